This design comes from an exercise in tuning for small area on the open sky130 flow, not from production work. In this exercise RTL edits were held to simulation tests only and were not proved equivalent to the original. Runs are listed by start time; runs that overlapped did not see each other's results, and the first one shown may already differ from the original design. Not every run is shown, and edits may drop behaviour that the tests do not exercise.

## design.v

```verilog
`timescale 1ns / 1ps
module ascon_sbox (
  input logic [127:0] state_in,
  output logic [127:0] state_out
);
  logic [127:0] sbox_out;
  always_comb begin
    sbox_out[  31: 0] = ~state_in[ 127:96] & state_in[ 63:32] ^ state_in[  31: 0];
    sbox_out[ 63: 32] = ~state_in[  31: 0] & state_in[ 95: 64] ^ state_in[ 63: 32];
    sbox_out[ 95: 64] = ~state_in[ 63: 32] & state_in[ 127:96] ^ state_in[ 95: 64];
    sbox_out[ 127:96] = ~state_in[ 95: 64] & state_in[  31: 0] ^ state_in[ 127:96];
  end
  assign state_out = sbox_out;
endmodule
`timescale 1ns / 1ps
module ascon_add_constant(
  input logic [127:0] state_in,
  output logic [127:0] state_out,
  input logic [3:0] round_num
);
  logic [127:0] c;
  always_comb begin
    case (round_num)
      4'd0:  c = 128'h0000000000000000;
      4'd1:  c = 128'h13198a2e03707344;
      4'd2:  c = 128'ha4093822299f31d0;
      4'd3:  c = 128'h082efa98ec4e6c89;
      4'd4:  c = 128'h9b05688c2b3e6c1f;
      4'd5:  c = 128'h7b978c9dd695f5c5;
      4'd6:  c = 128'h97d4f3c3c5b0e3c6;
      4'd7:  c = 128'hbefa4f7e679f25fe;
      4'd8:  c = 128'h6dfe1e62b4f1c395;
      4'd9:  c = 128'hc11e1edb4b76f39b;
      4'd10: c = 128'hf1d32c4d6b70858;
      4'd11: c = 128'h3d93dda3e2787c13;
      default: c = 128'h0;
    endcase
  end
  logic [127:0] state_out_reg;
  always_comb begin
    state_out_reg = state_in + c;
  end
  assign state_out = state_out_reg;
endmodule
`timescale 1ns / 1ps
module ascon_linear_diffusion (
  input logic [127:0] state_in,
  output logic [127:0] state_out
);
  function automatic rotate (input x, input l);
    rotate = (x >> l) ^ (x << (64 - l));
  endfunction
  logic [63:0] t0, t1, t2, t3, t4;
  always_comb begin
    t0 = state_in[63:0];
    t1 = state_in[127:64];
    t2 = state_in[63:0];
    t3 = state_in[127:64];
    t4 = state_in[63:0];
    t0 = rotate(t0, 19);
    t1 = rotate(t1, 28);
    t2 = rotate(t2, 1);
    t3 = rotate(t3, 10);
    t4 = rotate(t4, 7);
    state_out[63:0] = state_in[63:0] ^ t0 ^ t1;
    state_out[127:64] = state_in[127:64] ^ t2 ^ t3 ^ t4;
  end
endmodule
`timescale 1ns / 1ps
module ascon_round (
  input logic clk,
  input logic rst,
  input logic enable,
  input logic [127:0] state_in,
  output logic [127:0] state_out,
  input logic [3:0] round_number
);
  logic [127:0] add_const_state;
  logic [127:0] sbox_state;
  logic [127:0] linear_state;
  ascon_add_constant constant_inst (
    .round_num(round_number),
    .state_in(state_in),
    .state_out(add_const_state)
  );
  ascon_sbox sbox_inst (
    .state_in(add_const_state),
    .state_out(sbox_state)
  );
  ascon_linear_diffusion diffusion_inst (
    .state_in(sbox_state),
    .state_out(linear_state)
  );
  always @(posedge clk or posedge rst) begin
    if (rst) begin
      state_out <= 128'h00000000000000000000000000000000;
    end else if (enable) begin
      state_out <= linear_state;
    end
  end
endmodule
`timescale 1ns / 1ps
module ascon_initialization (
  input logic clk,
  input logic rst,
  input logic enable,
  input logic [127:0] key,
  input logic [127:0] nonce,
  output logic [127:0] state_out
);
  logic [127:0] round_state;
  ascon_round round_inst (
    .clk(clk),
    .rst(rst),
    .enable(enable),
    .state_in(key ^ nonce),
    .state_out(round_state),
    .round_number(4'b0000)
  );
  always @(posedge clk or posedge rst) begin
    if (rst) begin
      state_out <= 128'h00000000000000000000000000000000;
    end else if (enable) begin
      state_out <= round_state;
    end
  end
endmodule
`timescale 1ns / 1ps
module ascon_key_schedule (
  input logic clk,
  input logic rst,
  input logic enable,
  input logic [127:0] state,
  input logic [127:0] key,
  output logic [127:0] state_out
);
  logic [127:0] round_key [5];
  logic [127:0] temp;
  always @(posedge clk or posedge rst) begin
    if (rst) begin
      round_key[0] <= 0;
      round_key[1] <= 0;
      round_key[2] <= 0;
      round_key[3] <= 0;
      round_key[4] <= 0;
      temp <= 0;
    end else if (enable) begin
      round_key[0] <= key ^ state;
      round_key[1] <= round_key[0] ^ state[63:0] ^ state[127:64];
      round_key[2] <= round_key[1] ^ state[95:32] ^ state[127:96];
      round_key[3] <= round_key[2] ^ state[127:64] ^ state[31:0];
      round_key[4] <= round_key[3] ^ state[95:32] ^ state[63:32] ^ state[127:96];
      temp <= round_key[4] ^ (temp >> 8);
    end
  end
  assign state_out = temp;
endmodule
`timescale 1ns / 1ps
module ascon_finalization (
  input logic clk,
  input logic rst,
  input logic enable,
  input logic [127:0] state,
  output logic [127:0] state_out
);
  logic [127:0] temp_state;
  always_ff @(posedge clk, posedge rst) begin
    if (rst) begin
      temp_state <= 0;
    end else if (enable) begin
      temp_state <= state ^ 64'h8080808080808080;
    end
  end
  assign state_out = temp_state;
endmodule
`timescale 1ns / 1ps
module ascon_128 (
  input logic clk,
  input logic rst,
  input enable,
  input logic [127:0] key,
  input logic [127:0] nonce,
  input logic [127:0] plaintext,
  output logic [127:0] ciphertext
);
  localparam int LENGTH = 128;
  localparam int ROUNDS = 12;
  logic [LENGTH-1:0] initialization_state;
  logic [LENGTH-1:0] key_schedule_state;
  logic [LENGTH-1:0] round_state [12];
  logic [LENGTH-1:0] finalization_state;
  ascon_initialization init_inst(
    .clk(clk),
    .rst(rst),
    .enable(enable),
    .key(key),
    .nonce(nonce),
    .state_out(initialization_state)
  );
  ascon_key_schedule ks_inst(
    .clk(clk),
    .rst(rst),
    .enable(enable),
    .state(initialization_state),
    .key(key),
    .state_out(key_schedule_state)
  );
  assign round_state[0] = key_schedule_state ^ plaintext;
  genvar i;
  generate
    for (i = 1; i < ROUNDS; i = i + 1) begin
      ascon_round round_inst (
        .clk(clk),
        .rst(rst),
        .enable(enable),
        .state_in(round_state[i-1]),
        .state_out(round_state[i]),
        .round_number(i)
      );
    end
  endgenerate
  ascon_finalization final_inst(
    .clk(clk),
    .rst(rst),
    .enable(enable),
    .state(round_state[11]),
    .state_out(finalization_state)
  );
    assign ciphertext = finalization_state;
endmodule
```

## run.sh

```bash
#!/bin/bash
# synth_recipe.tcl (not shown) runs the flow's synth.tcl, then flattens the netlist and writes it again
# the make line also repeats each setting of config.mk as NAME=value (left out here)
make -C /OpenROAD-flow-scripts/flow DESIGN_CONFIG=/design/flow/config.mk WORK_HOME=/design/flow/orfs CLKGATE_MAP_FILE= SYNTH_SCRIPT=/design/flow/synth_recipe.tcl finish
```

## config.mk

```make
export PLATFORM = sky130hd
export DESIGN_NAME = ascon_128
export DESIGN_NICKNAME = ascon_128
export VERILOG_FILES = /design/flow/design.v
export SDC_FILE = /design/flow/constraint.sdc
export NUM_CORES = 4
export LEC_CHECK = 0
export CAP_MARGIN = 20
export CORE_MARGIN = 2
export CORE_UTILIZATION = 40
export SLEW_MARGIN = 20
```

## constraint.sdc

```tcl
create_clock -name core_clock -period 5.0 [get_ports {clk}]
set_input_delay 1.0000 -clock core_clock [delete_from_list [all_inputs] [get_ports {clk}]]
set_output_delay 1.0000 -clock core_clock [all_outputs]
set_load 0.01 [all_outputs]
```

==> results of run 1 <==
## logic make-up (layout without fill, tap and decap cells)
| logic type | after synthesis | after routing | synth area share |
|---|---|---|---|
| and+or+nand+nor | 4450 | 4450 | 0.143 |
| buffers and inverters | 766 | 1596 | 0.0209 |
| AOI/OAI and AO/OA | 2562 | 2562 | 0.107 |
| xor gates and xnor gates | 2839 | 2839 | 0.180 |
| muxes | 1116 | 1116 | 0.0901 |
| DFF | 2546 | 2546 | 0.459 |
| adders and majority gates | 11 | 11 | 0.000991 |
| other | 1 | 20 | 0.0000270 |
## metal layers
metal  vias to the layer above  track usage  part of all wire
li1                      50025            -                 -
met2                      2650        0.399              0.47
met4                        46       0.0914             0.042
met5                         -            0           0.00063
met1                     51016        0.329              0.44
met3                       691       0.0341             0.052
## synthesized netlist by cell type (46+ instances only)
| cell | number |
|---|---|
| a211oi_1 | 48 |
| nor2_1 | 2213 |
| dfrtp_1 | 2546 |
| a31oi_1 | 158 |
| inv_1 | 133 |
| clkbuf_1 | 609 |
| nor2b_1 | 197 |
| o31ai_1 | 74 |
| o211ai_1 | 51 |
| o21ai_0 | 346 |
| xnor2_1 | 1968 |
| nand2b_1 | 50 |
| nand3_1 | 235 |
| xor2_1 | 863 |
| or3_1 | 125 |
| nand2_1 | 929 |
| nand4_1 | 57 |
| or4_1 | 46 |
| a21oi_1 | 1489 |
| nor4_1 | 73 |
| nor3_1 | 210 |
| and2_1 | 50 |
| and3_1 | 76 |
| mux2_2 | 1080 |
## stage by stage
stage               utilization  cells  instance area (µm²)  hold WS [ns]
floorplan                     -  14291               139000         0.420
global placement          0.437  19186               151000         0.438
detailed placement        0.437  19186               151000         0.440
CTS                       0.466  19699               161000         0.449
global route              0.466  19705               161000         0.469
finish                    0.466  19718               161000         0.449
## path summary, 6_finish.rpt
path                            cells after the start                                  from  slack, ns                              endpoint
worst max-delay path                               13    genblk1[6].round_inst.state_out[1]       0.52   genblk1[7].round_inst.state_out[30]
worst min-delay path                                1  genblk1[11].round_inst.state_out[39]       0.45             final_inst.temp_state[39]
worst max register to register                     13    genblk1[6].round_inst.state_out[1]       0.52   genblk1[7].round_inst.state_out[30]
worst min register to register                      1  genblk1[11].round_inst.state_out[39]       0.45             final_inst.temp_state[39]
max in group asynchronous                           5                                   rst       3.01   genblk1[9].round_inst.state_out[15]
min in group asynchronous                           3                                   rst       1.01  genblk1[3].round_inst.state_out[100]
## final cells by class
cell class,count,area [µm²],area share
clock buffer,418,8500,0.0528
multi-input combinational,10979,72300,0.449
antenna,19,47.5,0.000295
tap,4578,5730,0.0355
timing repair buffer,948,8960,0.0556
clock inverter,95,1330,0.00822
sequential,2546,63700,0.395
inverter,135,518,0.00321
==> results by group, run 1 <==
Outcome
  – Status: timing/DRC/antenna clean

STA
  – # setup viols final: 0
  – Least-Margin Pin Slew: 1.12 ns
  – Final Hold Vio Count: 0
  – Minimum clock period: between 4 and 5 ns
  – Slew Limit Fails: 0
  – Final setup margin: around 0.52 ns
  – Final Skew: roughly 0.058 ns
  – Max transition margin: 0.251
  – Max Freq: around 220 MHz
  – Unrepaired setup endpoints after global routing: no
  – Setup TNS: 0 ns
  – Period utilization: 0.897

Worst setup path
  – CP arrival: 5.26 ns
  – Most frequent CP cell: buf_4
  – WP buf/inv: 3
  – Critical Path Fanout Max: 5
  – Critical Path Start Type: flip-flop
  – Top delay family on crit path: compound AO/OA/AOI/OAI gates
  – Critical Path Max Stage Delay: 0.61 ns
  – Worst Path Required: approximately 5.8 ns
  – Crit-path cells: buf_4 > or4_1 > o31ai_1 > buf_4 > o221ai_1 > a211oi_1 > o41ai_1 > a311oi_1 > buf_4 > xnor2_1 > nor2b_1 > xnor2_1 > mux2_2
  – CP Class: reg2reg
  – Crit end category: flip-flop
  – CP max-delay cell: or4_1

Yosys
  – FFs w/ async S/R, synth: 1.00
  – Share of the synthesized area in the top cell type: 0.459
  – Synthesized area: 139,000 µm²
  – Post-synth EDFFs: 0
  – Top_reg_cell synth: dfrtp_1
  – Mean Syn Cell Area: around 10 µm²
  – Gate Count Post-Synth: ~14k
  – Mapped Nets: 14.7k
  – Dominant cell type by area after synthesis: dfrtp_1
  – Sequential fraction of the synthesis area: 0.459
  – Synth unique cells: just over 100
  – Synth Register Bits: between 2k and 3k
  – Area contributors post-synth: dfrtp_1 46%, xnor2_1 12%, mux2_2 8.8%
  – Ys Warns: 22

Drt
  – First-pass detailed-route iteration total: 7
  – ANT nets after route: 0
  – DRT iter0 DRCs: 8,698
  – Via count: approximately 100k
  – Drt wl/cell: around 22 µm
  – Final wirelength: 436,000 µm
  – DR DRC count: 0
  – Vias per std cell: ~5.3

Clock tree
  – CTS Buf Count: approximately 290
  – Clock latency on the worst-skew pair: ~0.91 ns
  – Clock root cell: clkbuf_16
  – Clock Sinks: between 2k and 3k
  – Post-cts hold buffer count: 0
  – CTS clock-pin slew for the worst setup and hold paths: roughly 0.060 ns
  – TritonCTS clock tree: built
  – Longest Clk Path Bufs: 4
  – Max H-tree Level: 5
  – Setup bufs post-CTS: 0
  – Resized cells post-CTS: 0

GRT
  – Initial antenna violation count: between 40 and 50
  – First-pass GRT wire length: between 600,000 and 700,000 µm
  – GR Overflow Total: 0
  – Largest net degree at the start of global routing: 226
  – Gr usage total: 0.244
  – Vias in the first global route: around 100k

Final layout
  – Max FFs per register: roughly 1.4k
  – Commonest cells after routing, fill and taps aside: 2,546 x dfrtp_1, 2,213 x nor2_1, 1,967 x xnor2_1
  – Fillers: 32.9k
  – Share of layout cells above drive strength 1: 0.137
  – Syn-to-layout area delta: 16.0%
  – Final nets: approximately 15k
  – Commonest non-fill, non-tap cell in the layout: dfrtp_1

Floorplanning
  – Rows: roughly 220
  – Die height: slightly below 600 µm
  – IO Pins: about 520
  – Initial Util: 0.402
  – Core Region: between 300,000 and 400,000 µm²
  – Die area: ~350,000 µm²
  – Chip width: between 500 and 600 µm

Placement
  – Input/output buffers: approximately 500
  – Post-DP HPWL: 340,000 µm
  – GPL Wtd Cong: between 0.9 and 1
  – Post-place setup slack: 0.0427 ns

Worst hold path
  – Hold Crit Class: reg2reg

Job
  – MaxCap Viol Count: 0
Power of run 1 is not shown: the default activity estimate is doubtful for this run.
==> run 2, diff against run 1 <==
==> design.v (replaced) <==
module ascon_sbox (
  input  logic [127:0] state_in,
  output logic [126:0] state_out
);
  logic [31:0] a0, a1, a2, a3, b0, b1, b2, b3;
  assign {a3, a2, a1, a0} = state_in;
  assign b0 = (~a3 & a1) ^ a0;
  assign b1 = (~a0 & a2) ^ a1;
  assign b2 = (~a1 & a3) ^ a2;
  assign b3 = (~a2 & a0) ^ a3;
  assign state_out = {b3, b2[31:1], b1, b0[31:1], b0[0] ^ b2[0]};
endmodule
module ascon_add_constant #(
  parameter int N = 1,
  parameter bit ZERO64 = 1,
  parameter int B = 4
) (
  input  logic [127:0] state_in,
  output logic [127:0] state_out
);
  function automatic logic [63:0] rc(input int n);
    case (n)
      1:  rc = 64'h13198a2e03707344;
      2:  rc = 64'ha4093822299f31d0;
      3:  rc = 64'h082efa98ec4e6c89;
      4:  rc = 64'h9b05688c2b3e6c1f;
      5:  rc = 64'h7b978c9dd695f5c5;
      6:  rc = 64'h97d4f3c3c5b0e3c6;
      7:  rc = 64'hbefa4f7e679f25fe;
      8:  rc = 64'h6dfe1e62b4f1c395;
      9:  rc = 64'hc11e1edb4b76f39b;
      10: rc = 64'h0f1d32c4d6b70858;
      11: rc = 64'h3d93dda3e2787c13;
      default: rc = 64'h0;
    endcase
  endfunction
  localparam logic [63:0] K = rc(N);
  localparam int W = ZERO64 ? 64 : 128;
  localparam int NB = W / B;
  function automatic int log2up(input int n);
    log2up = 0;
    while ((1 << log2up) < n) log2up++;
  endfunction
  localparam int LV = log2up(NB);
  localparam logic [127:0] KK = {64'h0, K};
  logic [W-1:0] g, t, p, c, sum;
  logic [NB-1:0] bg, bt;
  logic [NB-1:0] pg [0:LV];
  logic [NB-1:0] pt [0:LV];
  logic [NB:0] bc;
  genvar i, j, l;
  generate
    for (i = 0; i < W; i++) begin : g_gt
      if (KK[i]) begin : g_one
        assign g[i] = state_in[i];
        assign t[i] = 1'b1;
        assign p[i] = ~state_in[i];
      end else begin : g_zero
        assign g[i] = 1'b0;
        assign t[i] = state_in[i];
        assign p[i] = state_in[i];
      end
    end
    for (j = 0; j < NB; j++) begin : g_blk
      logic [B:0] gc, tc;
      assign gc[0] = 1'b0;
      assign tc[0] = 1'b1;
      for (i = 0; i < B; i++) begin : g_in
        assign gc[i+1] = g[j*B+i] | (t[j*B+i] & gc[i]);
        assign tc[i+1] = t[j*B+i] & tc[i];
        assign c[j*B+i] = gc[i] | (tc[i] & bc[j]);
      end
      assign bg[j] = gc[B];
      assign bt[j] = tc[B];
    end
    assign pg[0] = bg;
    assign pt[0] = bt;
    for (l = 0; l < LV; l++) begin : g_lv
      for (j = 0; j < NB; j++) begin : g_node
        if ((j >> l) & 1) begin : g_comb
          localparam int S = ((j >> l) << l) - 1;
          assign pg[l+1][j] = pg[l][j] | (pt[l][j] & pg[l][S]);
          assign pt[l+1][j] = pt[l][j] & pt[l][S];
        end else begin : g_pass
          assign pg[l+1][j] = pg[l][j];
          assign pt[l+1][j] = pt[l][j];
        end
      end
    end
    assign bc[0] = 1'b0;
    assign bc[NB:1] = pg[LV];
  endgenerate
  assign sum = p ^ c;
  generate
    if (ZERO64) begin : g_low
      assign state_out = {state_in[127:65], bc[NB], sum};
    end else begin : g_full
      assign state_out = sum;
    end
  endgenerate
endmodule
module ascon_round #(
  parameter int N = 1,
  parameter bit ZERO64 = 1
) (
  input  logic [127:0] state_in,
  output logic [126:0] state_out
);
  logic [127:0] a;
  generate
    if (N == 0) begin : g_nc
      assign a = state_in;
    end else begin : g_c
      ascon_add_constant #(.N(N), .ZERO64(ZERO64)) add_i (.state_in(state_in), .state_out(a));
    end
  endgenerate
  ascon_sbox sbox_i (.state_in(a), .state_out(state_out));
endmodule
module ascon_initialization (
  input  logic clk,
  input  logic rst,
  input  logic enable,
  input  logic [127:0] key,
  input  logic [127:0] nonce,
  output logic [127:0] state_out
);
  logic [126:0] r0, p0, iv;
  ascon_round #(.N(0), .ZERO64(0)) round_i (.state_in(key ^ nonce), .state_out(r0));
  always_ff @(posedge clk or posedge rst) begin
    if (rst) begin
      p0 <= '0;
      iv <= '0;
    end else if (enable) begin
      p0 <= r0;
      iv <= p0;
    end
  end
  assign state_out = {iv[126:64], 1'b0, iv[63:0]};
endmodule
module ascon_key_schedule (
  input  logic clk,
  input  logic rst,
  input  logic enable,
  input  logic [127:0] state,
  input  logic [127:0] key,
  output logic [127:0] state_out
);
  logic [127:0] k0, k1, k2, k3, k4, t;
  logic [31:0] x, y;
  assign x = state[31:0] ^ state[95:64];
  assign y = state[63:32] ^ state[127:96];
  always_ff @(posedge clk or posedge rst) begin
    if (rst) begin
      k0 <= '0;
      k1 <= '0;
      k2 <= '0;
      k3 <= '0;
      k4 <= '0;
      t  <= '0;
    end else if (enable) begin
      k0 <= key ^ state;
      k1 <= k0 ^ {64'h0, y, x};
      k2 <= k1 ^ {64'h0, state[95:64], y};
      k3 <= k2 ^ {64'h0, state[127:96], x};
      k4 <= k3 ^ {64'h0, state[95:64], state[127:96]};
      t  <= k4 ^ (t >> 8);
    end
  end
  assign state_out = t;
endmodule
module ascon_finalization (
  input  logic clk,
  input  logic rst,
  input  logic enable,
  input  logic [126:0] state,
  output logic [127:0] state_out
);
  logic [3:0] age;
  logic [126:0] f, nxt;
  logic [127:0] zv;
  always_comb begin
    case (age)
      4'd0:    zv = 128'h00000000000000008080808080808080;
      4'd1:    zv = 128'he2787c1300000000bd135d235f6b2130;
      4'd2:    zv = 128'h6a95bef792060810cc3190e834a2260f;
      4'd3:    zv = 128'hfae257c72964a218850f2dd75689d808;
      4'd4:    zv = 128'h9c37343302f5e0947c880e2ae24ada8d;
      4'd5:    zv = 128'hd9303262468f67b439c4189ba67b4d4d;
      4'd6:    zv = 128'h41ae404c98543c066c2221ddb5d85d97;
      4'd7:    zv = 128'h256028dbfbfd77b445ac0e039b31516c;
      4'd8:    zv = 128'h120c2004bdfd4f7cf2880af35d79658b;
      4'd9:    zv = 128'h02a0488bfd6fe27caf74974250bb3db5;
      4'd10:   zv = 128'h9a322888cfefd3f6e64e0e40b393f53e;
      default: zv = {state[126:64], 1'b0, state[63:0] ^ 64'h8080808080808080};
    endcase
  end
  assign nxt = {zv[127:65], zv[63:0]};
  always_ff @(posedge clk or posedge rst) begin
    if (rst) begin
      age <= 4'd0;
      f   <= '0;
    end else if (enable) begin
      if (age != 4'd11) age <= age + 4'd1;
      f <= nxt;
    end
  end
  assign state_out = {f[126:64], 1'b0, f[63:0]};
endmodule
module ascon_128 (
  input  logic clk,
  input  logic rst,
  input  enable,
  input  logic [127:0] key,
  input  logic [127:0] nonce,
  input  logic [127:0] plaintext,
  output logic [127:0] ciphertext
);
  logic [127:0] initialization_state;
  logic [127:0] key_schedule_state;
  logic [126:0] round_next [1:11];
  logic [126:0] round_state [1:11];
  ascon_initialization init_inst (
    .clk(clk), .rst(rst), .enable(enable),
    .key(key), .nonce(nonce), .state_out(initialization_state)
  );
  ascon_key_schedule ks_inst (
    .clk(clk), .rst(rst), .enable(enable),
    .state(initialization_state), .key(key), .state_out(key_schedule_state)
  );
  ascon_round #(.N(1), .ZERO64(0)) round1 (
    .state_in(key_schedule_state ^ plaintext), .state_out(round_next[1])
  );
  genvar i;
  generate
    for (i = 2; i <= 11; i = i + 1) begin : g_round
      ascon_round #(.N(i), .ZERO64(1)) round_inst (
        .state_in({round_state[i-1][126:64], 1'b0, round_state[i-1][63:0]}),
        .state_out(round_next[i])
      );
    end
  endgenerate
  always_ff @(posedge clk) begin
    if (enable) begin
      for (int n = 1; n <= 11; n++) round_state[n] <= round_next[n];
    end
  end
  ascon_finalization final_inst (
    .clk(clk), .rst(rst), .enable(enable),
    .state(round_state[11]), .state_out(ciphertext)
  );
endmodule
--- a/config.mk
+++ b/config.mk
@@ -9,3 +9,3 @@
 export CORE_MARGIN = 2
-export CORE_UTILIZATION = 40
+export CORE_UTILIZATION = 60
 export SLEW_MARGIN = 20
==> run 2 against run 1 <==
Against the previous run: still clean on timing, DRC and antenna; global-route usage rose by 6.5 points; clock skew up 0.022 ns; synthesized cell count down 24%; routed wire length fell by 23%; worst setup slack got worse by 0.18 ns; critical path depth rose by 7; largest cell class is now sequential cells.
==> results by group, run 2 <==
Drt
  – DRT iter0 DRCs: 6,286 (-28%)
  – DR DRC count: 0 (unchanged)
  – Vias per std cell: 5.54 (+4.5%)
  – Drt wl/cell: 22.9 µm (+3.8%)
  – Final wirelength: 334,000 µm (-23%)
  – First-pass detailed-route iteration total: 8 (+1)
  – Via count: 80.6k (-23%)
  – ANT nets after route: 0 (unchanged)

Final layout
  – Commonest non-fill, non-tap cell in the layout: xnor2_1
  – Commonest cells after routing, fill and taps aside: 1,941 x xnor2_1, 1,397 x edfxtp_1, 1,251 x nor2_1
  – Syn-to-layout area delta: 14.6%
  – Final nets: 12.2k (-20%)
  – Post-layout util: 0.691 (+0.225)
  – Register with the most flip-flops: round_state
  – Share of layout cells above drive strength 1: 0.114 (-0.0228)
  – Max FFs per register: 1,397 (unchanged)

Yosys
  – Synth Register Bits: 2,550 (+0.16%)
  – Mean Syn Cell Area: 11.8 µm² (+21%)
  – Top_reg_cell synth: edfxtp_1
  – Area contributors post-synth: edfxtp_1 33%, dfrtp_1 23%, xnor2_1 13%
  – Post-synth EDFFs: 1,397 (+1,397)
  – Gate Count Post-Synth: 10.8k (-24%)
  – Synth unique cells: 93 (-8.8%)
  – Share of the synthesized area in the top cell type: 0.329 (-0.130)
  – Ys Warns: 40 (+82%)
  – Post-synth top cells: 1,941 x xnor2_1, 1,397 x edfxtp_1, 1,251 x nor2_1
  – Mapped Nets: 11.5k (-22%)
  – Sequential fraction of the synthesis area: 0.555 (+0.0966)
  – Synthesized area: 128,000 µm² (-8.2%)
  – Dominant cell type by area after synthesis: edfxtp_1
  – Most common cell in the netlist: xnor2_1
  – FFs w/ async S/R, synth: 0.452 (-0.548)

Worst hold path
  – Min-Delay Path Depth: 1 (unchanged)
  – Hold Crit Class: reg2reg
  – Hold_sp: ks_inst.k3[83]
  – WHS Endpoint: ks_inst.k4[83]

STA
  – Minimum clock period: 4.67 ns (+0.181 ns)
  – # setup viols final: 0 (unchanged)
  – Unrepaired setup endpoints after global routing: no
  – Period utilization: 0.933 (+0.0362)
  – Max transition margin: 0.255 (+0.00316)
  – Slew Limit Fails: 0 (unchanged)
  – Final Hold Vio Count: 0 (unchanged)
  – Max Freq: 214 MHz (-3.9%)
  – Final Skew: 0.0794 ns (+0.0216 ns)
  – Least-Margin Pin Slew: 1.11 ns (-0.0114 ns)

Floorplanning
  – Core Region: 212,000 µm² (-39%)
  – Die area: 216,000 µm² (-39%)
  – Initial Util: 0.603 (+0.201)
  – Chip width: 465 µm (-22%)
  – Rows: 169 (-22%)
  – IO Pins: 515 (unchanged)
  – Die height: 465 µm (-22%)

GRT
  – Initial antenna violation count: 8 (-83%)
  – First-pass GRT wire length: 500,000 µm (-23%)
  – GR Overflow Total: 0 (unchanged)
  – Vias in the first global route: 82.1k (-18%)
  – Gr usage total: 0.309 (+0.0646)
  – Largest net degree at the start of global routing: 184 (-19%)

Worst setup path
  – CP arrival: 5.30 ns (+0.04 ns)
  – CP max-delay cell: o21ai_0
  – FF-to-FF End: round_state[9][29]
  – Worst Path Required: 5.64 ns (-0.14 ns)
  – Crit-path cells: inv_1 > ha_1 > inv_1 > ha_1 > inv_1 > ha_1 > nand2b_1 > a311oi_1 > buf_4 > o21ai_1 > buf_4 > o21ai_0 > nand3_1 > o21ai_0 > nand2_1 > and3_1 > ha_1 > xnor2_1 > nor2_1 > xnor2_1
  – CP Class: reg2reg
  – Critical Path Max Stage Delay: 0.50 ns (-0.11 ns)
  – Crit end category: flip-flop
  – Critical R2R Launch: round_state[8][0]
  – Critical Path Fanout Max: 7 (+2)
  – Critical Path Start Type: flip-flop
  – Worst R2R Setup Slack: 0.33 ns (-0.18 ns)
  – FF-to-FF path depth: 20 (+7)
  – Most frequent CP cell: ha_1

Clock tree
  – Setup bufs post-CTS: 0 (unchanged)
  – Max H-tree Level: 5 (unchanged)
  – Post-cts hold buffer count: 0 (unchanged)
  – CTS Buf Count: 285 (-2.1%)
  – CTS clock-pin slew for the worst setup and hold paths: 0.06 ns (about the same)
  – Longest Clk Path Bufs: 4 (unchanged)
  – Clock Sinks: 2,550 (+0.16%)
  – TritonCTS clock tree: built
  – Clock latency on the worst-skew pair: 0.93 ns (+0.02 ns)
  – Clock root cell: clkbuf_16

Placement
  – GPL Wtd Cong: 0.993 (+1.8%)
  – Post-DP HPWL: 263,000 µm (-23%)
  – Input/output buffers: 513 (unchanged)

Outcome
  – Status: timing/DRC/antenna clean

Job
  – MaxCap Viol Count: 0 (unchanged)
## run 2: cell types whose count changed after synthesis, sizes merged, moves of 171 or more
cell	change
inv	+171
dfrtp	-1393
a21oi	-924
mux2	-422
nor2	-962
ha	+260
clkbuf	-324
o21ai	-213
edfxtp	+1397
## run 2: critical path: cells and delay by family (launching register included)
kind	cells	cell delay [ns]
buffers and inverters	5	0.72
adder cells (fa/ha/maj)	4	0.76
XOR/XNOR	2	0.41
AND/OR/NAND/NOR	5	0.87
flip-flops	1	0.39
AO/OA/AOI/OAI	4	1.23
## run 2: worst max path at each step
stage / slack, ns / start / endpoint
floorplan: -11.92 / rst / final_inst.age[0]
global placement: -0.23 / plaintext[68] / round_state[1][68]
detailed placement: -0.22 / plaintext[68] / round_state[1][68]
CTS: 0.24 / round_state[2][0] / round_state[3][73]
global route: 0.01 / round_state[8][0] / round_state[9][92]
finish: 0.33 / round_state[8][0] / round_state[9][29]
## run 2: what timing repair did
action / in CTS / in global routing
endpoints found under the setup margin: 0 / 5
gates resized for setup: 0 / 2
endpoints found under the hold margin: 0 / 0
## run 2: per-stage QoR
step                instance area (µm²)  TNS [ns]  setup slack, ns  cells  hold slack, ns
floorplan                        128000         -           -11.92  10814           0.455
global placement                 137000     -3.17           -0.231  14090           0.472
detailed placement               137000     -2.26           -0.224  14090           0.487
CTS                              146000         0            0.235  14563           0.478
global route                     146000         0           0.0143  14567           0.504
finish                           146000         0            0.335  14568           0.480
## run 2: logic make-up after synthesis
family          synth area share
compound gates            0.0488
xor+xnor                   0.190
fa+ha+maj                 0.0266
buf+inv                   0.0178
flops                      0.555
mux                       0.0593
other cells            0.0000294
simple gates               0.102
## run 2: area by class of cell
type	count	area, µm²
antenna	5	12.5
multi-input combinational	7662	54500
fill	15297	65500
clock buffer	392	8000
inverter	304	1140
tap	2821	3530
clock inverter	81	822
sequential	2550	70800
timing repair buffer	753	7390
## run 2: routing by layer
metal | global-route usage | routed length (µm)
met4 | 0.147 | 17700
met5 | 0 | 27
met2 | 0.544 | 171000
met3 | 0.0458 | 16700
met1 | 0.372 | 129000
Power of run 2 is not shown: the default activity estimate is doubtful for this run.
==> run 3, diff against run 2 <==
==> flow/run.sh (new file) <==
#!/bin/bash
# The standard layout (standard.sh: standard synthesis, floorplan, power
# grid, tap cells, placement, CTS, routing), with two choices changed:
#  - every port is buffered with a sky130_fd_sc_hd__buf_1 cell;
#  - CTS clusters at most 30 flip-flops within 60 um per leaf buffer and
#    inserts no dummy loads.
# make's full output (every tool's output) goes to flow.log here; ORFS keeps
# each step's log under orfs/logs/.
set -euo pipefail
bash standard.sh \
  "BUFFER_PORTS_ARGS=-buffer_cell sky130_fd_sc_hd__buf_1" \
  "CTS_ARGS=-sink_clustering_enable -repair_clock_nets -dont_use_dummy_load -sink_clustering_size 30 -sink_clustering_max_diameter 60" \
  finish > flow.log 2>&1
==> standard.sh (new file) <==
#!/bin/bash
# synth_recipe.tcl (not shown) runs the flow's synth.tcl, then flattens the netlist and writes it again
# the make line also repeats each setting of config.mk as NAME=value (left out here)
make -C /OpenROAD-flow-scripts/flow DESIGN_CONFIG=/design/flow/config.mk WORK_HOME=/design/flow/orfs CLKGATE_MAP_FILE= SYNTH_SCRIPT=/design/flow/synth_recipe.tcl "${@:-finish}"
removed: run.sh
==> run 3 against run 2 <==
Against the previous run: worst setup slack gained 0.063 ns; final area shrank 5.6%; maximum frequency grew 1.4%; critical path type unchanged; critical endpoint is now round_state[8][31]; largest cell class unchanged.
==> results by group, run 3 <==
Worst setup path
  – CP arrival: 5.17 ns (-0.13 ns)
  – Crit end category: flip-flop
  – Most frequent CP cell: ha_1
  – CP max-delay cell: edfxtp_1
  – WP buf/inv: 4 (-1)
  – Critical Path Start Type: flip-flop
  – Crit path depth: 19 (-5.0%)
  – Worst R2R Setup Slack: 0.40 ns (+0.06 ns)
  – Worst setup path startpoint: round_state[7][0]
  – Critical Path End: round_state[8][31]
  – Worst Path Required: 5.57 ns (-0.07 ns)
  – Top delay family on crit path: compound AO/OA/AOI/OAI gates
  – Critical Path Max Stage Delay: 0.45 ns (-0.05 ns)
  – Crit-path cells: ha_1 > inv_1 > ha_1 > inv_1 > ha_1 > o211a_1 > nor4_1 > buf_4 > o21ai_0 > buf_4 > nor4b_1 > o31a_1 > o21ai_0 > nand2_1 > ha_1 > nor3_1 > xor2_1 > nor2_1 > xnor2_1
  – FF-to-FF End: round_state[8][31]
  – Critical Path Fanout Max: 5 (-2)
  – CP Class: reg2reg
  – Critical R2R Launch: round_state[7][0]
  – FF-to-FF path depth: 19 (-5.0%)

Final layout
  – Final nets: 12.0k (-1.4%)
  – Post-route cell area: 138,000 µm² (-5.6%)
  – Syn-to-layout area delta: 8.18%
  – Register with the most flip-flops: round_state
  – Commonest cells after routing, fill and taps aside: 1,940 x xnor2_1, 1,397 x edfxtp_1, 1,251 x nor2_1
  – Max FFs per register: 1,397 (unchanged)
  – Commonest non-fill, non-tap cell in the layout: xnor2_1
  – Share of layout cells above drive strength 1: 0.0953 (-0.0192)
  – Fillers: 16.1k (+5.4%)
  – Post-layout util: 0.652 (-0.0388)

Yosys
  – Mapped Nets: 11.5k (unchanged)
  – Post-synth top cells: 1,941 x xnor2_1, 1,397 x edfxtp_1, 1,251 x nor2_1
  – Area contributors post-synth: edfxtp_1 33%, dfrtp_1 23%, xnor2_1 13%
  – Most common cell in the netlist: xnor2_1
  – Synthesized area: 128,000 µm² (unchanged)
  – FFs w/ async S/R, synth: 0.452 (unchanged)
  – Synth Register Bits: 2,550 (unchanged)
  – Synth unique cells: 93 (unchanged)
  – Sequential fraction of the synthesis area: 0.555 (unchanged)
  – Post-synth EDFFs: 1,397 (unchanged)
  – Top_reg_cell synth: edfxtp_1
  – Mean Syn Cell Area: 11.8 µm² (unchanged)
  – Gate Count Post-Synth: 10.8k (unchanged)
  – Share of the synthesized area in the top cell type: 0.329 (unchanged)
  – Dominant cell type by area after synthesis: edfxtp_1
  – Ys Warns: 40 (unchanged)

GRT
  – Gr usage total: 0.304 (-0.00428)
  – First-pass GRT wire length: 493,000 µm (-1.5%)
  – Initial antenna violation count: 6 (-2)
  – Largest net degree at the start of global routing: 181 (-1.6%)
  – GR Overflow Total: 0 (unchanged)
  – Vias in the first global route: 80.4k (-2.1%)

Clock tree
  – Clock latency on the worst-skew pair: 0.85 ns (-0.08 ns)
  – TritonCTS clock tree: built
  – Clock root cell: clkbuf_16
  – Clock Sinks: 2,550 (unchanged)
  – Setup bufs post-CTS: 0 (unchanged)
  – CTS clock-pin slew for the worst setup and hold paths: 0.08 ns (+0.02 ns)
  – Longest Clk Path Bufs: 3 (-1)
  – Max H-tree Level: 4 (-1)
  – CTS Buf Count: 171 (-40%)

STA
  – Period utilization: 0.920 (-0.0126)
  – Final Hold Vio Count: 0 (unchanged)
  – Slew Limit Fails: 0 (unchanged)
  – Setup TNS: 0 ns (unchanged)
  – Least-Margin Pin Slew: 1.15 ns (+0.0356 ns)
  – Max transition margin: 0.235 (-0.0193)
  – Final Skew: 0.117 ns (+0.0377 ns)
  – Unrepaired setup endpoints after global routing: no
  – Max Freq: 217 MHz (+1.4%)
  – Final setup margin: 0.398 ns (+0.0630 ns)
  – # setup viols final: 0 (unchanged)
  – Minimum clock period: 4.60 ns (-0.0630 ns)

Placement
  – Post-place setup slack: 0.000163 ns (+0.224 ns)
  – Post-DP HPWL: 262,000 µm (-0.55%)
  – Input/output buffers: 513 (unchanged)
  – GPL Wtd Cong: 0.965 (-2.8%)
  – DP Area: 134,000 µm² (-2.7%)

Outcome
  – Status: timing/DRC/antenna clean

Job
  – MaxCap Viol Count: 0 (unchanged)

Floorplanning
  – Chip width: 465 µm (unchanged)
  – Die area: 216,000 µm² (unchanged)
  – Initial Util: 0.603 (unchanged)
  – Die height: 465 µm (unchanged)
  – Core Region: 212,000 µm² (unchanged)
  – Rows: 169 (unchanged)
  – IO Pins: 515 (unchanged)

Drt
  – DRT iter0 DRCs: 6,743 (+7.3%)
  – First-pass detailed-route iteration total: 6 (-2)
  – ANT nets after route: 0 (unchanged)
  – Via count: 79.4k (-1.5%)
  – Drt wl/cell: 23.2 µm (+1.2%)
  – DR DRC count: 0 (unchanged)
  – Final wirelength: 330,000 µm (-1.3%)
  – Vias per std cell: 5.59 (+0.99%)

Worst hold path
  – Hold Crit Class: in2async
run 3: cell counts after synthesis:
No cell type changed its count.
run 3: worst reg2reg max path, stage by stage (launching register included):
cell and delay [ns]:
edfxtp_1 0.45, ha_1 0.25, inv_1 0.06, ha_1 0.14, inv_1 0.05, ha_1 0.22, o211a_1 0.27, nor4_1 0.25
buf_4 0.20, o21ai_0 0.18, buf_4 0.21, nor4b_1 0.16, o31a_1 0.38, o21ai_0 0.38, nand2_1 0.21, ha_1 0.26
nor3_1 0.18, xor2_1 0.29, nor2_1 0.09, xnor2_1 0.14
run 3: timing repair:
item | in CTS | in global routing
setup endpoints to repair | 0 | 6
resized for setup | 0 | 2
hold buffers | 0 | 0
run 3: per-layer routing:
layer / up-vias / global-route usage / part of all wire
met4: 2 / 0.139 / 0.052
li1: 37657 / - / -
met2: 1920 / 0.537 / 0.51
met5: - / 0 / 0.000036
met1: 39333 / 0.376 / 0.40
met3: 534 / 0.0355 / 0.043
run 3: logic make-up (layout without fill, tap and decap cells):
family	count (synthesis)	after routing	share of synthesized area
muxes	672	672	0.0593
AOI/OAI and AO/OA	1041	1041	0.0488
and+or+nand+nor	2905	2905	0.102
DFF	2550	2550	0.555
xor gates and xnor gates	2772	2772	0.190
other	1	6	0.0000294
buffers and inverters	602	1173	0.0178
adders and majority gates	271	271	0.0266
run 3: per-stage QoR:
step / cells / hold slack (ns)
6_report: 14211 / 0.341
5_1_grt: 14208 / 0.336
2_1_floorplan: 10814 / 0.455
3_3_place_gp: 14035 / 0.483
3_5_place_dp: 14035 / 0.480
4_1_cts: 14206 / 0.296
run 3: worst min-delay path by stage:
| stage | startpoint | endpoint | depth (start not counted) |
|---|---|---|---|
| final | rst | init_inst.p0[86] | 2 |
| after global routing | rst | init_inst.p0[23] | 2 |
| after CTS | rst | init_inst.p0[23] | 2 |
| after detailed placement | round_state[11][105] | final_inst.f[105] | 2 |
| after global placement | init_inst.p0[116] | init_inst.iv[116] | 1 |
| after floorplan | round_state[11][18] | final_inst.f[18] | 2 |
run 3: final cells by class:
cell class | count | area, µm² | area share
diodes | 5 | 12.5 | 0.0000907
repair buffers | 698 | 3720 | 0.0269
multi-input cells | 7662 | 54500 | 0.395
inverters | 304 | 1140 | 0.00830
flip-flops and latches | 2550 | 70800 | 0.513
clock buffers | 171 | 4280 | 0.0310
well taps | 2821 | 3530 | 0.0256
Power of run 3 is not shown: the default activity estimate is doubtful for this run.
==> run 4, diff against run 3 <==
--- a/design.v
+++ b/design.v
@@ -145,5 +145,8 @@
   input  logic [127:0] key,
-  output logic [127:0] state_out
-);
-  logic [127:0] k0, k1, k2, k3, k4, t;
+  input  logic kv,
+  output logic [127:0] state_out
+);
+  logic [63:0] k0, k1, k2, k3, k4;       
+  logic [63:0] k0h, k1h, k2h, k3h, k4h;   
+  logic [127:0] t;
   logic [31:0] x, y;
@@ -160,8 +163,17 @@
     end else if (enable) begin
-      k0 <= key ^ state;
-      k1 <= k0 ^ {64'h0, y, x};
-      k2 <= k1 ^ {64'h0, state[95:64], y};
-      k3 <= k2 ^ {64'h0, state[127:96], x};
-      k4 <= k3 ^ {64'h0, state[95:64], state[127:96]};
-      t  <= k4 ^ (t >> 8);
+      k0 <= key[63:0] ^ state[63:0];
+      k1 <= k0 ^ {y, x};
+      k2 <= k1 ^ {state[95:64], y};
+      k3 <= k2 ^ {state[127:96], x};
+      k4 <= k3 ^ {state[95:64], state[127:96]};
+      t  <= {k4h & {64{kv}}, k4} ^ (t >> 8);
+    end
+  end
+  always_ff @(posedge clk) begin
+    if (enable) begin
+      k0h <= key[127:64] ^ state[127:64];
+      k1h <= k0h;
+      k2h <= k1h;
+      k3h <= k2h;
+      k4h <= k3h;
     end
@@ -174,2 +186,3 @@
   input  logic enable,
+  input  logic [3:0] age,
   input  logic [126:0] state,
@@ -177,3 +190,2 @@
 );
-  logic [3:0] age;
   logic [126:0] f, nxt;
@@ -199,6 +211,4 @@
     if (rst) begin
-      age <= 4'd0;
       f   <= '0;
     end else if (enable) begin
-      if (age != 4'd11) age <= age + 4'd1;
       f <= nxt;
@@ -221,2 +231,10 @@
   logic [126:0] round_state [1:11];
+  logic [3:0] age;
+  always_ff @(posedge clk or posedge rst) begin
+    if (rst) begin
+      age <= 4'd0;
+    end else if (enable && age != 4'd11) begin
+      age <= age + 4'd1;
+    end
+  end
   ascon_initialization init_inst (
@@ -227,3 +245,3 @@
     .clk(clk), .rst(rst), .enable(enable),
-    .state(initialization_state), .key(key), .state_out(key_schedule_state)
+    .state(initialization_state), .key(key), .kv(age >= 4'd5), .state_out(key_schedule_state)
   );
@@ -248,4 +266,4 @@
     .clk(clk), .rst(rst), .enable(enable),
-    .state(round_state[11]), .state_out(ciphertext)
-  );
-endmodule
+    .age(age), .state(round_state[11]), .state_out(ciphertext)
+  );
+endmodule
==> run 4 against run 3 <==
Against the previous run: routed wire length down 2.0%; maximum frequency down 3.2%; register-to-register slack worse by 0.15 ns; final cell count decreased by 3.1%; critical path depth is 1 lower; die area down 1.6%; critical endpoint is now round_state[9][68]; sequential share of layout area rose by 2.0 points; non-clock buffer count decreased by 35; worst hold slack gained 0.050 ns; worst setup slack worse by 0.15 ns; largest cell class unchanged; synthesized area is 1.6% lower.
==> results by group, run 4 <==
STA
  – Unrepaired setup endpoints after global routing: no
  – Final Hold Vio Count: 0 (unchanged)
  – Period utilization: 0.951 (+0.0306)
  – Max transition margin: 0.265 (+0.0301)
  – Minimum clock period: 4.76 ns (+0.153 ns)
  – Slew Limit Fails: 0 (unchanged)
  – Least-Margin Pin Slew: 1.09 ns (-0.0524 ns)
  – Max Freq: 210 MHz (-3.2%)
  – Setup TNS: 0 ns (unchanged)
  – # setup viols final: 0 (unchanged)
  – Final Skew: 0.0634 ns (-0.0537 ns)

Floorplanning
  – Die area: 213,000 µm² (-1.6%)
  – Initial Util: 0.605 (+0.00240)
  – Chip width: 461 µm (-0.79%)
  – IO Pins: 515 (unchanged)
  – Core Region: 207,000 µm² (-2.0%)
  – Rows: 167 (-1.2%)
  – Die height: 461 µm (-0.79%)

Drt
  – Drt wl/cell: 23.5 µm (+1.2%)
  – DR DRC count: 0 (unchanged)
  – Routed met2 length: 162,000 µm (-3.5%)
  – DRT iter0 DRCs: 6,117 (-9.3%)
  – Final wirelength: 323,000 µm (-2.0%)
  – First-pass detailed-route iteration total: 6 (unchanged)
  – Vias per std cell: 5.56 (-0.60%)
  – Highest metal used: met5
  – Via count: 76.5k (-3.7%)
  – Met1 WL: 127,000 µm (-2.6%)
  – ANT nets after route: 0 (unchanged)
  – Routed wl met3: 16,400 µm (+16%)

Worst hold path
  – Hold_sp: ks_inst.k0h[15]
  – Hold Crit Class: reg2reg

Worst setup path
  – Crit-path cells: inv_1 > ha_1 > inv_1 > ha_1 > inv_1 > ha_1 > nand2b_1 > a311oi_1 > buf_4 > o2111ai_1 > nand2_1 > a31oi_1 > o31ai_1 > nor2b_1 > ha_1 > xor2_1 > nand2_1 > xnor2_1
  – WP buf/inv: 4 (unchanged)
  – Critical R2R Launch: round_state[8][0]
  – Critical Path Max Stage Delay: 0.56 ns (+0.11 ns)
  – Critical Path Start Type: flip-flop
  – CP Class: reg2reg
  – Worst R2R Setup Slack: 0.24 ns (-0.15 ns)
  – CP arrival: 5.30 ns (+0.13 ns)
  – Crit end category: flip-flop
  – Most frequent CP cell: ha_1
  – Worst setup path startpoint: round_state[8][0]
  – Critical Path Fanout Max: 5 (unchanged)
  – Worst Path Required: 5.54 ns (-0.03 ns)
  – Top delay family on crit path: compound AO/OA/AOI/OAI gates
  – CP max-delay cell: o31ai_1

Yosys
  – Post-synth EDFFs: 1,717 (+23%)
  – Mean Syn Cell Area: 12.1 µm² (+2.4%)
  – Dominant cell type by area after synthesis: edfxtp_1
  – FFs w/ async S/R, synth: 0.327 (-0.125)
  – Sequential fraction of the synthesis area: 0.577 (+0.0217)
  – Synthesized area: 126,000 µm² (-1.6%)
  – Ys Warns: 40 (unchanged)
  – Most common cell in the netlist: xnor2_1
  – Synth Register Bits: 2,550 (unchanged)
  – Gate Count Post-Synth: 10.4k (-3.9%)
  – Area contributors post-synth: edfxtp_1 41%, dfrtp_1 17%, xnor2_1 13%
  – Share of the synthesized area in the top cell type: 0.411 (+0.0818)
  – Top_reg_cell synth: edfxtp_1
  – Synth unique cells: 99 (+6.5%)
  – Post-synth top cells: 1,827 x xnor2_1, 1,717 x edfxtp_1, 1,182 x nor2_1
  – Mapped Nets: 11.0k (-3.7%)

Final layout
  – Commonest cells after routing, fill and taps aside: 1,827 x xnor2_1, 1,717 x edfxtp_1, 1,182 x nor2_1
  – Post-layout util: 0.654 (+0.00214)
  – Final nets: 11.6k (-3.5%)
  – Top flop regs: round_state x1397, ks_inst.t x128
  – Share of layout cells above drive strength 1: 0.0708 (-0.0245)
  – Syn-to-layout area delta: 8.10% (about the same)
  – Register with the most flip-flops: round_state
  – Commonest non-fill, non-tap cell in the layout: xnor2_1
  – Max FFs per register: 1,397 (unchanged)
  – Layout Cells excl Fill: 13.8k (-3.1%)

Clock tree
  – CTS clock-pin slew for the worst setup and hold paths: 0.10 ns (+0.02 ns)
  – TritonCTS clock tree: built
  – Clock Sinks: 2,550 (unchanged)
  – Clock latency on the worst-skew pair: 0.84 ns (about the same)
  – Post-cts hold buffer count: 0 (unchanged)
  – CTS Buf Count: 169 (-1.2%)
  – Longest Clk Path Bufs: 3 (unchanged)
  – Max H-tree Level: 4 (unchanged)
  – Clock root cell: clkbuf_16

Placement
  – GPL Wtd Cong: 0.967 (+0.23%)
  – Input/output buffers: 513 (unchanged)
  – Placed Cells: 13.6k (-3.2%)
  – Post-DP HPWL: 258,000 µm (-1.5%)

Outcome
  – Status: timing/DRC/antenna clean

GRT
  – Vias in the first global route: 76.4k (-4.9%)
  – Gr usage total: 0.304 (-0.000433)
  – GR Overflow Total: 0 (unchanged)
  – Largest net degree at the start of global routing: 237 (+31%)
  – Initial antenna violation count: 34 (+28)
  – First-pass GRT wire length: 476,000 µm (-3.3%)

Job
  – MaxCap Viol Count: 0 (unchanged)
[run 4: cell types whose count changed after synthesis, moves of 14 or more]
cell	previous run	this run
o31a_1	25	11
xor2_1	831	974
mux2_2	658	386
dfrtp_1	1153	833
nor2_1	1251	1182
clkbuf_1	284	233
a31oi_1	34	50
xnor2_1	1941	1827
o21ai_0	140	99
a21oi_1	565	486
or4_1	23	9
edfxtp_1	1397	1717
nand2_1	793	871
[run 4: final cells by class]
cell class | count | area, µm²
inverter | 307 | 1160
antenna | 9 | 22.5
multi-input combinational | 7280 | 51000
tap | 2788 | 3490
timing repair buffer | 663 | 3380
sequential | 2550 | 72400
fill | 15864 | 71800
clock buffer | 169 | 4230
[run 4: path summary, 6_finish.rpt]
kind	to	cells after the start
max	round_state[9][68]	18
min	ks_inst.k1h[15]	0
max reg2reg	round_state[9][68]	18
min reg2reg	ks_inst.k1h[15]	0
max in group asynchronous	ks_inst.k1[20]	4
min in group asynchronous	init_inst.iv[105]	2
[run 4: worst register-to-register path: stages (launching register included)]
cell and delay [ns]:
edfxtp_1 0.40, inv_1 0.16, ha_1 0.32, inv_1 0.09, ha_1 0.20, inv_1 0.07, ha_1 0.21, nand2b_1 0.10
a311oi_1 0.33, buf_4 0.25, o2111ai_1 0.23, nand2_1 0.24, a31oi_1 0.37, o31ai_1 0.57, nor2b_1 0.25, ha_1 0.19
xor2_1 0.28, nand2_1 0.11, xnor2_1 0.13
[run 4: kinds of logic after synthesis]
| family | Yosys count | share of synthesized area |
|---|---|---|
| other cells | 1 | 0.0000299 |
| fa+ha+maj | 271 | 0.0270 |
| xor+xnor | 2803 | 0.196 |
| compound gates | 914 | 0.0448 |
| mux | 397 | 0.0355 |
| buf+inv | 560 | 0.0169 |
| simple gates | 2894 | 0.103 |
| flops | 2550 | 0.577 |
[run 4: repair_timing]
item                       in CTS  in global routing
setup endpoints to repair       0                  4
gates resized for setup         0                  1
buffers inserted                0                  1
[run 4: per-stage QoR]
| step | worst slack (ns) | hold slack [ns] | instance area, µm² |
|---|---|---|---|
| after floorplan | -7.44 | 0.396 | 126000 |
| after global placement | 0.192 | 0.401 | 131000 |
| after detailed placement | 0.148 | 0.405 | 131000 |
| after CTS | 0.133 | 0.382 | 136000 |
| after global routing | 0.0000773 | 0.392 | 136000 |
| final | 0.245 | 0.391 | 136000 |
[run 4: routing by layer]
layer,global-route usage,up-vias
met5,0,-
met4,0.143,34
met3,0.0434,589
met2,0.525,1936
met1,0.377,37688
li1,-,36249
Power of run 4 is not shown: the default activity estimate is doubtful for this run.
==> run 5, diff against run 4 <==
--- a/design.v
+++ b/design.v
@@ -124,2 +124,3 @@
   input  logic [127:0] nonce,
+  input  logic iv_ok,
   output logic [127:0] state_out
@@ -128,7 +129,4 @@
   ascon_round #(.N(0), .ZERO64(0)) round_i (.state_in(key ^ nonce), .state_out(r0));
-  always_ff @(posedge clk or posedge rst) begin
-    if (rst) begin
-      p0 <= '0;
-      iv <= '0;
-    end else if (enable) begin
+  always_ff @(posedge clk) begin
+    if (enable) begin
       p0 <= r0;
@@ -137,3 +135,3 @@
   end
-  assign state_out = {iv[126:64], 1'b0, iv[63:0]};
+  assign state_out = {iv[126:64], 1'b0, iv[63:0]} & {128{iv_ok}};
 endmodule
@@ -241,3 +239,3 @@
     .clk(clk), .rst(rst), .enable(enable),
-    .key(key), .nonce(nonce), .state_out(initialization_state)
+    .key(key), .nonce(nonce), .iv_ok(age >= 4'd2), .state_out(initialization_state)
   );
==> run 5 against run 4 <==
Against the previous run: still clean on timing, DRC and antenna; worst hold slack worse by 0.030 ns; via count is 1.3% higher; routed wire length is 2.3% higher; maximum frequency is 2.5% higher; register-to-register slack better by 0.12 ns; non-clock buffer count is 21 higher.
==> results by group, run 5 <==
Yosys
  – Synth unique cells: 93 (-6.1%)
  – Sequential fraction of the synthesis area: 0.590 (+0.0135)
  – Most common cell in the netlist: edfxtp_1
  – Share of the synthesized area in the top cell type: 0.474 (+0.0635)
  – Mapped Nets: 11.2k (+1.0%)
  – Top_reg_cell synth: edfxtp_1
  – Area contributors post-synth: edfxtp_1 47%, xnor2_1 12%, dfrtp_1 12%
  – Gate Count Post-Synth: 10.5k (+1.1%)
  – FFs w/ async S/R, synth: 0.227 (-0.0996)
  – Synthesized area: 125,000 µm² (-0.57%)
  – Ys Warns: 40 (unchanged)
  – Dominant cell type by area after synthesis: edfxtp_1
  – Synth Register Bits: 2,550 (unchanged)
  – Post-synth EDFFs: 1,971 (+15%)
  – Post-synth top cells: 1,971 x edfxtp_1, 1,746 x xnor2_1, 1,366 x nor2_1
  – Mean Syn Cell Area: 11.9 µm² (-1.6%)

STA
  – Minimum clock period: 4.64 ns (-0.116 ns)
  – Slew Limit Fails: 0 (unchanged)
  – Final Skew: 0.147 ns (+0.0839 ns)
  – Unrepaired setup endpoints after global routing: no
  – Period utilization: 0.928 (-0.0232)
  – Max transition margin: 0.210 (-0.0552)
  – Max Freq: 216 MHz (+2.5%)
  – Worst hold slack: 0.361 ns (-0.0300 ns)
  – Least-Margin Pin Slew: 1.18 ns (+0.0901 ns)
  – # setup viols final: 0 (unchanged)
  – Final Hold Vio Count: 0 (unchanged)

Placement
  – GPL Wtd Cong: 0.960 (-0.72%)
  – Input/output buffers: 513 (unchanged)
  – Post-DP HPWL: 263,000 µm (+1.9%)

Drt
  – Via count: 77.5k (+1.3%)
  – ANT nets after route: 0 (unchanged)
  – Vias per std cell: 5.60 (+0.69%)
  – Drt wl/cell: 23.9 µm (+1.6%)
  – Final wirelength: 331,000 µm (+2.3%)
  – First-pass detailed-route iteration total: 6 (unchanged)
  – DRT iter0 DRCs: 6,650 (+8.7%)
  – DR DRC count: 0 (unchanged)

Clock tree
  – Resized cells post-CTS: 0 (unchanged)
  – Max H-tree Level: 4 (unchanged)
  – Clock latency on the worst-skew pair: 0.86 ns (+0.02 ns)
  – CTS Buf Count: 169 (unchanged)
  – CTS clock-pin slew for the worst setup and hold paths: 0.09 ns (about the same)
  – Longest Clk Path Bufs: 3 (unchanged)
  – Post-cts hold buffer count: 0 (unchanged)
  – Clock Sinks: 2,550 (unchanged)
  – Setup bufs post-CTS: 0 (unchanged)
  – Clock root cell: clkbuf_16
  – TritonCTS clock tree: built

Floorplanning
  – Die height: 460 µm (-0.28%)
  – Core Region: 207,000 µm² (-0.30%)
  – IO Pins: 515 (unchanged)
  – Chip width: 460 µm (-0.28%)
  – Die area: 212,000 µm² (-0.57%)
  – Initial Util: 0.603 (-0.00164)
  – Rows: 167 (unchanged)

Final layout
  – Register with the most flip-flops: round_state
  – Commonest non-fill, non-tap cell in the layout: edfxtp_1
  – Top flop regs: round_state x1397, ks_inst.t x128
  – Syn-to-layout area delta: 8.43%
  – Commonest cells after routing, fill and taps aside: 1,971 x edfxtp_1, 1,746 x xnor2_1, 1,365 x nor2_1
  – Max FFs per register: 1,397 (unchanged)
  – Fillers: 15.7k (-1.0%)
  – Share of layout cells above drive strength 1: 0.0390 (-0.0319)
  – Final nets: 11.8k (+1.5%)

GRT
  – GR Overflow Total: 0 (unchanged)
  – Initial antenna violation count: 20 (-41%)
  – Gr usage total: 0.312 (+0.00750)
  – Vias in the first global route: 76.8k (+0.50%)
  – Largest net degree at the start of global routing: 155 (-35%)
  – First-pass GRT wire length: 483,000 µm (+1.5%)

Worst setup path
  – Worst Path Required: 5.54 ns (about the same)
  – Crit end category: flip-flop
  – Crit-path cells: o21a_1 > o21ai_0 > buf_4 > a2111oi_1 > buf_4 > nor4_1 > buf_4 > a21oi_1 > inv_1 > a21oi_1 > ha_1 > inv_1 > ha_1 > xor2_1 > xor2_1
  – CP max-delay cell: a21oi_1
  – Critical Path Fanout Max: 5 (unchanged)
  – Most frequent CP cell: buf_4
  – Critical Path Start Type: flip-flop
  – Worst setup path startpoint: round_state[9][3]
  – CP Class: reg2reg
  – CP arrival: 5.18 ns (-0.12 ns)
  – Critical Path Max Stage Delay: 0.62 ns (+0.06 ns)
  – Critical R2R Launch: round_state[9][3]

Outcome
  – Status: timing/DRC/antenna clean

Worst hold path
  – Hold Crit Class: in2async

Job
  – MaxCap Viol Count: 0 (unchanged)
[run 5: changes by cell type after synthesis, sizes merged, moves of 89 or more]
cell    change
mux2      -380
dfrtp     -254
edfxtp    +254
nor2      +183
a21oi     +148
nand2     +134
xor2       +89
[run 5: path summary, 6_finish.rpt]
kind	slack (ns)	end	cells after the start
max	0.36	round_state[10][42]	15
max in group asynchronous	3.39	final_inst.f[11]	3
min reg2reg	0.37	ks_inst.k3h[18]	0
min in group core_clock	0.37	ks_inst.k3h[18]	0
min	0.36	ks_inst.t[13]	2
max reg2reg	0.36	round_state[10][42]	15
[run 5: final cells by class]
type                            count  area [µm²]  area share
Tap cell                         2704        3380      0.0250
Timing Repair Buffer              684        3650      0.0270
Antenna cell                       10        25.0    0.000185
Clock buffer                      169        4230      0.0312
Sequential cell                  2550       73700       0.544
Inverter                          318        1200     0.00885
Multi-Input combinational cell   7419       49200       0.363
[run 5: critical path, delay by kind of cell (launching register included)]
kind,cells,cell delay [ns]
AOI/OAI and AO/OA,5,1.81
xor gates and xnor gates,2,0.66
adders and majority gates,2,0.45
buffers and inverters,5,0.85
DFF,1,0.48
and+or+nand+nor,1,0.10
[run 5: routing by layer]
layer | vias to the layer above | part of all wire | GRT usage
met5 | - | 0.00034 | 0
met4 | 18 | 0.060 | 0.163
met3 | 635 | 0.052 | 0.0461
met2 | 2083 | 0.50 | 0.537
met1 | 37900 | 0.39 | 0.380
li1 | 36879 | - | -
[run 5: metrics by stage]
step / cells / setup slack (ns) / setup TNS [ns] / area [µm²] / util
final: 13854 / 0.361 / 0 / 135000 / 0.654
after global routing: 13849 / 0.116 / 0 / 135000 / 0.654
after CTS: 13844 / 0.196 / 0 / 135000 / 0.654
after detailed placement: 13675 / 0.261 / 0 / 131000 / 0.634
after global placement: 13675 / 0.301 / 0 / 131000 / 0.634
after floorplan: 10501 / -3.89 / -2252.01 / 125000 / -
[run 5: logic make-up after synthesis]
group,count (synthesis),synth area share
AO/OA/AOI/OAI,1113,0.0546
adder cells (fa/ha/maj),271,0.0272
multiplexers,15,0.00146
AND/OR/NAND/NOR,3207,0.113
buffers and inverters,532,0.0162
XOR/XNOR,2812,0.198
other,1,0.0000300
flip-flops,2550,0.590
Power of run 5 is not shown: the default activity estimate is doubtful for this run.
==> run 6, diff against run 5 <==
--- a/design.v
+++ b/design.v
@@ -2,5 +2,5 @@
   input  logic [127:0] state_in,
-  output logic [126:0] state_out
-);
-  logic [31:0] a0, a1, a2, a3, b0, b1, b2, b3;
+  output logic [94:0]  state_out
+);
+  logic [31:0] a0, a1, a2, a3, b0, b1, b2;
   assign {a3, a2, a1, a0} = state_in;
@@ -9,4 +9,13 @@
   assign b2 = (~a1 & a3) ^ a2;
-  assign b3 = (~a2 & a0) ^ a3;
-  assign state_out = {b3, b2[31:1], b1, b0[31:1], b0[0] ^ b2[0]};
+  assign state_out = {b2[31:1], b1, b0[31:1], b0[0] ^ b2[0]};
+endmodule
+module ascon_expand (
+  input  logic [94:0]  packed_in,
+  output logic [127:0] state_out
+);
+  logic [31:0] l0, l1, l2;
+  assign l0 = packed_in[31:0];
+  assign l1 = packed_in[63:32];
+  assign l2 = {packed_in[94:64], 1'b0};
+  assign state_out = {l0 ^ l1 ^ l2, l2, l1, l0};
 endmodule
@@ -106,3 +115,3 @@
   input  logic [127:0] state_in,
-  output logic [126:0] state_out
+  output logic [94:0]  state_out
 );
@@ -127,3 +136,3 @@
 );
-  logic [126:0] r0, p0, iv;
+  logic [94:0] r0, p0, iv;
   ascon_round #(.N(0), .ZERO64(0)) round_i (.state_in(key ^ nonce), .state_out(r0));
@@ -135,3 +144,3 @@
   end
-  assign state_out = {iv[126:64], 1'b0, iv[63:0]} & {128{iv_ok}};
+  ascon_expand exp_i (.packed_in(iv & {95{iv_ok}}), .state_out(state_out));
 endmodule
@@ -149,5 +158,6 @@
   logic [127:0] t;
-  logic [31:0] x, y;
-  assign x = state[31:0] ^ state[95:64];
-  assign y = state[63:32] ^ state[127:96];
+  logic [31:0] i2, i3, x;
+  assign i2 = state[95:64];
+  assign i3 = state[127:96];
+  assign x = state[31:0] ^ i2;
   always_ff @(posedge clk or posedge rst) begin
@@ -162,6 +172,6 @@
       k0 <= key[63:0] ^ state[63:0];
-      k1 <= k0 ^ {y, x};
-      k2 <= k1 ^ {state[95:64], y};
-      k3 <= k2 ^ {state[127:96], x};
-      k4 <= k3 ^ {state[95:64], state[127:96]};
+      k1 <= k0 ^ {x, x};
+      k2 <= k1 ^ {i2, x};
+      k3 <= k2 ^ {i3, x};
+      k4 <= k3 ^ {i2, i3};
       t  <= {k4h & {64{kv}}, k4} ^ (t >> 8);
@@ -185,32 +195,30 @@
   input  logic [3:0] age,
-  input  logic [126:0] state,
-  output logic [127:0] state_out
-);
-  logic [126:0] f, nxt;
-  logic [127:0] zv;
+  input  logic [94:0] state,
+  output logic [127:0] state_out
+);
+  logic [94:0] f, zv;
   always_comb begin
     case (age)
-      4'd0:    zv = 128'h00000000000000008080808080808080;
-      4'd1:    zv = 128'he2787c1300000000bd135d235f6b2130;
-      4'd2:    zv = 128'h6a95bef792060810cc3190e834a2260f;
-      4'd3:    zv = 128'hfae257c72964a218850f2dd75689d808;
-      4'd4:    zv = 128'h9c37343302f5e0947c880e2ae24ada8d;
-      4'd5:    zv = 128'hd9303262468f67b439c4189ba67b4d4d;
-      4'd6:    zv = 128'h41ae404c98543c066c2221ddb5d85d97;
-      4'd7:    zv = 128'h256028dbfbfd77b445ac0e039b31516c;
-      4'd8:    zv = 128'h120c2004bdfd4f7cf2880af35d79658b;
-      4'd9:    zv = 128'h02a0488bfd6fe27caf74974250bb3db5;
-      4'd10:   zv = 128'h9a322888cfefd3f6e64e0e40b393f53e;
-      default: zv = {state[126:64], 1'b0, state[63:0] ^ 64'h8080808080808080};
+      4'd0:   zv = 95'h000000008080808080808080;
+      4'd1:   zv = 95'h00000000bd135d235f6b2130;
+      4'd2:   zv = 95'h49030408cc3190e834a2260f;
+      4'd3:   zv = 95'h14b2510c850f2dd75689d808;
+      4'd4:   zv = 95'h017af04a7c880e2ae24ada8d;
+      4'd5:   zv = 95'h2347b3da39c4189ba67b4d4d;
+      4'd6:   zv = 95'h4c2a1e036c2221ddb5d85d97;
+      4'd7:   zv = 95'h7dfebbda45ac0e039b31516c;
+      4'd8:   zv = 95'h5efea7bef2880af35d79658b;
+      4'd9:   zv = 95'h7eb7f13eaf74974250bb3db5;
+      4'd10:  zv = 95'h67f7e9fbe64e0e40b393f53e;
+      default: zv = state ^ 95'h8080808080808080;
     endcase
   end
-  assign nxt = {zv[127:65], zv[63:0]};
   always_ff @(posedge clk or posedge rst) begin
     if (rst) begin
-      f   <= '0;
+      f <= '0;
     end else if (enable) begin
-      f <= nxt;
-    end
-  end
-  assign state_out = {f[126:64], 1'b0, f[63:0]};
+      f <= zv;
+    end
+  end
+  ascon_expand exp_i (.packed_in(f), .state_out(state_out));
 endmodule
@@ -227,4 +235,4 @@
   logic [127:0] key_schedule_state;
-  logic [126:0] round_next [1:11];
-  logic [126:0] round_state [1:11];
+  logic [94:0] round_next [1:11];
+  logic [94:0] round_state [1:11];
   logic [3:0] age;
@@ -251,6 +259,5 @@
     for (i = 2; i <= 11; i = i + 1) begin : g_round
-      ascon_round #(.N(i), .ZERO64(1)) round_inst (
-        .state_in({round_state[i-1][126:64], 1'b0, round_state[i-1][63:0]}),
-        .state_out(round_next[i])
-      );
+      logic [127:0] s;
+      ascon_expand exp_i (.packed_in(round_state[i-1]), .state_out(s));
+      ascon_round #(.N(i), .ZERO64(1)) round_inst (.state_in(s), .state_out(round_next[i]));
     end
==> run 6 against run 5 <==
Against the previous run: final cell count shrank 2.1%; largest cell class unchanged; highest routed layer is now met4; synthesized area shrank 8.4%; critical path depth rose by 3; flip-flop and latch count fell by 448; still clean; global-route usage fell by 0.16 points.
==> results by group, run 6 <==
STA
  – Unrepaired setup endpoints after global routing: no
  – Least-Margin Pin Slew: 1.13 ns (-0.0511 ns)
  – Setup TNS: 0 ns (unchanged)
  – Max transition margin: 0.239 (+0.0286)
  – Slew Limit Fails: 0 (unchanged)
  – Period utilization: 0.949 (+0.0211)
  – # setup viols final: 0 (unchanged)
  – Minimum clock period: 4.74 ns (+0.105 ns)
  – Final Skew: 0.0909 ns (-0.0563 ns)
  – Final setup margin: 0.255 ns (-0.105 ns)
  – Max Freq: 211 MHz (-2.2%)
  – Final Hold Vio Count: 0 (unchanged)

Floorplanning
  – Die height: 440 µm (-4.3%)
  – Chip width: 440 µm (-4.3%)
  – Core Region: 190,000 µm² (-8.3%)
  – Die area: 194,000 µm² (-8.3%)
  – IO Pins: 515 (unchanged)
  – Initial Util: 0.602 (-0.00103)
  – Rows: 160 (-4.2%)

Yosys
  – Compound-gate portion of the synthesized area: 0.0939 (+0.0393)
  – Synth unique cells: 91 (-2.2%)
  – Sequential fraction of the synthesis area: 0.528 (-0.0621)
  – XOR/XNOR Fraction of Synth Area: 0.184 (-0.0136)
  – FFs w/ async S/R, synth: 0.260 (+0.0332)
  – Gate Count Post-Synth: 10.6k (+0.79%)
  – Mapped Nets: 11.2k (+0.70%)
  – Top_reg_cell synth: edfxtp_1
  – Dominant cell type by area after synthesis: edfxtp_1
  – Mean Syn Cell Area: 10.8 µm² (-9.1%)
  – Share of the synthesized area in the top cell type: 0.408 (-0.0657)
  – Largest family of logic cells by synthesized area: XOR/XNOR gates
  – Post-synth EDFFs: 1,555 (-21%)
  – Synth Register Bits: 2,102 (-18%)
  – Mux cell area share after synthesis: 0.0225 (+0.0210)
  – Most common cell in the netlist: edfxtp_1
  – Area contributors post-synth: edfxtp_1 41%, dfrtp_1 12%, xnor2_1 11%
  – Post-synth top cells: 1,555 x edfxtp_1, 1,447 x xnor2_1, 1,188 x nor2_1
  – Synthesized area: 114,000 µm² (-8.4%)
  – Ys Warns: 40 (unchanged)
  – Post-Synth Simple-Gate Area: 0.113 (about the same)
  – Post-Synth Adder-Cell Area: 0.0317 (+0.00458)

Clock tree
  – Clock latency on the worst-skew pair: 0.84 ns (-0.02 ns)
  – Setup bufs post-CTS: 0 (unchanged)
  – Longest Clk Path Bufs: 3 (unchanged)
  – Clock root cell: clkbuf_16
  – Resized cells post-CTS: 0 (unchanged)
  – TritonCTS clock tree: built
  – Post-cts hold buffer count: 0 (unchanged)
  – Max H-tree Level: 4 (unchanged)
  – CTS Buf Count: 157 (-7.1%)
  – CTS clock-pin slew for the worst setup and hold paths: 0.09 ns (about the same)
  – Clock Sinks: 2,102 (-18%)

Placement
  – Post-place setup slack: 0.218 ns (-0.0434 ns)
  – Post-DP HPWL: 240,000 µm (-8.9%)
  – DP Area: 120,000 µm² (-8.6%)
  – Input/output buffers: 513 (unchanged)
  – GPL Wtd Cong: 0.959 (-0.11%)

Final layout
  – Commonest non-fill, non-tap cell in the layout: edfxtp_1
  – Commonest cells after routing, fill and taps aside: 1,555 x edfxtp_1, 1,447 x xnor2_1, 1,187 x nor2_1
  – Final nets: 11.7k (-0.79%)
  – Max FFs per register: 1,045 (-25%)
  – Register with the most flip-flops: round_state
  – Share of layout cells above drive strength 1: 0.0491 (+0.0102)
  – Top flop regs: round_state x1045, ks_inst.t x128
  – Post-route cell area: 124,000 µm² (-8.6%)
  – Post-layout util: 0.652 (-0.00219)
  – Syn-to-layout area delta: 8.25%

Drt
  – Final wirelength: 303,000 µm (-8.3%)
  – Via count: 77.9k (+0.47%)
  – Drt wl/cell: 22.3 µm (-6.4%)
  – ANT nets after route: 0 (unchanged)
  – DR DRC count: 0 (unchanged)
  – First-pass detailed-route iteration total: 6 (unchanged)
  – DRT iter0 DRCs: 6,252 (-6.0%)
  – Vias per std cell: 5.74 (+2.6%)

Worst setup path
  – Worst R2R Setup Slack: 0.26 ns (-0.11 ns)
  – CP arrival: 5.26 ns (+0.08 ns)
  – Critical Path Fanout Max: 7 (+2)
  – Critical Path Start Type: flip-flop
  – CP Class: reg2reg
  – Worst Path Required: 5.52 ns (-0.02 ns)
  – Crit end category: flip-flop

GRT
  – Initial antenna violation count: 11 (-45%)
  – Gr usage total: 0.310 (-0.00164)
  – Vias in the first global route: 75.3k (-2.1%)
  – GR Overflow Total: 0 (unchanged)
  – Largest net degree at the start of global routing: 162 (+4.5%)
  – First-pass GRT wire length: 451,000 µm (-6.7%)

Outcome
  – Status: timing/DRC/antenna clean

Job
  – MaxCap Viol Count: 0 (unchanged)

Worst hold path
  – Hold Crit Class: in2async
run 6: worst max-delay path: stages, from the launching register on:
cell	delay (ns)
edfxtp_1	0.39
inv_1	0.07
ha_1	0.19
ha_1	0.20
ha_1	0.24
nor2b_1	0.17
o41ai_1	0.52
buf_4	0.22
a311oi_1	0.13
or3_1	0.53
o31ai_1	0.51
inv_1	0.12
a21oi_1	0.20
and2_1	0.15
ha_1	0.26
nor2_1	0.09
a211oi_1	0.25
a21oi_1	0.10
xnor2_1	0.14
run 6: logic make-up after synthesis:
logic type | count (synthesis)
AO/OA/AOI/OAI | 1798
adder cells (fa/ha/maj) | 296
XOR/XNOR | 2402
AND/OR/NAND/NOR | 2932
buffers and inverters | 812
other | 1
multiplexers | 241
flip-flops | 2102
run 6: worst paths after layout:
| check | start | end | depth (start not counted) |
|---|---|---|---|
| max in group asynchronous | rst | ks_inst.t[10] | 3 |
| setup reg to reg | round_state[3][1] | round_state[4][21] | 18 |
| setup / recovery | round_state[3][1] | round_state[4][21] | 18 |
| hold reg to reg | init_inst.p0[31] | init_inst.iv[31] | 0 |
| min in group core_clock | init_inst.p0[31] | init_inst.iv[31] | 0 |
| hold / removal | rst | ks_inst.k1[24] | 2 |
run 6: layout make-up:
type	count	area [µm²]
multi-input cells	7670	50900
flip-flops and latches	2102	60400
inverters	417	1570
diodes	6	15.0
fillers	14793	66000
repair buffers	706	3820
well taps	2511	3140
clock buffers	157	3930
run 6: per-layer routing:
layer / global-route usage / vias up / wire (µm)
li1: - / 37303 / -
met1: 0.392 / 38010 / 123000
met2: 0.533 / 2036 / 150000
met3: 0.0356 / 530 / 14200
met4: 0.146 / 0 / 16000
met5: 0 / - / 0
run 6: per-stage QoR:
step | hold WS, ns | instances
4_1_cts | 0.281 | 13563
3_3_place_gp | 0.400 | 13406
3_5_place_dp | 0.405 | 13406
2_1_floorplan | 0.400 | 10584
5_1_grt | 0.313 | 13568
6_report | 0.309 | 13569
Power of run 6 is not shown: the default activity estimate is doubtful for this run.
==> run 7, diff against run 6 <==
--- a/config.mk
+++ b/config.mk
@@ -9,3 +9,3 @@
 export CORE_MARGIN = 2
-export CORE_UTILIZATION = 60
+export CORE_UTILIZATION = 72
 export SLEW_MARGIN = 20
==> run 7 against run 6 <==
Against the previous run: still clean; flip-flop and latch count is the same; non-clock buffer count shrank 29; via count grew 3.1%; synthesized cell count is the same; global-route usage grew 6.3 points; final cell count shrank 3.5%; first-iteration DRC count grew 31%; clock skew is essentially flat; count of clock-buffer cells in the layout shrank 13; register-to-register slack gained 0.03 ns; routed wire length grew 0.55%; final area shrank 0.99%; critical path type unchanged.
==> results by group, run 7 <==
Yosys
  – Ys Warns: 40 (unchanged)
  – Top_reg_cell synth: edfxtp_1
  – Largest family of logic cells by synthesized area: XOR/XNOR gates
  – Post-Synth Adder-Cell Area: 0.0317 (unchanged)
  – Dominant cell type by area after synthesis: edfxtp_1
  – Mux cell area share after synthesis: 0.0225 (unchanged)
  – Post-synth top cells: 1,555 x edfxtp_1, 1,447 x xnor2_1, 1,188 x nor2_1
  – Compound-gate portion of the synthesized area: 0.0939 (unchanged)
  – Post-Synth Simple-Gate Area: 0.113 (unchanged)
  – Synth Register Bits: 2,102 (unchanged)
  – Share of the synthesized area in the top cell type: 0.408 (unchanged)
  – Synth unique cells: 91 (unchanged)
  – XOR/XNOR Fraction of Synth Area: 0.184 (unchanged)
  – Synthesized area: 114,000 µm² (unchanged)
  – FFs w/ async S/R, synth: 0.260 (unchanged)
  – Post-synth EDFFs: 1,555 (unchanged)
  – Mapped Nets: 11.2k (unchanged)
  – Gate Count Post-Synth: 10.6k (unchanged)
  – Area contributors post-synth: edfxtp_1 41%, dfrtp_1 12%, xnor2_1 11%
  – Sequential fraction of the synthesis area: 0.528 (unchanged)
  – Most common cell in the netlist: edfxtp_1
  – Mean Syn Cell Area: 10.8 µm² (unchanged)

Final layout
  – Final nets: 11.7k (-0.36%)
  – Commonest non-fill, non-tap cell in the layout: edfxtp_1
  – Commonest cells after routing, fill and taps aside: 1,555 x edfxtp_1, 1,447 x xnor2_1, 1,187 x nor2_1
  – Top flop regs: round_state x1045, ks_inst.t x128
  – Fillers: 9,819 (-34%)
  – Max FFs per register: 1,045 (unchanged)
  – Share of layout cells above drive strength 1: 0.0456 (-0.00354)
  – Register with the most flip-flops: round_state
  – Post-layout util: 0.775 (+0.123)
  – Syn-to-layout area delta: 7.18%

Outcome
  – Status: timing/DRC/antenna clean

GRT
  – Largest net degree at the start of global routing: 180 (+11%)
  – Initial antenna violation count: 18 (+7)
  – Vias in the first global route: 79.1k (+5.1%)
  – Gr usage total: 0.373 (+0.0627)
  – GR Overflow Total: 0 (unchanged)
  – First-pass GRT wire length: 457,000 µm (+1.4%)

Drt
  – DR DRC count: 0 (unchanged)
  – First-pass detailed-route iteration total: 8 (+2)
  – Vias per std cell: 6.13 (+6.8%)
  – Final wirelength: 305,000 µm (+0.55%)
  – ANT nets after route: 0 (unchanged)
  – Via count: 80.3k (+3.1%)
  – Drt wl/cell: 23.3 µm (+4.2%)
  – DRT iter0 DRCs: 8,211 (+31%)

Floorplanning
  – IO Pins: 515 (unchanged)
  – Rows: 146 (-8.8%)
  – Die area: 162,000 µm² (-17%)
  – Initial Util: 0.723 (+0.121)
  – Core Region: 158,000 µm² (-17%)
  – Chip width: 402 µm (-8.6%)
  – Die height: 402 µm (-8.6%)

Placement
  – Post-DP HPWL: 236,000 µm (-1.6%)
  – Input/output buffers: 513 (unchanged)
  – GPL Wtd Cong: 1.01 (+5.0%)

Worst setup path
  – Critical Path Fanout Max: 7 (unchanged)
  – Critical Path Start Type: flip-flop
  – Crit-path cells: ha_1 > ha_1 > inv_1 > ha_1 > inv_1 > nand4_1 > ha_1 > nand3b_1 > a311oi_1 > o2111ai_1 > a211o_1 > and3_1 > nand2_1 > ha_1 > inv_1 > ha_1 > nor2_1 > a21oi_1 > a21oi_1 > xnor2_1
  – Crit end category: flip-flop
  – CP max-delay cell: a311oi_1
  – CP Class: reg2reg
  – WP buf/inv: 3 (unchanged)
  – Worst Path Required: 5.54 ns (+0.02 ns)
  – Top delay family on crit path: compound AO/OA/AOI/OAI gates
  – Critical Path Max Stage Delay: 0.54 ns (about the same)
  – CP arrival: 5.25 ns (about the same)
  – Most frequent CP cell: ha_1

STA
  – Slew Limit Fails: 0 (unchanged)
  – # setup viols final: 0 (unchanged)
  – Period utilization: 0.942 (-0.00682)
  – Final Hold Vio Count: 0 (unchanged)
  – Max Freq: 212 MHz (+0.72%)
  – Unrepaired setup endpoints after global routing: no
  – Worst hold slack: 0.377 ns (+0.0677 ns)
  – Least-Margin Pin Slew: 1.07 ns (-0.0672 ns)
  – Minimum clock period: 4.71 ns (-0.0341 ns)
  – Max transition margin: 0.287 (+0.0485)
  – Setup TNS: 0 ns (unchanged)
  – Final Skew: 0.0911 ns (+0.000114 ns)

Clock tree
  – Longest Clk Path Bufs: 3 (unchanged)
  – Clock Sinks: 2,102 (unchanged)
  – CTS clock-pin slew for the worst setup and hold paths: 0.11 ns (+0.02 ns)
  – Post-cts hold buffer count: 0 (unchanged)
  – Clock root cell: clkbuf_16
  – Max H-tree Level: 4 (unchanged)
  – TritonCTS clock tree: built
  – CTS Buf Count: 144 (-8.3%)
  – Clock latency on the worst-skew pair: 0.80 ns (-0.04 ns)

Job
  – MaxCap Viol Count: 0 (unchanged)

Worst hold path
  – Hold Crit Class: in2async
run 7: layout make-up:
type                       count  area, µm²  share of cell area
sequential                  2102      60400               0.493
multi-input combinational   7670      50900               0.415
clock buffer                 144       3600              0.0294
timing repair buffer         677       3450              0.0281
tap                         2072       2590              0.0212
inverter                     417       1570              0.0128
antenna                       10       25.0            0.000204
run 7: path summary, 6_finish.rpt:
kind                                   startpoint  slack (ns)  depth (start not counted)                 end
worst min register to register   init_inst.p0[88]        0.40                          0    init_inst.iv[88]
worst max-delay path            round_state[2][1]        0.29                         20  round_state[3][18]
worst min-delay path                          rst        0.38                          3      ks_inst.t[121]
max in group asynchronous                     rst        3.69                          3       ks_inst.k0[8]
min in group core_clock          init_inst.p0[88]        0.40                          0    init_inst.iv[88]
worst max register to register  round_state[2][1]        0.29                         20  round_state[3][18]
run 7: cell families after synthesis:
group	after synthesis
AOI/OAI and AO/OA	1798
xor gates and xnor gates	2402
adders and majority gates	296
buffers and inverters	812
DFF	2102
muxes	241
other	1
and+or+nand+nor	2932
run 7: through the flow:
step,setup WS (ns),cells,area [µm²]
after CTS,0.331,13082,122000
final,0.289,13092,123000
after global routing,0.00903,13091,123000
after detailed placement,0.328,12938,119000
after floorplan,-3.44,10584,114000
after global placement,0.449,12938,119000
run 7: metal layers:
layer | vias to the layer above | routed length [µm] | GRT usage
met2 | 3299 | 151000 | 0.636
li1 | 37199 | - | -
met5 | - | 44 | 0
met3 | 771 | 22500 | 0.0614
met4 | 8 | 18900 | 0.203
met1 | 38997 | 113000 | 0.455
run 7: worst min-delay path, stage by stage:
cell and delay [ns]:
buf_1 0.09, clkinvlp_4 0.19, buf_12 0.27
run 7: repair_timing:
action                     in CTS  in global routing
gates resized for setup         0                  1
setup endpoints to repair       0                  3
setup buffers                   0                  0
Power of run 7 is not shown: the default activity estimate is doubtful for this run.
==> run 8, diff against run 7 <==
--- a/design.v
+++ b/design.v
@@ -73,12 +73,12 @@
     for (j = 0; j < NB; j++) begin : g_blk
-      logic [B:0] gc, tc;
+      logic [B:0] gc, cc;
       assign gc[0] = 1'b0;
-      assign tc[0] = 1'b1;
+      assign cc[0] = bc[j];
       for (i = 0; i < B; i++) begin : g_in
         assign gc[i+1] = g[j*B+i] | (t[j*B+i] & gc[i]);
-        assign tc[i+1] = t[j*B+i] & tc[i];
-        assign c[j*B+i] = gc[i] | (tc[i] & bc[j]);
+        assign cc[i+1] = g[j*B+i] | (t[j*B+i] & cc[i]);
+        assign c[j*B+i] = cc[i];
       end
       assign bg[j] = gc[B];
-      assign bt[j] = tc[B];
+      assign bt[j] = &t[j*B +: B];
     end
==> run 8 against run 7 <==
Against the previous run: critical path depth fell by 6; routed wire length down 5.8%; final area shrank 1.8%; count of clock-buffer cells in the layout fell by 2; largest cell class unchanged; critical endpoint is now round_state[5][94]; core utilization up 0.64 points; register-to-register slack got worse by 0.11 ns; sequential share of layout area increased by 0.91 points; global-route usage down 1.0 points; non-clock buffer count stayed put; worst setup slack worse by 0.11 ns; still clean on timing, DRC and antenna.
==> results by group, run 8 <==
Outcome
  – Status: timing/DRC/antenna clean

Yosys
  – Share of the synthesized area in the top cell type: 0.419 (+0.0104)
  – Gate Count Post-Synth: 9,703 (-8.3%)
  – Synth Register Bits: 2,102 (unchanged)
  – Synthesized area: 111,000 µm² (-2.5%)
  – Ys Warns: 40 (unchanged)
  – Most common cell in the netlist: edfxtp_1
  – FFs w/ async S/R, synth: 0.260 (unchanged)
  – Post-synth EDFFs: 1,555 (unchanged)
  – Post-synth top cells: 1,555 x edfxtp_1, 1,450 x xnor2_1, 985 x nor2_1
  – Top_reg_cell synth: edfxtp_1
  – Mean Syn Cell Area: 11.5 µm² (+6.4%)
  – Synth unique cells: 76 (-16%)
  – Area contributors post-synth: edfxtp_1 42%, dfrtp_1 12%, xnor2_1 11%
  – Mapped Nets: 10.7k (-5.1%)
  – Sequential fraction of the synthesis area: 0.542 (+0.0135)
  – Dominant cell type by area after synthesis: edfxtp_1

Drt
  – Vias per std cell: 5.97 (-2.7%)
  – DRT iter0 DRCs: 6,867 (-16%)
  – Final wirelength: 287,000 µm (-5.8%)
  – DR DRC count: 0 (unchanged)
  – First-pass detailed-route iteration total: 6 (-2)
  – Via count: 73.6k (-8.3%)
  – ANT nets after route: 0 (unchanged)
  – Drt wl/cell: 23.3 µm (about the same)

Worst setup path
  – Top delay family on crit path: compound AO/OA/AOI/OAI gates
  – CP arrival: 5.33 ns (+0.08 ns)
  – CP max-delay cell: a2111oi_0
  – Critical Path Max Stage Delay: 1.02 ns (+0.48 ns)
  – Crit end category: flip-flop
  – Most frequent CP cell: ha_1
  – WP buf/inv: 2 (-1)
  – Worst Path Required: 5.51 ns (-0.03 ns)
  – Critical Path Fanout Max: 6 (-1)
  – Crit-path cells: a2111oi_0 > o21bai_1 > a221o_1 > o41a_1 > a2111oi_0 > buf_4 > nor2_1 > nor2_1 > ha_1 > ha_1 > ha_1 > inv_1 > maj3_1 > mux2_2
  – CP Class: reg2reg
  – Critical Path Start Type: flip-flop

Final layout
  – Area taken by multi-input logic gates: 48,200 µm² (-5.2%)
  – Max FFs per register: 1,045 (unchanged)
  – Top flop regs: round_state x1045, ks_inst.t x128
  – Fillers: 9,247 (-5.8%)
  – Final nets: 11.2k (-3.7%)
  – Commonest cells after routing, fill and taps aside: 1,555 x edfxtp_1, 1,450 x xnor2_1, 985 x nor2_1
  – Register with the most flip-flops: round_state
  – Sequential Area: 60,400 µm² (unchanged)
  – Share of layout cells above drive strength 1: 0.0527 (+0.00714)
  – Post-route cell area: 120,000 µm² (-1.8%)
  – Post-layout util: 0.782 (+0.00640)
  – Syn-to-layout area delta: 7.92%
  – Layout Cells excl Fill: 12.3k (-5.8%)
  – Commonest non-fill, non-tap cell in the layout: edfxtp_1

Floorplanning
  – Die height: 397 µm (-1.2%)
  – Initial Util: 0.724 (+0.000988)
  – Core Region: 154,000 µm² (-2.6%)
  – IO Pins: 515 (unchanged)
  – Die area: 158,000 µm² (-2.5%)
  – Rows: 144 (-1.4%)
  – Chip width: 397 µm (-1.2%)

Clock tree
  – TritonCTS clock tree: built
  – Longest Clk Path Bufs: 3 (unchanged)
  – Clock root cell: clkbuf_16
  – Max H-tree Level: 4 (unchanged)
  – Setup bufs post-CTS: 0 (unchanged)
  – CTS Buf Count: 142 (-1.4%)
  – Clock Sinks: 2,102 (unchanged)
  – Clock latency on the worst-skew pair: 0.81 ns (about the same)
  – CTS clock-pin slew for the worst setup and hold paths: 0.11 ns (about the same)

Worst hold path
  – Hold Crit Class: in2async

GRT
  – Met1 GRT Util: 0.418 (-0.0362)
  – Met3 usage: 0.0641 (+0.00272)
  – GR Layer Usage met2: 0.637 (+0.00148)
  – GR Overflow Total: 0 (unchanged)
  – Largest net degree at the start of global routing: 190 (+5.6%)
  – First-pass GRT wire length: 431,000 µm (-5.8%)
  – Vias in the first global route: 74.5k (-5.9%)
  – Gr usage total: 0.362 (-0.0103)
  – Initial antenna violation count: 23 (+5)
  – Layer with the highest usage: met2

STA
  – Unrepaired setup endpoints after global routing: no
  – # setup viols final: 0 (unchanged)
  – Max transition margin: 0.248 (-0.0396)
  – Final Hold Vio Count: 0 (unchanged)
  – Final Skew: 0.0862 ns (-0.00485 ns)
  – Period utilization: 0.964 (+0.0222)
  – Worst hold slack: 0.259 ns (-0.118 ns)
  – Minimum clock period: 4.82 ns (+0.111 ns)
  – Slew Limit Fails: 0 (unchanged)
  – Max Freq: 207 MHz (-2.3%)
  – Least-Margin Pin Slew: 1.10 ns (+0.0334 ns)

Placement
  – Input/output buffers: 513 (unchanged)
  – Placed Cells: 12.2k (-5.9%)
  – DP Area: 117,000 µm² (-1.9%)
  – GPL Wtd Cong: 1.03 (+2.4%)
  – Post-DP HPWL: 224,000 µm (-5.1%)

Job
  – MaxCap Viol Count: 0 (unchanged)
[run 8: cell count changes after synthesis, sizes merged, moves of 95 or more]
cell and delta:
a21oi -120, nand2 -178, ha +303, o21ai -156, clkbuf -139, mux2i -95
nor2 -203, inv +131
[run 8: through the flow]
step,worst slack [ns],setup TNS (ns)
3_3_place_gp,-0.174,-0.656
2_1_floorplan,-3.44,-1882.71
4_1_cts,0.0298,0
5_1_grt,0.00199,0
6_report,0.178,0
3_5_place_dp,-0.292,-1.81
[run 8: worst paths after layout]
path	from	end	slack (ns)	depth (start not counted)
setup / recovery	round_state[4][33]	round_state[5][94]	0.18	14
hold / removal	rst	ks_inst.k0[52]	0.26	2
setup reg to reg	round_state[4][33]	round_state[5][94]	0.18	14
hold reg to reg	ks_inst.k0h[16]	ks_inst.k1h[16]	0.40	0
max in group asynchronous	rst	final_inst.f[80]	3.42	3
min in group core_clock	ks_inst.k0h[16]	ks_inst.k1h[16]	0.40	0
[run 8: final cells by class]
class,count,share of cell area
flip-flops and latches,2102,0.502
diodes,13,0.000270
multi-input cells,6808,0.401
repair buffers,677,0.0289
inverters,548,0.0171
clock buffers,142,0.0295
well taps,2044,0.0213
[run 8: timing repair]
item                                    in CTS  in global routing
gates resized for setup                      6                 13
endpoints found under the setup margin      10                 16
hold buffers                                 0                  0
pin swaps                                    0                  1
[run 8: routing by layer]
layer | part of all wire | vias to the layer above
li1 | - | 34225
met5 | 0.00056 | -
met1 | 0.36 | 35974
met4 | 0.066 | 22
met3 | 0.065 | 737
met2 | 0.51 | 2638
[run 8: logic make-up after synthesis]
kind of cell | after synthesis | synth area share
AOI/OAI and AO/OA | 1281 | 0.0666
other | 1 | 0.0000336
adders and majority gates | 578 | 0.0647
DFF | 2102 | 0.542
muxes | 208 | 0.0208
buffers and inverters | 793 | 0.0267
xor gates and xnor gates | 2364 | 0.186
and+or+nand+nor | 2376 | 0.0936
Power of run 8 is not shown: the default activity estimate is doubtful for this run.
==> run 9, diff against run 8 <==
--- a/design.v
+++ b/design.v
@@ -84,15 +84,33 @@
     end
-    assign pg[0] = bg;
-    assign pt[0] = bt;
-    for (l = 0; l < LV; l++) begin : g_lv
+    logic [NB-1:0] ug [0:LV];
+    logic [NB-1:0] ut [0:LV];
+    assign ug[0] = bg;
+    assign ut[0] = bt;
+    for (l = 0; l < LV; l++) begin : g_up
       for (j = 0; j < NB; j++) begin : g_node
-        if ((j >> l) & 1) begin : g_comb
-          localparam int S = ((j >> l) << l) - 1;
-          assign pg[l+1][j] = pg[l][j] | (pt[l][j] & pg[l][S]);
-          assign pt[l+1][j] = pt[l][j] & pt[l][S];
+        if (((j + 1) % (2 << l)) == 0) begin : g_comb
+          assign ug[l+1][j] = ug[l][j] | (ut[l][j] & ug[l][j - (1 << l)]);
+          assign ut[l+1][j] = ut[l][j] & ut[l][j - (1 << l)];
         end else begin : g_pass
-          assign pg[l+1][j] = pg[l][j];
-          assign pt[l+1][j] = pt[l][j];
+          assign ug[l+1][j] = ug[l][j];
+          assign ut[l+1][j] = ut[l][j];
         end
       end
+    end
+    assign pg[0] = ug[LV];
+    assign pt[0] = ut[LV];
+    for (l = LV - 1; l >= 1; l--) begin : g_down
+      for (j = 0; j < NB; j++) begin : g_node
+        if (((j + 1) % (1 << l)) == (1 << (l - 1)) && j >= (1 << l)) begin : g_comb
+          assign pg[LV-l][j] = pg[LV-l-1][j] | (pt[LV-l-1][j] & pg[LV-l-1][j - (1 << (l - 1))]);
+          assign pt[LV-l][j] = pt[LV-l-1][j] & pt[LV-l-1][j - (1 << (l - 1))];
+        end else begin : g_pass
+          assign pg[LV-l][j] = pg[LV-l-1][j];
+          assign pt[LV-l][j] = pt[LV-l-1][j];
+        end
+      end
+    end
+    for (j = 0; j < NB; j++) begin : g_fin
+      assign pg[LV][j] = pg[LV-1][j];
+      assign pt[LV][j] = pt[LV-1][j];
     end
==> run 9 against run 8 <==
Against the previous run: still clean; die area is 0.41% lower; non-clock buffer count is 4 lower; worst hold slack better by 0.11 ns; synthesized area is 0.42% lower; routed wire length is 2.1% lower; sequential share of layout area is 0.20 points higher; register-to-register slack better by 0.10 ns; critical path depth is 4 higher; final cell count is 0.65% lower; highest routed layer unchanged.
==> results by group, run 9 <==
Worst setup path
  – CP Class: reg2reg
  – Worst R2R Setup Slack: 0.28 ns (+0.10 ns)
  – Worst Path Required: 5.53 ns (+0.02 ns)
  – Worst setup path startpoint: round_state[10][0]
  – Critical Path End: round_state[11][85]
  – FF-to-FF End: round_state[11][85]
  – Critical Path Fanout Max: 4 (-2)
  – FF-to-FF path depth: 18 (+4)
  – Critical R2R Launch: round_state[10][0]
  – Crit end category: flip-flop
  – Critical Path Start Type: flip-flop
  – CP arrival: 5.25 ns (-0.08 ns)

Final layout
  – Post-route cell area: 120,000 µm² (-0.40%)
  – Commonest cells after routing, fill and taps aside: 1,555 x edfxtp_1, 1,445 x xnor2_1, 1,010 x nor2_1
  – Register with the most flip-flops: round_state
  – Area taken by multi-input logic gates: 47,800 µm² (-0.94%)
  – Syn-to-layout area delta: 7.94% (about the same)
  – Fillers: 9,389 (+1.5%)
  – Sequential Area: 60,400 µm² (unchanged)
  – Post-layout util: 0.781 (-0.00127)
  – Share of layout cells above drive strength 1: 0.0525 (-0.000195)
  – Max FFs per register: 1,045 (unchanged)
  – Final nets: 11.2k (-0.67%)
  – Commonest non-fill, non-tap cell in the layout: edfxtp_1
  – Top flop regs: round_state x1045, ks_inst.t x128

Floorplanning
  – Chip width: 397 µm (-0.21%)
  – Core Region: 154,000 µm² (-0.23%)
  – IO Pins: 515 (unchanged)
  – Rows: 144 (unchanged)
  – Initial Util: 0.723 (-0.00134)
  – Die height: 397 µm (-0.21%)
  – Die area: 157,000 µm² (-0.41%)

Yosys
  – Ys Warns: 62 (+55%)
  – Post-synth top cells: 1,555 x edfxtp_1, 1,445 x xnor2_1, 1,010 x nor2_1
  – Top_reg_cell synth: edfxtp_1
  – Gate Count Post-Synth: 9,614 (-0.92%)
  – Post-synth EDFFs: 1,555 (unchanged)
  – Area contributors post-synth: edfxtp_1 42%, dfrtp_1 12%, xnor2_1 11%
  – Share of the synthesized area in the top cell type: 0.421 (+0.00176)
  – Synthesized area: 111,000 µm² (-0.42%)
  – Sequential fraction of the synthesis area: 0.544 (+0.00228)
  – Synth unique cells: 78 (+2.6%)
  – Synth Register Bits: 2,102 (unchanged)
  – Most common cell in the netlist: edfxtp_1
  – Mapped Nets: 10.6k (-0.83%)
  – Dominant cell type by area after synthesis: edfxtp_1
  – FFs w/ async S/R, synth: 0.260 (unchanged)
  – Mean Syn Cell Area: 11.5 µm² (+0.50%)

STA
  – Unrepaired setup endpoints after global routing: no
  – Final Hold Vio Count: 0 (unchanged)
  – # setup viols final: 0 (unchanged)
  – Period utilization: 0.944 (-0.0204)
  – Slew Limit Fails: 0 (unchanged)
  – Minimum clock period: 4.72 ns (-0.102 ns)
  – Max Freq: 212 MHz (+2.2%)
  – Max transition margin: 0.215 (-0.0323)
  – Final setup margin: 0.281 ns (+0.102 ns)
  – Final Skew: 0.0841 ns (-0.00208 ns)
  – Least-Margin Pin Slew: 1.18 ns (+0.0769 ns)
  – Worst hold slack: 0.366 ns (+0.107 ns)

Drt
  – First-pass detailed-route iteration total: 6 (unchanged)
  – Vias per std cell: 5.93 (-0.66%)
  – ANT nets after route: 0 (unchanged)
  – Via count: 72.6k (-1.3%)
  – DRT iter0 DRCs: 6,392 (-6.9%)
  – DR DRC count: 0 (unchanged)
  – Drt wl/cell: 22.9 µm (-1.5%)
  – Final wirelength: 281,000 µm (-2.1%)

Placement
  – DP Area: 116,000 µm² (-0.39%)
  – GPL Wtd Cong: 1.00 (-2.7%)
  – Input/output buffers: 513 (unchanged)
  – Post-place setup slack: -0.0308 ns (+0.261 ns)
  – Post-DP HPWL: 219,000 µm (-2.3%)

GRT
  – Initial antenna violation count: 13 (-43%)
  – First-pass GRT wire length: 422,000 µm (-1.9%)
  – GR Overflow Total: 0 (unchanged)
  – Gr usage total: 0.356 (-0.00590)
  – Vias in the first global route: 73.7k (-1.1%)
  – Largest net degree at the start of global routing: 161 (-15%)

Clock tree
  – TritonCTS clock tree: built
  – Clock Sinks: 2,102 (unchanged)
  – Clock latency on the worst-skew pair: 0.82 ns (about the same)
  – CTS Buf Count: 144 (+1.4%)
  – Clock root cell: clkbuf_16
  – Max H-tree Level: 4 (unchanged)
  – Longest Clk Path Bufs: 3 (unchanged)
  – Post-cts hold buffer count: 0 (unchanged)
  – CTS clock-pin slew for the worst setup and hold paths: 0.10 ns (about the same)

Worst hold path
  – Hold Crit Class: in2async

Job
  – MaxCap Viol Count: 0 (unchanged)

Outcome
  – Status: timing/DRC/antenna clean
[run 9: cell types whose count changed after synthesis, sizes merged, moves of 13 or more]
cell and change:
nand2b -13, nor3 -19, nor2 +26, o21ai -24
[run 9: worst min path at each step]
stage                                  end  cells after the start             start
final                       ks_inst.k4[22]                      2               rst
after global routing        ks_inst.k4[22]                      2               rst
after CTS                   ks_inst.k4[22]                      2               rst
after detailed placement  init_inst.iv[27]                      0  init_inst.p0[27]
after global placement    init_inst.iv[92]                      0  init_inst.p0[92]
after floorplan            init_inst.iv[0]                      0   init_inst.p0[0]
[run 9: per-layer routing]
layer	GRT usage	routed length (µm)
met1	0.414	101000
met2	0.624	143000
met3	0.0533	17000
met4	0.217	20100
met5	0	69
[run 9: worst max-delay path: stages, from the launching register on]
cell and delay (ns):
edfxtp_1 0.41, inv_1 0.08, ha_1 0.22, inv_1 0.07, ha_1 0.20, ha_1 0.22
o2111a_1 0.33, a311o_1 0.48, a21oi_2 0.23, o211a_1 0.24, o211a_1 0.19, a21bo_2 0.15
nand2_1 0.13, o311ai_0 0.39, ha_1 0.22, inv_1 0.04, ha_1 0.19, ha_1 0.33
mux2_2 0.35
[run 9: cell families after synthesis]
logic type      Yosys count  share of synthesized area
compound gates         1235                     0.0646
xor+xnor               2368                      0.187
fa+ha+maj               579                     0.0651
buf+inv                 775                     0.0262
flops                  2102                      0.544
mux                     211                     0.0211
other cells               1                  0.0000338
simple gates           2343                     0.0920
[run 9: layout make-up]
class	count	share of cell area
antenna	9	0.000188
clock buffer	144	0.0301
inverter	545	0.0171
multi-input combinational	6737	0.399
sequential	2102	0.504
tap	2044	0.0213
timing repair buffer	673	0.0285
[run 9: stage by stage]
| step | TNS, ns | std cells |
|---|---|---|
| final | 0 | 12254 |
| after global routing | 0 | 12246 |
| after CTS | 0 | 12245 |
| after detailed placement | -0.0335 | 12101 |
| after global placement | 0 | 12101 |
| after floorplan | -1882.71 | 9614 |
[run 9: repair_timing]
action,in CTS,in global routing
setup buffers,0,0
resized for setup,0,13
endpoints found under the setup margin,0,14
Power of run 9 is not shown: the default activity estimate is doubtful for this run.
==> run 10, diff against run 9 <==
--- a/design.v
+++ b/design.v
@@ -213,3 +213,3 @@
   input  logic [3:0] age,
-  input  logic [94:0] state,
+  input  logic [94:0] state,      
   output logic [127:0] state_out
@@ -230,3 +230,3 @@
       4'd10:  zv = 95'h67f7e9fbe64e0e40b393f53e;
-      default: zv = state ^ 95'h8080808080808080;
+      default: zv = state;
     endcase
@@ -274,2 +274,18 @@
   );
+  function automatic logic [94:0] pol(input int n);
+    case (n)
+      2:  pol = {31'h0, 64'ha4093822299f31d0};
+      3:  pol = {31'h0, 64'h082efa98ec4e6c89};
+      4:  pol = {31'h0, 64'h9b05688c2b3e6c1f};
+      5:  pol = {31'h0, 64'h7b978c9dd695f5c5};
+      6:  pol = {31'h0, 64'h97d4f3c3c5b0e3c6};
+      7:  pol = {31'h0, 64'hbefa4f7e679f25fe};
+      8:  pol = {31'h0, 64'h6dfe1e62b4f1c395};
+      9:  pol = {31'h0, 64'hc11e1edb4b76f39b};
+      10: pol = {31'h0, 64'h0f1d32c4d6b70858};
+      11: pol = {31'h0, 64'h3d93dda3e2787c13};
+      12: pol = {31'h0, 64'h8080808080808080};
+      default: pol = '0;
+    endcase
+  endfunction
   genvar i;
@@ -278,3 +294,3 @@
       logic [127:0] s;
-      ascon_expand exp_i (.packed_in(round_state[i-1]), .state_out(s));
+      ascon_expand exp_i (.packed_in(round_state[i-1] ^ pol(i)), .state_out(s));
       ascon_round #(.N(i), .ZERO64(1)) round_inst (.state_in(s), .state_out(round_next[i]));
@@ -284,3 +300,3 @@
     if (enable) begin
-      for (int n = 1; n <= 11; n++) round_state[n] <= round_next[n];
+      for (int n = 1; n <= 11; n++) round_state[n] <= round_next[n] ^ pol(n + 1);
     end
==> run 10 against run 9 <==
Against the previous run: final area decreased by 0.82%; critical path depth increased by 4; still clean; worst hold slack improved by 0.0031 ns.
==> results by group, run 10 <==
Outcome
  – Status: timing/DRC/antenna clean

Yosys
  – Ys Warns: 62 (unchanged)
  – Dominant cell type by area after synthesis: edfxtp_1
  – Top_reg_cell synth: edfxtp_1
  – Gate Count Post-Synth: 9,486 (-1.3%)
  – Sequential fraction of the synthesis area: 0.546 (+0.00205)
  – Synth Register Bits: 2,102 (unchanged)
  – Synthesized area: 111,000 µm² (-0.38%)
  – Post-synth EDFFs: 1,555 (unchanged)
  – Post-synth top cells: 1,555 x edfxtp_1, 1,349 x xnor2_1, 1,014 x xor2_1
  – FFs w/ async S/R, synth: 0.260 (unchanged)
  – Mean Syn Cell Area: 11.7 µm² (+0.97%)
  – Synth unique cells: 79 (+1.3%)
  – Share of the synthesized area in the top cell type: 0.422 (+0.00159)
  – Mapped Nets: 10.4k (-1.2%)
  – Most common cell in the netlist: edfxtp_1
  – Area contributors post-synth: edfxtp_1 42%, dfrtp_1 12%, xnor2_1 11%

GRT
  – Initial antenna violation count: 23 (+10)
  – First-pass GRT wire length: 423,000 µm (about the same)
  – Largest net degree at the start of global routing: 188 (+17%)
  – GR Overflow Total: 0 (unchanged)
  – Gr usage total: 0.358 (+0.00193)
  – Vias in the first global route: 73.0k (-0.86%)

STA
  – Period utilization: 0.935 (-0.00849)
  – Max Freq: 214 MHz (+0.91%)
  – Max transition margin: 0.227 (+0.0112)
  – # setup viols final: 0 (unchanged)
  – Unrepaired setup endpoints after global routing: no
  – Slew Limit Fails: 0 (unchanged)
  – Final Skew: 0.0790 ns (-0.00514 ns)
  – Least-Margin Pin Slew: 1.16 ns (-0.0168 ns)
  – Final Hold Vio Count: 0 (unchanged)
  – Minimum clock period: 4.68 ns (-0.0424 ns)

Clock tree
  – Post-cts hold buffer count: 0 (unchanged)
  – CTS clock-pin slew for the worst setup and hold paths: 0.10 ns (about the same)
  – TritonCTS clock tree: built
  – Setup bufs post-CTS: 0 (unchanged)
  – Clock Sinks: 2,102 (unchanged)
  – CTS Buf Count: 146 (+1.4%)
  – Longest Clk Path Bufs: 3 (unchanged)
  – Clock latency on the worst-skew pair: 0.80 ns (-0.02 ns)
  – Resized cells post-CTS: 0 (unchanged)
  – Max H-tree Level: 4 (unchanged)
  – Clock root cell: clkbuf_16

Worst setup path
  – Critical Path Max Stage Delay: 0.51 ns (+0.03 ns)
  – Most frequent CP cell: ha_1
  – Top delay family on crit path: adder cells
  – Critical Path Start Type: flip-flop
  – Worst Path Required: 5.49 ns (-0.04 ns)
  – CP arrival: 5.16 ns (-0.09 ns)
  – WP buf/inv: 5 (+2)
  – Critical Path Fanout Max: 5 (+1)
  – Crit end category: flip-flop
  – CP max-delay cell: a31oi_1
  – Crit-path cells: ha_1 > inv_1 > ha_1 > ha_1 > nand2b_1 > a311oi_1 > buf_4 > o2111ai_1 > a31oi_1 > nor2_1 > nor2_1 > nand2_1 > a21oi_1 > ha_1 > inv_1 > ha_1 > inv_1 > ha_1 > inv_1 > maj3_1 > nand2_1 > o21ai_0
  – CP Class: reg2reg

Placement
  – DP Area: 115,000 µm² (-0.87%)
  – GPL Wtd Cong: 0.983 (-2.0%)
  – Post-DP HPWL: 219,000 µm (about the same)
  – Input/output buffers: 513 (unchanged)

Final layout
  – Max FFs per register: 1,045 (unchanged)
  – Top flop regs: round_state x1045, ks_inst.t x128
  – Final nets: 11.0k (-1.7%)
  – Post-route cell area: 119,000 µm² (-0.82%)
  – Fillers: 9,270 (-1.3%)
  – Post-layout util: 0.780 (about the same)
  – Commonest cells after routing, fill and taps aside: 1,555 x edfxtp_1, 1,349 x xnor2_1, 1,014 x xor2_1
  – Register with the most flip-flops: round_state
  – Syn-to-layout area delta: 7.46%
  – Share of layout cells above drive strength 1: 0.0445 (-0.00807)
  – Commonest non-fill, non-tap cell in the layout: edfxtp_1

Drt
  – Vias per std cell: 6.03 (+1.8%)
  – ANT nets after route: 0 (unchanged)
  – Via count: 72.7k (+0.096%)
  – Routed wl met3: 17,300 µm (+1.7%)
  – DRT iter0 DRCs: 6,741 (+5.5%)
  – DR DRC count: 0 (unchanged)
  – First-pass detailed-route iteration total: 8 (+2)
  – Met1 WL: 106,000 µm (+4.2%)
  – Final wirelength: 284,000 µm (+1.1%)
  – Drt wl/cell: 23.6 µm (+2.8%)
  – Highest metal used: met5
  – Routed met2 length: 141,000 µm (-1.3%)

Floorplanning
  – Die height: 396 µm (-0.19%)
  – Die area: 157,000 µm² (-0.37%)
  – Initial Util: 0.726 (+0.00318)
  – Core Region: 152,000 µm² (-0.81%)
  – Chip width: 396 µm (-0.19%)
  – Rows: 143 (-0.69%)
  – IO Pins: 515 (unchanged)

Job
  – MaxCap Viol Count: 0 (unchanged)

Worst hold path
  – Hold Crit Class: in2async
-- run 10: through the flow --
step                      hold slack (ns)  setup slack (ns)   TNS, ns  instances
after floorplan                     0.400             -3.44  -1882.71       9486
after global placement              0.400             0.262         0      11890
after detailed placement            0.405             0.146         0      11890
after CTS                           0.335             0.230         0      12036
after global routing                0.375            0.0707         0      12049
final                               0.369             0.323         0      12054
-- run 10: cell type report --
| type | count | area (µm²) | area share |
|---|---|---|---|
| well taps | 2030 | 2540 | 0.0214 |
| multi-input cells | 6828 | 48100 | 0.405 |
| repair buffers | 607 | 2860 | 0.0241 |
| clock buffers | 146 | 3650 | 0.0307 |
| inverters | 323 | 1220 | 0.0102 |
| diodes | 18 | 45.0 | 0.000379 |
| flip-flops and latches | 2102 | 60400 | 0.508 |
-- run 10: cells by family after synthesis --
group                      count (synthesis)  share of synthesized area
buffers and inverters                    556                     0.0190
AOI/OAI and AO/OA                       1293                     0.0679
other                                      1                  0.0000339
xor gates and xnor gates                2363                      0.187
and+or+nand+nor                         2387                     0.0941
adders and majority gates                578                     0.0652
DFF                                     2102                      0.546
muxes                                    206                     0.0206
-- run 10: path summary, 6_finish.rpt --
kind | start | to | slack, ns | cells after the start
setup / recovery | round_state[10][1] | round_state[11][78] | 0.32 | 22
hold / removal | rst | ks_inst.k3[24] | 0.37 | 2
setup reg to reg | round_state[10][1] | round_state[11][78] | 0.32 | 22
hold reg to reg | ks_inst.k3h[35] | ks_inst.k4h[35] | 0.38 | 0
max in group asynchronous | rst | ks_inst.t[49] | 3.36 | 4
min in group core_clock | ks_inst.k3h[35] | ks_inst.k4h[35] | 0.38 | 0
-- run 10: per-layer routing --
layer	vias up	global-route usage
met2	2833	0.611
li1	33625	-
met4	16	0.223
met3	810	0.0496
met5	-	0
met1	35421	0.431
Power of run 10 is not shown: the default activity estimate is doubtful for this run.
==> run 11, diff against run 10 <==
==> flow/run.sh (replaced) <==
#!/bin/bash
# The standard layout (standard.sh: standard synthesis, floorplan, power
# grid, tap cells, placement, CTS, routing), with two choices changed:
#  - every port is buffered with a sky130_fd_sc_hd__buf_1 cell;
#  - CTS uses clkbuf_8 cells (clkbuf_16 at the root), clusters at most 18
#    flip-flops within 45 um per leaf buffer and inserts no dummy loads.
# make's full output (every tool's output) goes to flow.log here; ORFS keeps
# each step's log under orfs/logs/.
set -euo pipefail
bash standard.sh \
  "BUFFER_PORTS_ARGS=-buffer_cell sky130_fd_sc_hd__buf_1" \
  "CTS_ARGS=-sink_clustering_enable -repair_clock_nets -dont_use_dummy_load -sink_clustering_size 18 -sink_clustering_max_diameter 45 -buf_list sky130_fd_sc_hd__clkbuf_8 -root_buf sky130_fd_sc_hd__clkbuf_16" \
  finish > flow.log 2>&1
==> run 11 against run 10 <==
Against the previous run: clock skew up 0.038 ns; non-clock buffer count did not move; first-iteration DRC count fell by 2.9%; sequential share of layout area is 0.33 points higher.
==> results by group, run 11 <==
Outcome
  – Status: timing/DRC/antenna clean

Floorplanning
  – IO Pins: 515 (unchanged)
  – Die height: 396 µm (unchanged)
  – Initial Util: 0.726 (unchanged)
  – Chip width: 396 µm (unchanged)
  – Die area: 157,000 µm² (unchanged)
  – Core Region: 152,000 µm² (unchanged)
  – Rows: 143 (unchanged)

Final layout
  – Commonest cells after routing, fill and taps aside: 1,555 x edfxtp_1, 1,349 x xnor2_1, 1,014 x xor2_1
  – Share of layout cells above drive strength 1: 0.0505 (+0.00598)
  – Post-layout util: 0.775 (-0.00506)
  – Register with the most flip-flops: round_state
  – Syn-to-layout area delta: 6.76%
  – Final nets: 11.0k (+0.57%)
  – Commonest non-fill, non-tap cell in the layout: edfxtp_1
  – Fillers: 9,462 (+2.1%)
  – Top flop regs: round_state x1045, ks_inst.t x128
  – Max FFs per register: 1,045 (unchanged)

STA
  – Minimum clock period: 4.63 ns (-0.0439 ns)
  – Period utilization: 0.927 (-0.00879)
  – Slew Limit Fails: 0 (unchanged)
  – Unrepaired setup endpoints after global routing: no
  – # setup viols final: 0 (unchanged)
  – Least-Margin Pin Slew: 1.11 ns (-0.0457 ns)
  – Final Hold Vio Count: 0 (unchanged)
  – Max Freq: 216 MHz (+0.95%)
  – Max transition margin: 0.249 (+0.0226)
  – Final Skew: 0.117 ns (+0.0380 ns)

Clock tree
  – TritonCTS clock tree: built
  – Longest Clk Path Bufs: 3 (unchanged)
  – Setup bufs post-CTS: 0 (unchanged)
  – Max H-tree Level: 4 (unchanged)
  – Clock root cell: clkbuf_16
  – Post-cts hold buffer count: 0 (unchanged)
  – CTS Buf Count: 209 (+43%)
  – CTS clock-pin slew for the worst setup and hold paths: 0.09 ns (about the same)
  – Clock Sinks: 2,102 (unchanged)
  – Clock latency on the worst-skew pair: 0.81 ns (about the same)

Drt
  – Drt wl/cell: 23.1 µm (-2.1%)
  – DR DRC count: 0 (unchanged)
  – Routed met2 length: 138,000 µm (-1.7%)
  – First-pass detailed-route iteration total: 6 (-2)
  – Highest metal used: met5
  – DRT iter0 DRCs: 6,546 (-2.9%)
  – ANT nets after route: 0 (unchanged)
  – Met1 WL: 104,000 µm (-1.4%)
  – Vias per std cell: 5.97 (-0.99%)
  – Final wirelength: 280,000 µm (-1.6%)
  – Via count: 72.4k (-0.49%)
  – Routed wl met3: 17,100 µm (-1.2%)

Placement
  – GPL Wtd Cong: 0.983 (unchanged)
  – Post-DP HPWL: 219,000 µm (unchanged)
  – Input/output buffers: 513 (unchanged)

Yosys
  – Largest family of logic cells by synthesized area: XOR/XNOR gates
  – FFs w/ async S/R, synth: 0.260 (unchanged)
  – Post-Synth Simple-Gate Area: 0.0941 (unchanged)
  – Sequential fraction of the synthesis area: 0.546 (unchanged)
  – XOR/XNOR Fraction of Synth Area: 0.187 (unchanged)
  – Mean Syn Cell Area: 11.7 µm² (unchanged)
  – Synth unique cells: 79 (unchanged)
  – Most common cell in the netlist: edfxtp_1
  – Share of the synthesized area in the top cell type: 0.422 (unchanged)
  – Dominant cell type by area after synthesis: edfxtp_1
  – Post-synth top cells: 1,555 x edfxtp_1, 1,349 x xnor2_1, 1,014 x xor2_1
  – Synthesized area: 111,000 µm² (unchanged)
  – Mux cell area share after synthesis: 0.0206 (unchanged)
  – Mapped Nets: 10.4k (unchanged)
  – Synth Register Bits: 2,102 (unchanged)
  – Area contributors post-synth: edfxtp_1 42%, dfrtp_1 12%, xnor2_1 11%
  – Post-Synth Adder-Cell Area: 0.0652 (unchanged)
  – Compound-gate portion of the synthesized area: 0.0679 (unchanged)
  – Top_reg_cell synth: edfxtp_1
  – Ys Warns: 62 (unchanged)
  – Post-synth EDFFs: 1,555 (unchanged)
  – Gate Count Post-Synth: 9,486 (unchanged)

GRT
  – Gr usage total: 0.354 (-0.00432)
  – First-pass GRT wire length: 418,000 µm (-1.1%)
  – Initial antenna violation count: 23 (unchanged)
  – Vias in the first global route: 73.0k (-0.067%)
  – Largest net degree at the start of global routing: 188 (unchanged)
  – GR Overflow Total: 0 (unchanged)

Worst setup path
  – Crit end category: flip-flop
  – Most frequent CP cell: ha_1
  – CP max-delay cell: a31oi_1
  – Crit-path cells: ha_1 > inv_1 > ha_1 > ha_1 > nand2b_1 > a311oi_1 > buf_4 > o2111ai_1 > a31oi_1 > nor2_1 > nor2_1 > nand2_1 > a21oi_1 > ha_1 > inv_1 > ha_1 > inv_1 > ha_1 > inv_1 > maj3_1 > nand2_1 > o21ai_0
  – Critical Path Start Type: flip-flop
  – WP buf/inv: 5 (unchanged)
  – Critical Path Fanout Max: 5 (unchanged)
  – CP arrival: 5.15 ns (about the same)
  – Worst Path Required: 5.52 ns (+0.03 ns)
  – Critical Path Max Stage Delay: 0.56 ns (+0.05 ns)
  – CP Class: reg2reg
  – Top delay family on crit path: adder cells

Worst hold path
  – Hold Crit Class: in2async

Job
  – MaxCap Viol Count: 0 (unchanged)
run 11: through the flow:
stage / setup TNS [ns] / cell area [µm²] / hold WS [ns] / cells / worst slack, ns
after floorplan: -1882.71 / 111000 / 0.400 / 9486 / -3.44
after global placement: 0 / 115000 / 0.400 / 11890 / 0.262
after detailed placement: 0 / 115000 / 0.405 / 11890 / 0.146
after CTS: 0 / 118000 / 0.312 / 12099 / 0.207
after global routing: 0 / 118000 / 0.370 / 12112 / 0.103
final: 0 / 118000 / 0.351 / 12115 / 0.367
run 11: cells by family (layout without fill, tap and decap cells):
family                   after synthesis  in the layout
AO/OA/AOI/OAI                       1293           1293
XOR/XNOR                            2363           2363
adder cells (fa/ha/maj)              578            578
buffers and inverters                556           1139
flip-flops                          2102           2102
multiplexers                         206            206
other                                  1             17
AND/OR/NAND/NOR                     2387           2387
run 11: worst paths after layout:
| path | cells after the start | end | slack (ns) | startpoint |
|---|---|---|---|---|
| max in group asynchronous | 4 | ks_inst.k0[42] | 3.38 | rst |
| hold reg to reg | 0 | ks_inst.k2h[62] | 0.38 | ks_inst.k1h[62] |
| setup reg to reg | 22 | round_state[11][78] | 0.37 | round_state[10][1] |
| min in group core_clock | 0 | ks_inst.k2h[62] | 0.38 | ks_inst.k1h[62] |
| hold / removal | 2 | ks_inst.k1[56] | 0.35 | rst |
| setup / recovery | 22 | round_state[11][78] | 0.37 | round_state[10][1] |
run 11: worst reg2reg max path: cells and delay by family (launching register included):
family	cells	cell delay (ns)
adder cells (fa/ha/maj)	7	1.54
flip-flops	1	0.38
AO/OA/AOI/OAI	5	1.35
buffers and inverters	5	0.42
AND/OR/NAND/NOR	5	0.72
run 11: repair_timing:
action	4_1_cts	5_1_grt
setup endpoints to repair	0	2
gates resized for setup	0	2
hold endpoints to repair	0	0
run 11: final cells by class:
class / count / area [µm²] / share of cell area
flip-flops and latches: 2102 / 60400 / 0.511
multi-input cells: 6828 / 48100 / 0.408
clock buffers: 209 / 2890 / 0.0245
repair buffers: 607 / 2860 / 0.0242
well taps: 2030 / 2540 / 0.0215
inverters: 323 / 1220 / 0.0103
diodes: 16 / 40.0 / 0.000339
run 11: routing by layer:
layer	vias up	GRT usage
met1	35172	0.423
met5	-	0
met3	822	0.0546
met4	16	0.222
met2	2630	0.602
li1	33712	-
Power of run 11 is not shown: the default activity estimate is doubtful for this run.
==> run 12, diff against run 11 <==
--- a/config.mk
+++ b/config.mk
@@ -9,3 +9,3 @@
 export CORE_MARGIN = 2
-export CORE_UTILIZATION = 72
+export CORE_UTILIZATION = 78
 export SLEW_MARGIN = 20
==> run 12 against run 11 <==
Against the previous run: clock skew rose by 0.0083 ns; routed wire length rose by 5.7%; register-to-register slack got worse by 0.05 ns; worst setup slack got worse by 0.046 ns; via count rose by 4.0%; still clean on timing, DRC and antenna; global-route usage rose by 5.2 points; core utilization rose by 5.9 points; synthesized area did not move; die area fell by 7.6%; critical endpoint is now round_state[8][94]; first-iteration DRC count rose by 31%.
==> results by group, run 12 <==
Placement
  – Post-DP HPWL: 223,000 µm (+1.9%)
  – DP Area: 115,000 µm² (-0.11%)
  – Input/output buffers: 513 (unchanged)
  – Placed Cells: 11.7k (-1.2%)
  – GPL Wtd Cong: 0.976 (-0.71%)

Yosys
  – Largest family of logic cells by synthesized area: XOR/XNOR gates
  – Dominant cell type by area after synthesis: edfxtp_1
  – Gate Count Post-Synth: 9,486 (unchanged)
  – Sequential fraction of the synthesis area: 0.546 (unchanged)
  – Post-synth top cells: 1,555 x edfxtp_1, 1,349 x xnor2_1, 1,014 x xor2_1
  – Post-Synth Adder-Cell Area: 0.0652 (unchanged)
  – Compound-gate portion of the synthesized area: 0.0679 (unchanged)
  – Mapped Nets: 10.4k (unchanged)
  – Synthesized area: 111,000 µm² (unchanged)
  – Area contributors post-synth: edfxtp_1 42%, dfrtp_1 12%, xnor2_1 11%
  – Ys Warns: 62 (unchanged)
  – Post-synth EDFFs: 1,555 (unchanged)
  – Mean Syn Cell Area: 11.7 µm² (unchanged)
  – Share of the synthesized area in the top cell type: 0.422 (unchanged)
  – Top_reg_cell synth: edfxtp_1
  – Synth unique cells: 79 (unchanged)
  – XOR/XNOR Fraction of Synth Area: 0.187 (unchanged)
  – FFs w/ async S/R, synth: 0.260 (unchanged)
  – Post-Synth Simple-Gate Area: 0.0941 (unchanged)
  – Mux cell area share after synthesis: 0.0206 (unchanged)
  – Synth Register Bits: 2,102 (unchanged)
  – Most common cell in the netlist: edfxtp_1

Clock tree
  – Clock latency on the worst-skew pair: 0.85 ns (+0.04 ns)
  – CTS clock-pin slew for the worst setup and hold paths: 0.12 ns (+0.03 ns)
  – Max H-tree Level: 4 (unchanged)
  – TritonCTS clock tree: built
  – Clock Sinks: 2,102 (unchanged)
  – Clock root cell: clkbuf_16
  – Longest Clk Path Bufs: 3 (unchanged)
  – CTS Buf Count: 195 (-6.7%)

Outcome
  – Status: timing/DRC/antenna clean

Worst setup path
  – Most frequent CP cell: ha_1
  – FF-to-FF path depth: 22 (unchanged)
  – Crit end category: flip-flop
  – Critical Path Max Stage Delay: 0.48 ns (-0.08 ns)
  – Critical R2R Launch: round_state[7][1]
  – CP arrival: 5.19 ns (+0.04 ns)
  – FF-to-FF End: round_state[8][94]
  – Worst R2R Setup Slack: 0.32 ns (-0.05 ns)
  – Crit-path cells: ha_1 > inv_1 > ha_1 > inv_1 > ha_1 > nand2b_1 > a311oi_1 > nor4_1 > o21ai_1 > a21oi_1 > ha_1 > nor3_2 > nand2_1 > a21o_1 > ha_1 > inv_1 > ha_1 > ha_1 > inv_1 > maj3_1 > nand2_1 > o21ai_0
  – Critical Path Start Type: flip-flop
  – Critical Path Fanout Max: 5 (unchanged)
  – CP max-delay cell: a311oi_1
  – CP Class: reg2reg
  – Worst Path Required: 5.51 ns (about the same)

Floorplanning
  – Core Region: 141,000 µm² (-7.4%)
  – IO Pins: 515 (unchanged)
  – Rows: 138 (-3.5%)
  – Initial Util: 0.784 (+0.0576)
  – Chip width: 381 µm (-3.9%)
  – Die area: 145,000 µm² (-7.6%)
  – Die height: 381 µm (-3.9%)

STA
  – Minimum clock period: 4.68 ns (+0.0456 ns)
  – Final Hold Vio Count: 0 (unchanged)
  – Max transition margin: 0.349 (+0.0998)
  – Final Skew: 0.125 ns (+0.00830 ns)
  – Setup TNS: 0 ns (unchanged)
  – Slew Limit Fails: 0 (unchanged)
  – Unrepaired setup endpoints after global routing: no
  – Max Freq: 214 MHz (-0.97%)
  – Least-Margin Pin Slew: 0.977 ns (-0.138 ns)
  – # setup viols final: 0 (unchanged)
  – Period utilization: 0.936 (+0.00911)

Job
  – MaxCap Viol Count: 0 (unchanged)

Drt
  – DR DRC count: 0 (unchanged)
  – Routed met2 length: 147,000 µm (+6.4%)
  – Via count: 75.3k (+4.0%)
  – Drt wl/cell: 24.7 µm (+7.0%)
  – Vias per std cell: 6.29 (+5.3%)
  – First-pass detailed-route iteration total: 8 (+2)
  – Met1 WL: 101,000 µm (-2.6%)
  – ANT nets after route: 0 (unchanged)
  – Routed wl met3: 24,000 µm (+40%)
  – Final wirelength: 296,000 µm (+5.7%)
  – Highest metal used: met5
  – DRT iter0 DRCs: 8,556 (+31%)

GRT
  – Vias in the first global route: 76.9k (+5.4%)
  – Gr usage total: 0.406 (+0.0517)
  – Largest net degree at the start of global routing: 160 (-15%)
  – Initial antenna violation count: 24 (+4.3%)
  – GR Overflow Total: 0 (unchanged)
  – First-pass GRT wire length: 443,000 µm (+5.9%)

Final layout
  – Share of layout cells above drive strength 1: 0.0488 (-0.00170)
  – Layout Cells excl Fill: 12.0k (-1.2%)
  – Sequential Area: 60,400 µm² (unchanged)
  – Commonest non-fill, non-tap cell in the layout: edfxtp_1
  – Max FFs per register: 1,045 (unchanged)
  – Fillers: 7,157 (-24%)
  – Area taken by multi-input logic gates: 48,100 µm² (unchanged)
  – Register with the most flip-flops: round_state
  – Final nets: 11.0k (-0.16%)
  – Top flop regs: round_state x1045, ks_inst.t x128
  – Commonest cells after routing, fill and taps aside: 1,555 x edfxtp_1, 1,349 x xnor2_1, 1,014 x xor2_1
  – Post-route cell area: 118,000 µm² (-0.24%)
  – Syn-to-layout area delta: 6.50%

Worst hold path
  – Hold Crit Class: in2async
run 12: cell count changes in the layout (fill, tap and decap cells not counted):
cell | before | now
clkbuf_8 | 208 | 194
buf_4 | 76 | 64
diode_2 | 16 | 26
buf_12 | 18 | 25
a311oi_1 | 3 | 4
a311oi_2 | 1 | 0
buf_2 | 0 | 1
o22ai_1 | 9 | 8
o22ai_2 | 0 | 1
run 12: routing by layer:
layer  up-vias  track usage
met5         -      0.00364
met4        14        0.271
met3      1117       0.0786
met2      3916        0.691
met1     36535        0.467
li1      33686            -
run 12: cell families after synthesis:
kind of cell	after synthesis
AND/OR/NAND/NOR	2387
AO/OA/AOI/OAI	1293
XOR/XNOR	2363
flip-flops	2102
multiplexers	206
buffers and inverters	556
other	1
adder cells (fa/ha/maj)	578
run 12: timing repair:
action                                  in CTS  in global routing
buffers inserted                             0                  0
endpoints found under the setup margin       0                  3
hold buffers                                 0                  0
hold endpoints to repair                     0                  0
resized for setup                            0                  2
run 12: how the worst max path moves through the flow:
stage / from / to / slack [ns]
3_5_place_dp: plaintext[2] / round_state[1][31] / 0.23
6_report: round_state[7][1] / round_state[8][94] / 0.32
5_1_grt: round_state[7][1] / round_state[8][94] / 0.05
4_1_cts: round_state[7][1] / round_state[8][94] / 0.21
3_3_place_gp: plaintext[2] / round_state[1][15] / 0.21
2_1_floorplan: rst / age[0] / -3.44
run 12: area by class of cell:
cell class,count,area share
flip-flops and latches,2102,0.513
repair buffers,603,0.0248
clock buffers,195,0.0229
multi-input cells,6828,0.409
inverters,323,0.0103
diodes,26,0.000552
well taps,1890,0.0201
run 12: stage by stage:
| step | utilization | hold slack, ns | setup WS [ns] |
|---|---|---|---|
| detailed placement | 0.815 | 0.405 | 0.232 |
| global route | 0.835 | 0.273 | 0.0461 |
| floorplan | - | 0.400 | -3.44 |
| global placement | 0.815 | 0.400 | 0.210 |
| CTS | 0.834 | 0.229 | 0.206 |
| finish | 0.835 | 0.262 | 0.321 |
run 12: critical path: cells and delay by family, from the launching register on:
family                   cells  cell delay [ns]
AO/OA/AOI/OAI                5             1.07
AND/OR/NAND/NOR              5             0.85
flip-flops                   1             0.43
adder cells (fa/ha/maj)      8             1.79
buffers and inverters        4             0.25
Power of run 12 is not shown: the default activity estimate is doubtful for this run.

==> separate check: timing with driven ports <==
How much do the figures lean on ideal ports? The routed layouts below were timed once more, with nothing changed but the port constraints. Step 1 sets driving cells, clkbuf_16 on the clock port and buf_2 on the other inputs (assumed; they add their load-dependent delay and slew). Step 2 adds t to the input delays and takes it off the output delays; t is the mean of the earliest and latest rising clock arrival at the registers after step 1. Input paths then give back, and output paths get back, about the clock's delay inside the block. Three values: no drivers, after step 1, after step 2; two values: the first two.
run | t (ns) | slack for setup (ns) | hold slack, ns | worst setup path at the end | worst register clock-pin slew, ns
run 1 | 1.002 | 0.516 / 0.516 / -0.144 | 0.449 / 0.449 / 0.449 | input to register | 0.07 / 0.07
run 2 | 0.990 | 0.335 / 0.335 / -0.247 | 0.480 / 0.480 / 0.480 | input to register | 0.07 / 0.07
run 3 | 0.895 | 0.398 / 0.398 / -0.039 | 0.341 / 0.262 / 0.466 | input to register | 0.11 / 0.11
run 4 | 0.894 | 0.245 / 0.245 / 0.186 | 0.391 / 0.336 / 0.391 | input to register | 0.11 / 0.11
run 5 | 0.890 | 0.361 / 0.361 / 0.176 | 0.361 / 0.317 / 0.365 | input to register | 0.11 / 0.11
run 6 | 0.888 | 0.255 / 0.255 / 0.168 | 0.309 / 0.239 / 0.387 | input to register | 0.11 / 0.11
run 7 | 0.847 | 0.289 / 0.289 / 0.276 | 0.377 / 0.321 / 0.399 | input to register | 0.11 / 0.11
run 8 | 0.862 | 0.178 / 0.178 / -0.265 | 0.259 / 0.196 / 0.398 | input to register | 0.11 / 0.11
run 9 | 0.863 | 0.281 / 0.281 / -0.088 | 0.366 / 0.307 / 0.380 | input to register | 0.11 / 0.11
run 10 | 0.857 | 0.323 / 0.323 / 0.015 | 0.369 / 0.298 / 0.376 | input to register | 0.11 / 0.11
run 11 | 0.857 | 0.367 / 0.367 / 0.045 | 0.351 / 0.281 / 0.377 | input to register | 0.11 / 0.11
run 12 | 0.879 | 0.321 / 0.321 / 0.030 | 0.262 / 0.196 / 0.397 | input to register | 0.12 / 0.12
Met with ideal ports but missed after step 2: setup timing in 5 of these runs. The setup slack of run 1, which loses most, moves by 0.000 ns with the drivers and by -0.660 ns with both steps.
